Source: an optimization exercise on an open RTL-to-GDS flow (aim: small area and a short achievable clock period). Production flows keep margins and buffers that such runs may drop.
Only simulation tests tie the RTL to the original design; equivalence was not proved.
The runs stand in the order in which they began. Some may have run side by side, so a run need not build on the results above it, and the first need not be the original design.
The series may have gaps, and a smaller design here may also do less where the tests do not look.

## design/flow/config.mk

```make
export PLATFORM = sky130hd
export DESIGN_NAME = mac_array_4x4
export DESIGN_NICKNAME = mac_array_4x4
export VERILOG_FILES = /design/flow/design.v
export SDC_FILE = /design/flow/constraint.sdc
export NUM_CORES = 4
export LEC_CHECK = 0
export CAP_MARGIN = 20
export CORE_MARGIN = 2
export CORE_UTILIZATION = 40
export SLEW_MARGIN = 20
```

## design/flow/constraint.sdc

```tcl
create_clock -name core_clock -period 18.0 [get_ports {clk}]
set_input_delay 3.6000 -clock core_clock [delete_from_list [all_inputs] [get_ports {clk}]]
set_output_delay 3.6000 -clock core_clock [all_outputs]
set_load 0.01 [all_outputs]
```

## design/flow/design.v

```verilog
`timescale 1ns/1ps
module adder_32bit (
    input wire [31:0] a,
    input wire [31:0] b,
    output wire [31:0] sum
);
    wire [31:0] p, g;
    wire [32:0] c;
    assign c[0] = 1'b0;
    wire [7:0] block_p, block_g;
    wire [8:0] block_c;
    assign block_c[0] = 1'b0;
    assign p = a ^ b;   
    assign g = a & b;   
    assign c[1] = g[0] | (p[0] & c[0]);
    assign c[2] = g[1] | (p[1] & c[1]);
    assign c[3] = g[2] | (p[2] & c[2]);
    assign c[4] = g[3] | (p[3] & c[3]);
    assign block_p[0] = p[0] & p[1] & p[2] & p[3];
    assign block_g[0] = g[3] | (p[3] & g[2]) | (p[3] & p[2] & g[1]) | (p[3] & p[2] & p[1] & g[0]);
    assign c[5] = g[4] | (p[4] & c[4]);
    assign c[6] = g[5] | (p[5] & c[5]);
    assign c[7] = g[6] | (p[6] & c[6]);
    assign c[8] = g[7] | (p[7] & c[7]);
    assign block_p[1] = p[4] & p[5] & p[6] & p[7];
    assign block_g[1] = g[7] | (p[7] & g[6]) | (p[7] & p[6] & g[5]) | (p[7] & p[6] & p[5] & g[4]);
    assign c[9]  = g[8]  | (p[8]  & c[8]);
    assign c[10] = g[9]  | (p[9]  & c[9]);
    assign c[11] = g[10] | (p[10] & c[10]);
    assign c[12] = g[11] | (p[11] & c[11]);
    assign block_p[2] = p[8] & p[9] & p[10] & p[11];
    assign block_g[2] = g[11] | (p[11] & g[10]) | (p[11] & p[10] & g[9]) | (p[11] & p[10] & p[9] & g[8]);
    assign c[13] = g[12] | (p[12] & c[12]);
    assign c[14] = g[13] | (p[13] & c[13]);
    assign c[15] = g[14] | (p[14] & c[14]);
    assign c[16] = g[15] | (p[15] & c[15]);
    assign block_p[3] = p[12] & p[13] & p[14] & p[15];
    assign block_g[3] = g[15] | (p[15] & g[14]) | (p[15] & p[14] & g[13]) | (p[15] & p[14] & p[13] & g[12]);
    assign c[17] = g[16] | (p[16] & c[16]);
    assign c[18] = g[17] | (p[17] & c[17]);
    assign c[19] = g[18] | (p[18] & c[18]);
    assign c[20] = g[19] | (p[19] & c[19]);
    assign block_p[4] = p[16] & p[17] & p[18] & p[19];
    assign block_g[4] = g[19] | (p[19] & g[18]) | (p[19] & p[18] & g[17]) | (p[19] & p[18] & p[17] & g[16]);
    assign c[21] = g[20] | (p[20] & c[20]);
    assign c[22] = g[21] | (p[21] & c[21]);
    assign c[23] = g[22] | (p[22] & c[22]);
    assign c[24] = g[23] | (p[23] & c[23]);
    assign block_p[5] = p[20] & p[21] & p[22] & p[23];
    assign block_g[5] = g[23] | (p[23] & g[22]) | (p[23] & p[22] & g[21]) | (p[23] & p[22] & p[21] & g[20]);
    assign c[25] = g[24] | (p[24] & c[24]);
    assign c[26] = g[25] | (p[25] & c[25]);
    assign c[27] = g[26] | (p[26] & c[26]);
    assign c[28] = g[27] | (p[27] & c[27]);
    assign block_p[6] = p[24] & p[25] & p[26] & p[27];
    assign block_g[6] = g[27] | (p[27] & g[26]) | (p[27] & p[26] & g[25]) | (p[27] & p[26] & p[25] & g[24]);
    assign c[29] = g[28] | (p[28] & c[28]);
    assign c[30] = g[29] | (p[29] & c[29]);
    assign c[31] = g[30] | (p[30] & c[30]);
    assign c[32] = g[31] | (p[31] & c[31]);
    assign block_p[7] = p[28] & p[29] & p[30] & p[31];
    assign block_g[7] = g[31] | (p[31] & g[30]) | (p[31] & p[30] & g[29]) | (p[31] & p[30] & p[29] & g[28]);
    assign block_c[1] = block_g[0] | (block_p[0] & block_c[0]);
    assign block_c[2] = block_g[1] | (block_p[1] & block_c[1]);
    assign block_c[3] = block_g[2] | (block_p[2] & block_c[2]);
    assign block_c[4] = block_g[3] | (block_p[3] & block_c[3]);
    assign block_c[5] = block_g[4] | (block_p[4] & block_c[4]);
    assign block_c[6] = block_g[5] | (block_p[5] & block_c[5]);
    assign block_c[7] = block_g[6] | (block_p[6] & block_c[6]);
    assign block_c[8] = block_g[7] | (block_p[7] & block_c[7]);
    assign sum = p ^ c[31:0];
endmodule
`timescale 1ns/1ps
module csa_32bit (
    input wire [31:0] a,
    input wire [31:0] b,
    input wire [31:0] c,
    output wire [31:0] sum,
    output wire [31:0] carry
);
    genvar i;
    generate
        for (i = 0; i < 32; i = i + 1) begin : csa_bit
            full_adder fa (
                .a(a[i]),
                .b(b[i]),
                .c_in(c[i]),
                .sum(sum[i]),
                .c_out(carry[i])
            );
        end
    endgenerate
endmodule
module full_adder (
    input wire a,
    input wire b,
    input wire c_in,
    output wire sum,
    output wire c_out
);
    wire xor_ab, and_ab, and_xor_cin;
    xor_gate xor1 (.a(a), .b(b), .out(xor_ab));
    xor_gate xor2 (.a(xor_ab), .b(c_in), .out(sum));
    and_gate and1 (.a(a), .b(b), .out(and_ab));
    and_gate and2 (.a(xor_ab), .b(c_in), .out(and_xor_cin));
    or_gate or1 (.a(and_ab), .b(and_xor_cin), .out(c_out));
endmodule
`timescale 1ns/1ps
module and_gate (
    input wire a,
    input wire b,
    output wire out
);
    and(out,a,b);
endmodule
module xor_gate (
    input wire a,
    input wire b,
    output wire out
);
    xor(out,a,b);
endmodule
module or_gate (
    input wire a,
    input wire b,
    output wire out
);
    or(out,a,b);
endmodule
module multiplier_16bit (
    input wire [15:0] a,
    input wire [15:0] b,
    output wire [31:0] product
);
    wire [31:0] pp [15:0];
    genvar i, j;
    generate
        for (i = 0; i < 16; i = i + 1) begin : pp_row
            for (j = 0; j < 16; j = j + 1) begin : pp_col
                wire pp_bit;
                and pp_and (pp_bit, a[j], b[i]);
                assign pp[i][j+i] = pp_bit;
            end
            if (i > 0) begin : lower_zeros
                for (j = 0; j < i; j = j + 1) begin : lz
                    assign pp[i][j] = 1'b0;
                end
            end
            if (i + 16 < 32) begin : upper_zeros
                for (j = i + 16; j < 32; j = j + 1) begin : uz
                    assign pp[i][j] = 1'b0;
                end
            end
        end
    endgenerate
    wire [31:0] s1_sum[5:0], s1_carry[5:0];
    csa_32bit csa1_0 (.a(pp[0]), .b(pp[1]), .c(pp[2]), .sum(s1_sum[0]), .carry(s1_carry[0]));
    csa_32bit csa1_1 (.a(pp[3]), .b(pp[4]), .c(pp[5]), .sum(s1_sum[1]), .carry(s1_carry[1]));
    csa_32bit csa1_2 (.a(pp[6]), .b(pp[7]), .c(pp[8]), .sum(s1_sum[2]), .carry(s1_carry[2]));
    csa_32bit csa1_3 (.a(pp[9]), .b(pp[10]), .c(pp[11]), .sum(s1_sum[3]), .carry(s1_carry[3]));
    csa_32bit csa1_4 (.a(pp[12]), .b(pp[13]), .c(pp[14]), .sum(s1_sum[4]), .carry(s1_carry[4]));
    assign s1_sum[5] = pp[15];
    assign s1_carry[5] = 32'd0;
    wire [31:0] s2_sum[3:0], s2_carry[3:0];
    csa_32bit csa2_0 (.a(s1_sum[0]), .b({s1_carry[0][30:0], 1'b0}), .c(s1_sum[1]),
                      .sum(s2_sum[0]), .carry(s2_carry[0]));
    csa_32bit csa2_1 (.a({s1_carry[1][30:0], 1'b0}), .b(s1_sum[2]), .c({s1_carry[2][30:0], 1'b0}),
                      .sum(s2_sum[1]), .carry(s2_carry[1]));
    csa_32bit csa2_2 (.a(s1_sum[3]), .b({s1_carry[3][30:0], 1'b0}), .c(s1_sum[4]),
                      .sum(s2_sum[2]), .carry(s2_carry[2]));
    csa_32bit csa2_3 (.a({s1_carry[4][30:0], 1'b0}), .b(s1_sum[5]), .c({s1_carry[5][30:0], 1'b0}),
                      .sum(s2_sum[3]), .carry(s2_carry[3]));
    wire [31:0] s3_sum[2:0], s3_carry[2:0];
    csa_32bit csa3_0 (.a(s2_sum[0]), .b({s2_carry[0][30:0], 1'b0}), .c(s2_sum[1]),
                      .sum(s3_sum[0]), .carry(s3_carry[0]));
    csa_32bit csa3_1 (.a({s2_carry[1][30:0], 1'b0}), .b(s2_sum[2]), .c({s2_carry[2][30:0], 1'b0}),
                      .sum(s3_sum[1]), .carry(s3_carry[1]));
    assign s3_sum[2] = s2_sum[3];
    assign s3_carry[2] = {s2_carry[3][30:0], 1'b0};
    wire [31:0] s4_sum[1:0], s4_carry[1:0];
    csa_32bit csa4_0 (.a(s3_sum[0]), .b({s3_carry[0][30:0], 1'b0}), .c(s3_sum[1]),
                      .sum(s4_sum[0]), .carry(s4_carry[0]));
    csa_32bit csa4_1 (.a({s3_carry[1][30:0], 1'b0}), .b(s3_sum[2]), .c(s3_carry[2]),
                      .sum(s4_sum[1]), .carry(s4_carry[1]));
    wire [31:0] final_sum, final_carry;
    csa_32bit csa_final (.a(s4_sum[0]), .b({s4_carry[0][30:0], 1'b0}), .c(s4_sum[1]),
                         .sum(final_sum), .carry(final_carry));
    wire [31:0] shifted_carry;
    assign shifted_carry = {final_carry[30:0], 1'b0};
    wire [31:0] temp_sum;
    adder_32bit final_adder1 (.a(final_sum), .b(shifted_carry), .sum(temp_sum));
    wire [31:0] shifted_carry2;
    assign shifted_carry2 = {s4_carry[1][30:0], 1'b0};
    adder_32bit final_adder2 (.a(temp_sum), .b(shifted_carry2), .sum(product));
endmodule
`timescale 1ns/1ps
module pe (
    input wire clk,
    input wire rst_n,
    input wire en,
    input wire [15:0] a_in,       
    input wire [15:0] b_in,       
    input wire [31:0] partial_sum_in,   
    input wire load_acc,          
    output reg [15:0] a_out,      
    output reg [15:0] b_out,      
    output wire [31:0] acc_out    
);
    wire [31:0] mult_result;
    wire [31:0] add_result;
    reg [31:0] accumulator;
    multiplier_16bit mult_inst (
        .a(a_in),
        .b(b_in),
        .product(mult_result)
    );
    adder_32bit add_inst (
        .a(accumulator),
        .b(mult_result),
        .sum(add_result)
    );
    always @(posedge clk or negedge rst_n) begin
        if (!rst_n) begin
            accumulator <= 32'd0;
        end else if (load_acc) begin
            accumulator <= partial_sum_in;
        end else if (en) begin
            accumulator <= add_result;
        end
    end
    always @(posedge clk or negedge rst_n) begin
        if (!rst_n) begin
            a_out <= 16'd0;
            b_out <= 16'd0;
        end else if (en) begin
            a_out <= a_in;
            b_out <= b_in;
        end
    end
    assign acc_out = accumulator;
endmodule
`timescale 1ns/1ps
module mac_array_4x4 (
    input wire clk,
    input wire rst_n,
    input wire en,
    input wire load_acc,
    input wire [15:0] a_in_0,
    input wire [15:0] a_in_1,
    input wire [15:0] a_in_2,
    input wire [15:0] a_in_3,
    input wire [15:0] b_in_0,
    input wire [15:0] b_in_1,
    input wire [15:0] b_in_2,
    input wire [15:0] b_in_3,
    input wire [511:0] partial_sum_init,
    output wire [31:0] result_0_0, result_0_1, result_0_2, result_0_3,
    output wire [31:0] result_1_0, result_1_1, result_1_2, result_1_3,
    output wire [31:0] result_2_0, result_2_1, result_2_2, result_2_3,
    output wire [31:0] result_3_0, result_3_1, result_3_2, result_3_3
);
    wire [15:0] a_wire [0:3][0:4];   
    wire [15:0] b_wire [0:4][0:3];   
    assign a_wire[0][0] = a_in_0;
    assign a_wire[1][0] = a_in_1;
    assign a_wire[2][0] = a_in_2;
    assign a_wire[3][0] = a_in_3;
    assign b_wire[0][0] = b_in_0;
    assign b_wire[0][1] = b_in_1;
    assign b_wire[0][2] = b_in_2;
    assign b_wire[0][3] = b_in_3;
    wire [31:0] acc_out [0:3][0:3];
    genvar row, col;
    generate
        for (row = 0; row < 4; row = row + 1) begin : pe_row
            for (col = 0; col < 4; col = col + 1) begin : pe_col
                pe pe_inst (
                    .clk(clk),
                    .rst_n(rst_n),
                    .en(en),
                    .a_in(a_wire[row][col]),
                    .b_in(b_wire[row][col]),
                    .partial_sum_in(partial_sum_init[(row*4+col)*32 +: 32]),
                    .load_acc(load_acc),
                    .a_out(a_wire[row][col+1]),
                    .b_out(b_wire[row+1][col]),
                    .acc_out(acc_out[row][col])
                );
            end
        end
    endgenerate
    assign result_0_0 = acc_out[0][0];
    assign result_0_1 = acc_out[0][1];
    assign result_0_2 = acc_out[0][2];
    assign result_0_3 = acc_out[0][3];
    assign result_1_0 = acc_out[1][0];
    assign result_1_1 = acc_out[1][1];
    assign result_1_2 = acc_out[1][2];
    assign result_1_3 = acc_out[1][3];
    assign result_2_0 = acc_out[2][0];
    assign result_2_1 = acc_out[2][1];
    assign result_2_2 = acc_out[2][2];
    assign result_2_3 = acc_out[2][3];
    assign result_3_0 = acc_out[3][0];
    assign result_3_1 = acc_out[3][1];
    assign result_3_2 = acc_out[3][2];
    assign result_3_3 = acc_out[3][3];
endmodule
```

## design/flow/run.sh

```bash
#!/bin/bash
# synth_recipe.tcl (not shown) runs the flow's synth.tcl, then flattens the netlist and writes it again
# the make line also repeats each setting of config.mk as NAME=value (left out here)
make -C /OpenROAD-flow-scripts/flow DESIGN_CONFIG=/design/flow/config.mk WORK_HOME=/design/flow/orfs CLKGATE_MAP_FILE= SYNTH_SCRIPT=/design/flow/synth_recipe.tcl finish
```

==> key figures, run 1 <==
Synthesis
  – Sequential area share after synthesis: 12.79%
  – Largest family of logic cells by synthesized area: adder cells
  – Yosys cell types: 24
  – Syn Inst Count: 17,770
  – Fraction of synthesized area in multiplexers: 2.565%
  – Post-Synth Adder-Cell Area: 53.37%
  – Warnings, synthesis: 3
  – Synth Area in Compound Gates: 2.933%
  – Cell Area, Synth: 175,200 um^2
  – Top cell type's share of synthesized area: 46.06%
  – Post-synthesis simple-gate area fraction: 16.57%
  – Synth top area cells: fa_1 (46%), and2_1 (14%), dfrtp_1 (13%), inv_1 (9.6%), ha_1 (7.3%)
  – Synth area leader: fa_1
  – Synth Area in XOR/XNOR: 0.2399%
  – Synth Register Bits: 896
  – Net Count, Synth: 23,470
  – Syn_area_per_cell: 9.860 um^2

Placed design
  – Port-buffer cells: 1,155
  – Final HPWL DP: 420,700 um
  – Placed Cells: 24,290
  – GPL Wtd Cong: 0.9020

STA
  – Slew of the pin with the lowest slew margin: 1113 ps
  – Setup TNS: 0 ps
  – RSZ-0062 raised after global routing: false
  – Max Freq: 0.05829 GHz
  – Final period utilization: 95.32%
  – Clock skew: 58.59 ps
  – Final slew viol count: 0
  – Setup violation total in the final timing report: 0
  – Post-layout min period: 17,160 ps
  – Max transition margin: 25.60%
  – Final Hold Fails: 0
  – Hold_ws: 508.9 ps

Final layout
  – # fillers: 41,980
  – Layout cells sized above 1: 5.297%
  – Fin nets: 24,370
  – Post-layout utilization of the core: 45.37%
  – Non-filler cells, final: 24,560
  – Layout area overhead: 13.20%

Critical path
  – CP max stage cell: fa_1
  – Crit-path max cell delay: 550 ps
  – Worst Path Required: 18,800 ps
  – CP arrival: 17,960 ps
  – CP Launch Type: primary input
  – Crit end category: register
  – Most frequent CP cell: fa_1
  – Worst-path fanout max: 10
  – Kind of critical path: in2reg

Detailed routing
  – Via count: 118,700
  – Final routed DRC violation total: 0
  – Drt first pass iters: 5
  – Routed wire per std cell: 20.97 um
  – Vias/cell: 4.831
  – WL final: 515,000 um
  – Post-DRT Antenna Nets: 0
  – Initial DRC Count: 6,188

Floorplanning
  – Io pins: 1,156
  – DIE WIDTH: 665.9 um
  – CORE AREA: 437,200 um^2
  – Row Count: 243
  – DIE HEIGHT: 665.9 um
  – Starting density of the core: 40.08%
  – Die area: 443,400 um^2

Clocking
  – Clk pin slew, worst setup/hold paths: 60 ps
  – H-tree depth: 4
  – Cts repair resizes: 0
  – CTS root buf: clkbuf_16
  – CTS buffer count: 135
  – Longest Clk Path Bufs: 4
  – Post-CTS Repair Setup Buffers: 0
  – Clock Latency Late Sink: 890 ps
  – Clk sinks: 896
  – CTS Hold Buffers Added: 0
  – TritonCTS clock tree: yes

GRT
  – Initial antenna violation count: 60
  – Vias in the first global route: 132,000
  – Overall Global Routing Usage: 24.08%
  – Largest net degree at the start of global routing: 214
  – Global-route wire length before repair: 815,800 um
  – GRT overflow: 0

Run status
  – Status: no timing/DRC/antenna violations

Min path
  – Worst hold path class: reg2reg

Flow run
  – Number of max-cap violations: 0
## registers in the layout, summed over array words and instances, names as in the netlist
register                           cells
pe_row.pe_col.pe_inst.a_out          192
pe_row.pe_col.pe_inst.accumulator    512
pe_row.pe_col.pe_inst.b_out          192
## kinds of logic (layout without fill, tap and decap cells)
logic type      Yosys count  in the layout
flops                   896            896
fa+ha+maj              5056           5056
mux                     401            401
buf+inv                5251           6245
xor+xnor                 48             48
simple gates           5114           5114
compound gates         1007           1007
other cells               0             40
## metal layers
layer | part of all wire, % | global-route usage (%) | vias up | routed length, um
met5 | 0.032 | 0 | - | 167
met4 | 3.2 | 6.734 | 24 | 16690
met3 | 5.0 | 3.403 | 603 | 25810
met2 | 49 | 40.98 | 2490 | 253200
met1 | 43 | 32.10 | 62780 | 219100
li1 | - | - | 52780 | -
## per-stage QoR
step	area, um^2	worst slack (ps)
final	198400	843.0
after global routing	198300	369.6
after CTS	198300	831.1
after detailed placement	193600	-214.7
after global placement	193600	-79.40
after floorplan	175200	1016
## synth_stat cells
library cell,instances
a22oi_1,7
nand2b_1,10
o211ai_1,9
nand2_1,1158
o21ai_0,912
mux2_2,385
buf_6,14
o311ai_0,7
ha_1,1024
and2_1,3920
mux2i_1,16
dfrtp_1,896
clkbuf_1,570
nand3_1,9
xor2_1,16
nor2_1,17
a2bb2oi_1,9
xnor2_1,32
fa_1,4032
buf_1,1
buf_2,142
o21ai_1,63
inv_1,4471
buf_4,53
## cells in the final DEF (no fill, tap or decap), types with 19 or more instances in the layout
master           Yosys  final
dfrtp_1            896    896
nand2_1           1158   1158
mux2_2             385    385
bufinv_16            0     20
clkbuf_16            0    136
clkdlybuf4s50_1      0   1152
xnor2_1             32     30
diode_2              0     40
o21ai_0            912    912
ha_1              1024   1024
o21ai_1             63     63
clkinv_2             0     19
inv_1             4471   4471
and2_1            3920   3920
fa_1              4032   4032
buf_4               53    376
## path summary, 6_finish.rpt
path / depth (start not counted) / slack, ps / start / endpoint
max: 43 / 840 / b_in_1[0] / pe_row[0].pe_col[1].pe_inst.accumulator[31]$_DFFE_PN0P_
min: 1 / 510 / pe_row[0].pe_col[0].pe_inst.b_out[3]$_DFFE_PN0P_ / pe_row[0].pe_col[0].pe_inst.b_out[3]$_DFFE_PN0P_
max reg2reg: 40 / 2210 / pe_row[1].pe_col[1].pe_inst.a_out[6]$_DFFE_PN0P_ / pe_row[1].pe_col[2].pe_inst.accumulator[31]$_DFFE_PN0P_
min reg2reg: 1 / 510 / pe_row[0].pe_col[0].pe_inst.b_out[3]$_DFFE_PN0P_ / pe_row[0].pe_col[0].pe_inst.b_out[3]$_DFFE_PN0P_
max in group asynchronous: 5 / 12040 / rst_n / pe_row[3].pe_col[3].pe_inst.accumulator[26]$_DFFE_PN0P_
min in group asynchronous: 1 / 2700 / rst_n / pe_row[0].pe_col[0].pe_inst.accumulator[5]$_DFFE_PN0P_
## area by class of cell
type                    instances  area (um^2)  area share, %
multi-input cells           11630       132600          66.87
flip-flops and latches        896        22420          11.30
inverters                    4471        16780          8.460
repair buffers               1538        14540          7.329
well taps                    5757         7203          3.631
clock buffers                 164         3618          1.824
clock inverters                72         1054         0.5311
diodes                         40        100.1        0.05046
## critical path: cells and delay by family
| kind | cells | cell delay, ps |
|---|---|---|
| AOI/OAI and AO/OA | 1 | 130 |
| xor gates and xnor gates | 2 | 390 |
| adders and majority gates | 31 | 12660 |
| buffers and inverters | 7 | 900 |
| and+or+nand+nor | 2 | 280 |
Power of run 1 is left out: the tool's default activity adds up to more than one toggle a clock period on the data nets, which glitch-free logic cannot reach.
==> run 2, diff against run 1 <==
==> design/flow/design.v (replaced) <==
`timescale 1ns/1ps
`timescale 1ns/1ps
module full_adder (
    input wire a,
    input wire b,
    input wire c_in,
    output wire sum,
    output wire c_out
);
    assign sum = a ^ b ^ c_in;
    assign c_out = (a & b) | (a & c_in) | (b & c_in);
endmodule
`timescale 1ns/1ps
`timescale 1ns/1ps
`timescale 1ns/1ps
module mac_array_4x4 (
    input wire clk,
    input wire rst_n,
    input wire en,
    input wire load_acc,
    input wire [15:0] a_in_0,
    input wire [15:0] a_in_1,
    input wire [15:0] a_in_2,
    input wire [15:0] a_in_3,
    input wire [15:0] b_in_0,
    input wire [15:0] b_in_1,
    input wire [15:0] b_in_2,
    input wire [15:0] b_in_3,
    input wire [511:0] partial_sum_init,
    output wire [31:0] result_0_0, result_0_1, result_0_2, result_0_3,
    output wire [31:0] result_1_0, result_1_1, result_1_2, result_1_3,
    output wire [31:0] result_2_0, result_2_1, result_2_2, result_2_3,
    output wire [31:0] result_3_0, result_3_1, result_3_2, result_3_3
);
    wire [15:0] a_op [0:3][0:3];    
    wire [15:0] b_op [0:3][0:3];    
    wire [31:0] acc_q [0:3][0:3];   
    genvar row, col;
    generate
        for (row = 0; row < 4; row = row + 1) begin : pe_row
            for (col = 0; col < 4; col = col + 1) begin : pe_col
                reg [15:0] a_out, b_out;
                reg [31:0] accumulator;
                wire [15:0] a_in = a_op[row][col];
                wire [15:0] b_in = b_op[row][col];
                wire [31:0] partial_sum_in = partial_sum_init[(row*4+col)*32 +: 32];
                wire [15:0] ag = a_in;
                wire [255:0] ppn;
                genvar i, j;
                for (i = 0; i < 16; i = i + 1) begin : ppr
                    for (j = 0; j < 16; j = j + 1) begin : ppc
                        assign ppn[i*16+j] = ~(ag[j] & b_in[i]);
                    end
                end
                reg [7:1] cb;
                wire [31:0] accn = ~accumulator;
                wire [7:1] cbn = ~cb;
                wire hs0, hc0, s0, c0, hs1, hc1, s1, c1, s2, c2, hs2, hc2, s3, c3, s4, c4;
                wire s5, c5, s6, c6, s7, c7, s8, c8, s9, c9, s10, c10, hs3, hc3, s11, c11;
                wire s12, c12, s13, c13, s14, c14, s15, c15, hs4, hc4, s16, c16, s17, c17, s18, c18;
                wire s19, c19, s20, c20, s21, c21, hs5, hc5, s22, c22, s23, c23, s24, c24, s25, c25;
                wire s26, c26, s27, c27, s28, c28, s29, c29, s30, c30, s31, c31, s32, c32, s33, c33;
                wire s34, c34, s35, c35, s36, c36, s37, c37, hs6, hc6, s38, c38, s39, c39, s40, c40;
                wire s41, c41, s42, c42, s43, c43, s44, c44, s45, c45, s46, c46, hs7, hc7, s47, c47;
                wire s48, c48, s49, c49, s50, c50, s51, c51, s52, c52, s53, c53, s54, c54, s55, c55;
                wire s56, c56, hs8, hc8, s57, c57, s58, c58, s59, c59, s60, c60, s61, c61, s62, c62;
                wire s63, c63, s64, c64, s65, c65, s66, c66, s67, c67, s68, c68, s69, c69, s70, c70;
                wire s71, c71, s72, c72, s73, c73, s74, c74, s75, c75, s76, c76, s77, c77, s78, c78;
                wire s79, c79, s80, c80, hs9, hc9, s81, c81, s82, c82, s83, c83, s84, c84, s85, c85;
                wire s86, c86, s87, c87, s88, c88, s89, c89, s90, c90, s91, c91, s92, c92, s93, c93;
                wire hs10, hc10, s94, c94, s95, c95, s96, c96, s97, c97, s98, c98, s99, c99, s100, c100;
                wire s101, c101, s102, c102, s103, c103, s104, c104, s105, c105, s106, c106, s107, c107, hs11, hc11;
                wire s108, c108, s109, c109, s110, c110, s111, c111, s112, c112, s113, c113, s114, c114, s115, c115;
                wire s116, c116, s117, c117, s118, c118, s119, c119, s120, c120, s121, c121, s122, c122, s123, c123;
                wire s124, c124, s125, c125, s126, c126, s127, c127, s128, c128, s129, c129, s130, c130, s131, c131;
                wire s132, c132, s133, c133, s134, c134, s135, c135, s136, c136, s137, c137, s138, c138, s139, c139;
                wire s140, c140, s141, c141, s142, c142, s143, c143, s144, c144, s145, c145, s146, c146, s147, c147;
                wire s148, c148, s149, c149, s150, c150, s151, c151, s152, c152, s153, c153, s154, c154, s155, c155;
                wire s156, c156, s157, c157, s158, c158, s159, c159, s160, c160, s161, c161, s162, c162, s163, c163;
                wire s164, c164, s165, c165, s166, c166, s167, c167, s168, c168, s169, c169, s170, c170, s171, c171;
                wire s172, c172, hs12, hc12, s173, c173, s174, c174, s175, c175, s176, c176, s177, c177, s178, c178;
                wire s179, c179, s180, c180, s181, c181, s182, c182, hs13, hc13, s183, c183, s184, c184, s185, c185;
                wire s186, c186, s187, c187, s188, c188, s189, c189, s190, c190, s191, c191, hs14, hc14, s192, c192;
                wire s193, c193, s194, c194, s195, c195, s196, c196, s197, c197, s198, c198, s199, c199, hs15, hc15;
                wire s200, c200, s201, c201, s202, c202, s203, c203, s204, c204, s205, c205, s206, c206, s207, c207;
                wire s208, c208, s209, c209, s210, c210, s211, c211, s212, c212, s213, c213, hs16, hc16, s214, c214;
                wire s215, c215, s216, c216, s217, c217, s218, c218, hs17, hc17, s219, c219, s220, c220, s221, c221;
                wire s222, c222, hs18, hc18, s223, c223, s224, c224, s225, c225, s226, c226, s227, c227, s228, c228;
                wire hs19, hc19, s229, c229, hs20, hc20, hs21, hc21;
                assign hs0 = ~(ppn[1] ^ ppn[16]);
                assign hc0 = ppn[1] | ppn[16];
                full_adder fa0 (.a(ppn[2]), .b(ppn[17]), .c_in(ppn[32]), .sum(s0), .c_out(c0));
                assign hs1 = ~(accn[2] ^ hc0);
                assign hc1 = accn[2] | hc0;
                full_adder fa1 (.a(ppn[3]), .b(ppn[18]), .c_in(ppn[33]), .sum(s1), .c_out(c1));
                full_adder fa2 (.a(ppn[48]), .b(accn[3]), .c_in(c0), .sum(s2), .c_out(c2));
                assign hs2 = ~(hc1 ^ s1);
                assign hc2 = hc1 | s1;
                full_adder fa3 (.a(ppn[4]), .b(ppn[19]), .c_in(ppn[34]), .sum(s3), .c_out(c3));
                full_adder fa4 (.a(ppn[49]), .b(ppn[64]), .c_in(accn[4]), .sum(s4), .c_out(c4));
                full_adder fa5 (.a(cbn[1]), .b(c1), .c_in(s3), .sum(s5), .c_out(c5));
                full_adder fa6 (.a(s4), .b(hc2), .c_in(c2), .sum(s6), .c_out(c6));
                full_adder fa7 (.a(ppn[5]), .b(ppn[20]), .c_in(ppn[35]), .sum(s7), .c_out(c7));
                full_adder fa8 (.a(ppn[50]), .b(ppn[65]), .c_in(ppn[80]), .sum(s8), .c_out(c8));
                full_adder fa9 (.a(accn[5]), .b(c3), .c_in(c4), .sum(s9), .c_out(c9));
                full_adder fa10 (.a(s7), .b(s8), .c_in(c5), .sum(s10), .c_out(c10));
                assign hs3 = ~(s9 ^ c6);
                assign hc3 = s9 | c6;
                full_adder fa11 (.a(ppn[6]), .b(ppn[21]), .c_in(ppn[36]), .sum(s11), .c_out(c11));
                full_adder fa12 (.a(ppn[51]), .b(ppn[66]), .c_in(ppn[81]), .sum(s12), .c_out(c12));
                full_adder fa13 (.a(ppn[96]), .b(accn[6]), .c_in(c7), .sum(s13), .c_out(c13));
                full_adder fa14 (.a(c8), .b(s11), .c_in(s12), .sum(s14), .c_out(c14));
                full_adder fa15 (.a(c9), .b(s13), .c_in(s14), .sum(s15), .c_out(c15));
                assign hs4 = ~(c10 ^ hc3);
                assign hc4 = c10 | hc3;
                full_adder fa16 (.a(ppn[7]), .b(ppn[22]), .c_in(ppn[37]), .sum(s16), .c_out(c16));
                full_adder fa17 (.a(ppn[52]), .b(ppn[67]), .c_in(ppn[82]), .sum(s17), .c_out(c17));
                full_adder fa18 (.a(ppn[97]), .b(ppn[112]), .c_in(accn[7]), .sum(s18), .c_out(c18));
                full_adder fa19 (.a(c11), .b(c12), .c_in(s16), .sum(s19), .c_out(c19));
                full_adder fa20 (.a(s17), .b(s18), .c_in(c13), .sum(s20), .c_out(c20));
                full_adder fa21 (.a(c14), .b(s19), .c_in(s20), .sum(s21), .c_out(c21));
                assign hs5 = ~(c15 ^ hc4);
                assign hc5 = c15 | hc4;
                full_adder fa22 (.a(ppn[8]), .b(ppn[23]), .c_in(ppn[38]), .sum(s22), .c_out(c22));
                full_adder fa23 (.a(ppn[53]), .b(ppn[68]), .c_in(ppn[83]), .sum(s23), .c_out(c23));
                full_adder fa24 (.a(ppn[98]), .b(ppn[113]), .c_in(ppn[128]), .sum(s24), .c_out(c24));
                full_adder fa25 (.a(accn[8]), .b(cbn[2]), .c_in(c16), .sum(s25), .c_out(c25));
                full_adder fa26 (.a(c17), .b(c18), .c_in(s22), .sum(s26), .c_out(c26));
                full_adder fa27 (.a(s23), .b(s24), .c_in(c19), .sum(s27), .c_out(c27));
                full_adder fa28 (.a(s25), .b(s26), .c_in(c20), .sum(s28), .c_out(c28));
                full_adder fa29 (.a(s27), .b(c21), .c_in(s28), .sum(s29), .c_out(c29));
                full_adder fa30 (.a(ppn[9]), .b(ppn[24]), .c_in(ppn[39]), .sum(s30), .c_out(c30));
                full_adder fa31 (.a(ppn[54]), .b(ppn[69]), .c_in(ppn[84]), .sum(s31), .c_out(c31));
                full_adder fa32 (.a(ppn[99]), .b(ppn[114]), .c_in(ppn[129]), .sum(s32), .c_out(c32));
                full_adder fa33 (.a(ppn[144]), .b(accn[9]), .c_in(c22), .sum(s33), .c_out(c33));
                full_adder fa34 (.a(c23), .b(c24), .c_in(s30), .sum(s34), .c_out(c34));
                full_adder fa35 (.a(s31), .b(s32), .c_in(c25), .sum(s35), .c_out(c35));
                full_adder fa36 (.a(c26), .b(s33), .c_in(s34), .sum(s36), .c_out(c36));
                full_adder fa37 (.a(c27), .b(s35), .c_in(s36), .sum(s37), .c_out(c37));
                assign hs6 = ~(c28 ^ s37);
                assign hc6 = c28 | s37;
                full_adder fa38 (.a(ppn[10]), .b(ppn[25]), .c_in(ppn[40]), .sum(s38), .c_out(c38));
                full_adder fa39 (.a(ppn[55]), .b(ppn[70]), .c_in(ppn[85]), .sum(s39), .c_out(c39));
                full_adder fa40 (.a(ppn[100]), .b(ppn[115]), .c_in(ppn[130]), .sum(s40), .c_out(c40));
                full_adder fa41 (.a(ppn[145]), .b(ppn[160]), .c_in(accn[10]), .sum(s41), .c_out(c41));
                full_adder fa42 (.a(c30), .b(c31), .c_in(c32), .sum(s42), .c_out(c42));
                full_adder fa43 (.a(s38), .b(s39), .c_in(s40), .sum(s43), .c_out(c43));
                full_adder fa44 (.a(s41), .b(c33), .c_in(c34), .sum(s44), .c_out(c44));
                full_adder fa45 (.a(s42), .b(s43), .c_in(c35), .sum(s45), .c_out(c45));
                full_adder fa46 (.a(c36), .b(s44), .c_in(s45), .sum(s46), .c_out(c46));
                assign hs7 = ~(c37 ^ s46);
                assign hc7 = c37 | s46;
                full_adder fa47 (.a(ppn[11]), .b(ppn[26]), .c_in(ppn[41]), .sum(s47), .c_out(c47));
                full_adder fa48 (.a(ppn[56]), .b(ppn[71]), .c_in(ppn[86]), .sum(s48), .c_out(c48));
                full_adder fa49 (.a(ppn[101]), .b(ppn[116]), .c_in(ppn[131]), .sum(s49), .c_out(c49));
                full_adder fa50 (.a(ppn[146]), .b(ppn[161]), .c_in(ppn[176]), .sum(s50), .c_out(c50));
                full_adder fa51 (.a(accn[11]), .b(c38), .c_in(c39), .sum(s51), .c_out(c51));
                full_adder fa52 (.a(c40), .b(c41), .c_in(s47), .sum(s52), .c_out(c52));
                full_adder fa53 (.a(s48), .b(s49), .c_in(s50), .sum(s53), .c_out(c53));
                full_adder fa54 (.a(c42), .b(c43), .c_in(s51), .sum(s54), .c_out(c54));
                full_adder fa55 (.a(s52), .b(s53), .c_in(c44), .sum(s55), .c_out(c55));
                full_adder fa56 (.a(s54), .b(c45), .c_in(s55), .sum(s56), .c_out(c56));
                assign hs8 = ~(c46 ^ s56);
                assign hc8 = c46 | s56;
                full_adder fa57 (.a(ppn[12]), .b(ppn[27]), .c_in(ppn[42]), .sum(s57), .c_out(c57));
                full_adder fa58 (.a(ppn[57]), .b(ppn[72]), .c_in(ppn[87]), .sum(s58), .c_out(c58));
                full_adder fa59 (.a(ppn[102]), .b(ppn[117]), .c_in(ppn[132]), .sum(s59), .c_out(c59));
                full_adder fa60 (.a(ppn[147]), .b(ppn[162]), .c_in(ppn[177]), .sum(s60), .c_out(c60));
                full_adder fa61 (.a(ppn[192]), .b(accn[12]), .c_in(cbn[3]), .sum(s61), .c_out(c61));
                full_adder fa62 (.a(c47), .b(c48), .c_in(c49), .sum(s62), .c_out(c62));
                full_adder fa63 (.a(c50), .b(s57), .c_in(s58), .sum(s63), .c_out(c63));
                full_adder fa64 (.a(s59), .b(s60), .c_in(s61), .sum(s64), .c_out(c64));
                full_adder fa65 (.a(c51), .b(c52), .c_in(c53), .sum(s65), .c_out(c65));
                full_adder fa66 (.a(s62), .b(s63), .c_in(s64), .sum(s66), .c_out(c66));
                full_adder fa67 (.a(c54), .b(s65), .c_in(s66), .sum(s67), .c_out(c67));
                full_adder fa68 (.a(c55), .b(s67), .c_in(c56), .sum(s68), .c_out(c68));
                full_adder fa69 (.a(ppn[13]), .b(ppn[28]), .c_in(ppn[43]), .sum(s69), .c_out(c69));
                full_adder fa70 (.a(ppn[58]), .b(ppn[73]), .c_in(ppn[88]), .sum(s70), .c_out(c70));
                full_adder fa71 (.a(ppn[103]), .b(ppn[118]), .c_in(ppn[133]), .sum(s71), .c_out(c71));
                full_adder fa72 (.a(ppn[148]), .b(ppn[163]), .c_in(ppn[178]), .sum(s72), .c_out(c72));
                full_adder fa73 (.a(ppn[193]), .b(ppn[208]), .c_in(accn[13]), .sum(s73), .c_out(c73));
                full_adder fa74 (.a(c57), .b(c58), .c_in(c59), .sum(s74), .c_out(c74));
                full_adder fa75 (.a(c60), .b(c61), .c_in(s69), .sum(s75), .c_out(c75));
                full_adder fa76 (.a(s70), .b(s71), .c_in(s72), .sum(s76), .c_out(c76));
                full_adder fa77 (.a(s73), .b(c62), .c_in(c63), .sum(s77), .c_out(c77));
                full_adder fa78 (.a(c64), .b(s74), .c_in(s75), .sum(s78), .c_out(c78));
                full_adder fa79 (.a(s76), .b(c65), .c_in(c66), .sum(s79), .c_out(c79));
                full_adder fa80 (.a(s77), .b(s78), .c_in(c67), .sum(s80), .c_out(c80));
                assign hs9 = ~(s79 ^ s80);
                assign hc9 = s79 | s80;
                full_adder fa81 (.a(ppn[14]), .b(ppn[29]), .c_in(ppn[44]), .sum(s81), .c_out(c81));
                full_adder fa82 (.a(ppn[59]), .b(ppn[74]), .c_in(ppn[89]), .sum(s82), .c_out(c82));
                full_adder fa83 (.a(ppn[104]), .b(ppn[119]), .c_in(ppn[134]), .sum(s83), .c_out(c83));
                full_adder fa84 (.a(ppn[149]), .b(ppn[164]), .c_in(ppn[179]), .sum(s84), .c_out(c84));
                full_adder fa85 (.a(ppn[194]), .b(ppn[209]), .c_in(ppn[224]), .sum(s85), .c_out(c85));
                full_adder fa86 (.a(accn[14]), .b(c69), .c_in(c70), .sum(s86), .c_out(c86));
                full_adder fa87 (.a(c71), .b(c72), .c_in(c73), .sum(s87), .c_out(c87));
                full_adder fa88 (.a(s81), .b(s82), .c_in(s83), .sum(s88), .c_out(c88));
                full_adder fa89 (.a(s84), .b(s85), .c_in(c74), .sum(s89), .c_out(c89));
                full_adder fa90 (.a(c75), .b(c76), .c_in(s86), .sum(s90), .c_out(c90));
                full_adder fa91 (.a(s87), .b(s88), .c_in(c77), .sum(s91), .c_out(c91));
                full_adder fa92 (.a(s89), .b(c78), .c_in(s90), .sum(s92), .c_out(c92));
                full_adder fa93 (.a(c79), .b(s91), .c_in(s92), .sum(s93), .c_out(c93));
                assign hs10 = ~(c80 ^ s93);
                assign hc10 = c80 | s93;
                full_adder fa94 (.a(ppn[15]), .b(ppn[30]), .c_in(ppn[45]), .sum(s94), .c_out(c94));
                full_adder fa95 (.a(ppn[60]), .b(ppn[75]), .c_in(ppn[90]), .sum(s95), .c_out(c95));
                full_adder fa96 (.a(ppn[105]), .b(ppn[120]), .c_in(ppn[135]), .sum(s96), .c_out(c96));
                full_adder fa97 (.a(ppn[150]), .b(ppn[165]), .c_in(ppn[180]), .sum(s97), .c_out(c97));
                full_adder fa98 (.a(ppn[195]), .b(ppn[210]), .c_in(ppn[225]), .sum(s98), .c_out(c98));
                full_adder fa99 (.a(ppn[240]), .b(accn[15]), .c_in(c81), .sum(s99), .c_out(c99));
                full_adder fa100 (.a(c82), .b(c83), .c_in(c84), .sum(s100), .c_out(c100));
                full_adder fa101 (.a(c85), .b(s94), .c_in(s95), .sum(s101), .c_out(c101));
                full_adder fa102 (.a(s96), .b(s97), .c_in(s98), .sum(s102), .c_out(c102));
                full_adder fa103 (.a(c86), .b(c87), .c_in(c88), .sum(s103), .c_out(c103));
                full_adder fa104 (.a(s99), .b(s100), .c_in(s101), .sum(s104), .c_out(c104));
                full_adder fa105 (.a(s102), .b(c89), .c_in(c90), .sum(s105), .c_out(c105));
                full_adder fa106 (.a(s103), .b(s104), .c_in(c91), .sum(s106), .c_out(c106));
                full_adder fa107 (.a(c92), .b(s105), .c_in(s106), .sum(s107), .c_out(c107));
                assign hs11 = ~(c93 ^ hc10);
                assign hc11 = c93 | hc10;
                full_adder fa108 (.a(ppn[31]), .b(ppn[46]), .c_in(ppn[61]), .sum(s108), .c_out(c108));
                full_adder fa109 (.a(ppn[76]), .b(ppn[91]), .c_in(ppn[106]), .sum(s109), .c_out(c109));
                full_adder fa110 (.a(ppn[121]), .b(ppn[136]), .c_in(ppn[151]), .sum(s110), .c_out(c110));
                full_adder fa111 (.a(ppn[166]), .b(ppn[181]), .c_in(ppn[196]), .sum(s111), .c_out(c111));
                full_adder fa112 (.a(ppn[211]), .b(ppn[226]), .c_in(ppn[241]), .sum(s112), .c_out(c112));
                full_adder fa113 (.a(accn[16]), .b(cbn[4]), .c_in(c94), .sum(s113), .c_out(c113));
                full_adder fa114 (.a(c95), .b(c96), .c_in(c97), .sum(s114), .c_out(c114));
                full_adder fa115 (.a(c98), .b(s108), .c_in(s109), .sum(s115), .c_out(c115));
                full_adder fa116 (.a(s110), .b(s111), .c_in(s112), .sum(s116), .c_out(c116));
                full_adder fa117 (.a(c99), .b(c100), .c_in(c101), .sum(s117), .c_out(c117));
                full_adder fa118 (.a(c102), .b(s113), .c_in(s114), .sum(s118), .c_out(c118));
                full_adder fa119 (.a(s115), .b(s116), .c_in(c103), .sum(s119), .c_out(c119));
                full_adder fa120 (.a(c104), .b(s117), .c_in(s118), .sum(s120), .c_out(c120));
                full_adder fa121 (.a(c105), .b(s119), .c_in(s120), .sum(s121), .c_out(c121));
                full_adder fa122 (.a(c106), .b(s121), .c_in(c107), .sum(s122), .c_out(c122));
                full_adder fa123 (.a(ppn[47]), .b(ppn[62]), .c_in(ppn[77]), .sum(s123), .c_out(c123));
                full_adder fa124 (.a(ppn[92]), .b(ppn[107]), .c_in(ppn[122]), .sum(s124), .c_out(c124));
                full_adder fa125 (.a(ppn[137]), .b(ppn[152]), .c_in(ppn[167]), .sum(s125), .c_out(c125));
                full_adder fa126 (.a(ppn[182]), .b(ppn[197]), .c_in(ppn[212]), .sum(s126), .c_out(c126));
                full_adder fa127 (.a(ppn[227]), .b(ppn[242]), .c_in(accn[17]), .sum(s127), .c_out(c127));
                full_adder fa128 (.a(c108), .b(c109), .c_in(c110), .sum(s128), .c_out(c128));
                full_adder fa129 (.a(c111), .b(c112), .c_in(s123), .sum(s129), .c_out(c129));
                full_adder fa130 (.a(s124), .b(s125), .c_in(s126), .sum(s130), .c_out(c130));
                full_adder fa131 (.a(s127), .b(c113), .c_in(c114), .sum(s131), .c_out(c131));
                full_adder fa132 (.a(c115), .b(c116), .c_in(s128), .sum(s132), .c_out(c132));
                full_adder fa133 (.a(s129), .b(s130), .c_in(c117), .sum(s133), .c_out(c133));
                full_adder fa134 (.a(c118), .b(s131), .c_in(s132), .sum(s134), .c_out(c134));
                full_adder fa135 (.a(c119), .b(c120), .c_in(s133), .sum(s135), .c_out(c135));
                full_adder fa136 (.a(s134), .b(c121), .c_in(s135), .sum(s136), .c_out(c136));
                full_adder fa137 (.a(ppn[63]), .b(ppn[78]), .c_in(ppn[93]), .sum(s137), .c_out(c137));
                full_adder fa138 (.a(ppn[108]), .b(ppn[123]), .c_in(ppn[138]), .sum(s138), .c_out(c138));
                full_adder fa139 (.a(ppn[153]), .b(ppn[168]), .c_in(ppn[183]), .sum(s139), .c_out(c139));
                full_adder fa140 (.a(ppn[198]), .b(ppn[213]), .c_in(ppn[228]), .sum(s140), .c_out(c140));
                full_adder fa141 (.a(ppn[243]), .b(accn[18]), .c_in(c123), .sum(s141), .c_out(c141));
                full_adder fa142 (.a(c124), .b(c125), .c_in(c126), .sum(s142), .c_out(c142));
                full_adder fa143 (.a(c127), .b(s137), .c_in(s138), .sum(s143), .c_out(c143));
                full_adder fa144 (.a(s139), .b(s140), .c_in(c128), .sum(s144), .c_out(c144));
                full_adder fa145 (.a(c129), .b(c130), .c_in(s141), .sum(s145), .c_out(c145));
                full_adder fa146 (.a(s142), .b(s143), .c_in(c131), .sum(s146), .c_out(c146));
                full_adder fa147 (.a(c132), .b(s144), .c_in(s145), .sum(s147), .c_out(c147));
                full_adder fa148 (.a(c133), .b(s146), .c_in(c134), .sum(s148), .c_out(c148));
                full_adder fa149 (.a(s147), .b(c135), .c_in(s148), .sum(s149), .c_out(c149));
                full_adder fa150 (.a(ppn[79]), .b(ppn[94]), .c_in(ppn[109]), .sum(s150), .c_out(c150));
                full_adder fa151 (.a(ppn[124]), .b(ppn[139]), .c_in(ppn[154]), .sum(s151), .c_out(c151));
                full_adder fa152 (.a(ppn[169]), .b(ppn[184]), .c_in(ppn[199]), .sum(s152), .c_out(c152));
                full_adder fa153 (.a(ppn[214]), .b(ppn[229]), .c_in(ppn[244]), .sum(s153), .c_out(c153));
                full_adder fa154 (.a(accn[19]), .b(c137), .c_in(c138), .sum(s154), .c_out(c154));
                full_adder fa155 (.a(c139), .b(c140), .c_in(s150), .sum(s155), .c_out(c155));
                full_adder fa156 (.a(s151), .b(s152), .c_in(s153), .sum(s156), .c_out(c156));
                full_adder fa157 (.a(c141), .b(c142), .c_in(c143), .sum(s157), .c_out(c157));
                full_adder fa158 (.a(s154), .b(s155), .c_in(s156), .sum(s158), .c_out(c158));
                full_adder fa159 (.a(c144), .b(c145), .c_in(s157), .sum(s159), .c_out(c159));
                full_adder fa160 (.a(s158), .b(c146), .c_in(c147), .sum(s160), .c_out(c160));
                full_adder fa161 (.a(s159), .b(c148), .c_in(s160), .sum(s161), .c_out(c161));
                full_adder fa162 (.a(ppn[95]), .b(ppn[110]), .c_in(ppn[125]), .sum(s162), .c_out(c162));
                full_adder fa163 (.a(ppn[140]), .b(ppn[155]), .c_in(ppn[170]), .sum(s163), .c_out(c163));
                full_adder fa164 (.a(ppn[185]), .b(ppn[200]), .c_in(ppn[215]), .sum(s164), .c_out(c164));
                full_adder fa165 (.a(ppn[230]), .b(ppn[245]), .c_in(accn[20]), .sum(s165), .c_out(c165));
                full_adder fa166 (.a(cbn[5]), .b(c150), .c_in(c151), .sum(s166), .c_out(c166));
                full_adder fa167 (.a(c152), .b(c153), .c_in(s162), .sum(s167), .c_out(c167));
                full_adder fa168 (.a(s163), .b(s164), .c_in(s165), .sum(s168), .c_out(c168));
                full_adder fa169 (.a(c154), .b(c155), .c_in(c156), .sum(s169), .c_out(c169));
                full_adder fa170 (.a(s166), .b(s167), .c_in(s168), .sum(s170), .c_out(c170));
                full_adder fa171 (.a(c157), .b(c158), .c_in(s169), .sum(s171), .c_out(c171));
                full_adder fa172 (.a(s170), .b(c159), .c_in(s171), .sum(s172), .c_out(c172));
                assign hs12 = ~(c160 ^ s172);
                assign hc12 = c160 | s172;
                full_adder fa173 (.a(ppn[111]), .b(ppn[126]), .c_in(ppn[141]), .sum(s173), .c_out(c173));
                full_adder fa174 (.a(ppn[156]), .b(ppn[171]), .c_in(ppn[186]), .sum(s174), .c_out(c174));
                full_adder fa175 (.a(ppn[201]), .b(ppn[216]), .c_in(ppn[231]), .sum(s175), .c_out(c175));
                full_adder fa176 (.a(ppn[246]), .b(accn[21]), .c_in(c162), .sum(s176), .c_out(c176));
                full_adder fa177 (.a(c163), .b(c164), .c_in(c165), .sum(s177), .c_out(c177));
                full_adder fa178 (.a(s173), .b(s174), .c_in(s175), .sum(s178), .c_out(c178));
                full_adder fa179 (.a(c166), .b(c167), .c_in(c168), .sum(s179), .c_out(c179));
                full_adder fa180 (.a(s176), .b(s177), .c_in(s178), .sum(s180), .c_out(c180));
                full_adder fa181 (.a(c169), .b(c170), .c_in(s179), .sum(s181), .c_out(c181));
                full_adder fa182 (.a(s180), .b(c171), .c_in(s181), .sum(s182), .c_out(c182));
                assign hs13 = ~(c172 ^ s182);
                assign hc13 = c172 | s182;
                full_adder fa183 (.a(ppn[127]), .b(ppn[142]), .c_in(ppn[157]), .sum(s183), .c_out(c183));
                full_adder fa184 (.a(ppn[172]), .b(ppn[187]), .c_in(ppn[202]), .sum(s184), .c_out(c184));
                full_adder fa185 (.a(ppn[217]), .b(ppn[232]), .c_in(ppn[247]), .sum(s185), .c_out(c185));
                full_adder fa186 (.a(accn[22]), .b(c173), .c_in(c174), .sum(s186), .c_out(c186));
                full_adder fa187 (.a(c175), .b(s183), .c_in(s184), .sum(s187), .c_out(c187));
                full_adder fa188 (.a(s185), .b(c176), .c_in(c177), .sum(s188), .c_out(c188));
                full_adder fa189 (.a(c178), .b(s186), .c_in(s187), .sum(s189), .c_out(c189));
                full_adder fa190 (.a(c179), .b(s188), .c_in(c180), .sum(s190), .c_out(c190));
                full_adder fa191 (.a(s189), .b(c181), .c_in(s190), .sum(s191), .c_out(c191));
                assign hs14 = ~(c182 ^ s191);
                assign hc14 = c182 | s191;
                full_adder fa192 (.a(ppn[143]), .b(ppn[158]), .c_in(ppn[173]), .sum(s192), .c_out(c192));
                full_adder fa193 (.a(ppn[188]), .b(ppn[203]), .c_in(ppn[218]), .sum(s193), .c_out(c193));
                full_adder fa194 (.a(ppn[233]), .b(ppn[248]), .c_in(accn[23]), .sum(s194), .c_out(c194));
                full_adder fa195 (.a(c183), .b(c184), .c_in(c185), .sum(s195), .c_out(c195));
                full_adder fa196 (.a(s192), .b(s193), .c_in(s194), .sum(s196), .c_out(c196));
                full_adder fa197 (.a(c186), .b(c187), .c_in(s195), .sum(s197), .c_out(c197));
                full_adder fa198 (.a(s196), .b(c188), .c_in(c189), .sum(s198), .c_out(c198));
                full_adder fa199 (.a(s197), .b(c190), .c_in(s198), .sum(s199), .c_out(c199));
                assign hs15 = ~(c191 ^ s199);
                assign hc15 = c191 | s199;
                full_adder fa200 (.a(ppn[159]), .b(ppn[174]), .c_in(ppn[189]), .sum(s200), .c_out(c200));
                full_adder fa201 (.a(ppn[204]), .b(ppn[219]), .c_in(ppn[234]), .sum(s201), .c_out(c201));
                full_adder fa202 (.a(ppn[249]), .b(accn[24]), .c_in(cbn[6]), .sum(s202), .c_out(c202));
                full_adder fa203 (.a(c192), .b(c193), .c_in(c194), .sum(s203), .c_out(c203));
                full_adder fa204 (.a(s200), .b(s201), .c_in(s202), .sum(s204), .c_out(c204));
                full_adder fa205 (.a(c195), .b(c196), .c_in(s203), .sum(s205), .c_out(c205));
                full_adder fa206 (.a(s204), .b(c197), .c_in(s205), .sum(s206), .c_out(c206));
                full_adder fa207 (.a(c198), .b(s206), .c_in(c199), .sum(s207), .c_out(c207));
                full_adder fa208 (.a(ppn[175]), .b(ppn[190]), .c_in(ppn[205]), .sum(s208), .c_out(c208));
                full_adder fa209 (.a(ppn[220]), .b(ppn[235]), .c_in(ppn[250]), .sum(s209), .c_out(c209));
                full_adder fa210 (.a(accn[25]), .b(c200), .c_in(c201), .sum(s210), .c_out(c210));
                full_adder fa211 (.a(c202), .b(s208), .c_in(s209), .sum(s211), .c_out(c211));
                full_adder fa212 (.a(c203), .b(c204), .c_in(s210), .sum(s212), .c_out(c212));
                full_adder fa213 (.a(s211), .b(c205), .c_in(s212), .sum(s213), .c_out(c213));
                assign hs16 = ~(c206 ^ s213);
                assign hc16 = c206 | s213;
                full_adder fa214 (.a(ppn[191]), .b(ppn[206]), .c_in(ppn[221]), .sum(s214), .c_out(c214));
                full_adder fa215 (.a(ppn[236]), .b(ppn[251]), .c_in(accn[26]), .sum(s215), .c_out(c215));
                full_adder fa216 (.a(c208), .b(c209), .c_in(s214), .sum(s216), .c_out(c216));
                full_adder fa217 (.a(s215), .b(c210), .c_in(c211), .sum(s217), .c_out(c217));
                full_adder fa218 (.a(s216), .b(c212), .c_in(s217), .sum(s218), .c_out(c218));
                assign hs17 = ~(c213 ^ s218);
                assign hc17 = c213 | s218;
                full_adder fa219 (.a(ppn[207]), .b(ppn[222]), .c_in(ppn[237]), .sum(s219), .c_out(c219));
                full_adder fa220 (.a(ppn[252]), .b(accn[27]), .c_in(c214), .sum(s220), .c_out(c220));
                full_adder fa221 (.a(c215), .b(s219), .c_in(c216), .sum(s221), .c_out(c221));
                full_adder fa222 (.a(s220), .b(c217), .c_in(s221), .sum(s222), .c_out(c222));
                assign hs18 = ~(c218 ^ s222);
                assign hc18 = c218 | s222;
                full_adder fa223 (.a(ppn[223]), .b(ppn[238]), .c_in(ppn[253]), .sum(s223), .c_out(c223));
                full_adder fa224 (.a(accn[28]), .b(cbn[7]), .c_in(c219), .sum(s224), .c_out(c224));
                full_adder fa225 (.a(s223), .b(c220), .c_in(s224), .sum(s225), .c_out(c225));
                full_adder fa226 (.a(c221), .b(s225), .c_in(c222), .sum(s226), .c_out(c226));
                full_adder fa227 (.a(ppn[239]), .b(ppn[254]), .c_in(accn[29]), .sum(s227), .c_out(c227));
                full_adder fa228 (.a(c223), .b(s227), .c_in(c224), .sum(s228), .c_out(c228));
                assign hs19 = ~(c225 ^ s228);
                assign hc19 = c225 | s228;
                full_adder fa229 (.a(ppn[255]), .b(accn[30]), .c_in(c227), .sum(s229), .c_out(c229));
                assign hs20 = ~(s229 ^ c228);
                assign hc20 = s229 | c228;
                assign hs21 = ~(accn[31] ^ c229);
                assign hc21 = accn[31] | c229;
                wire [31:0] xn = {hs21, hs20, hs19, hc18, hc17, hc16, hs16, hc15, hc14, hc13, hc12, c161, c149, c136, s136, hc11, s107, hc9, c68, hc8, hc7, hc6, c29, hc5, s21, s15, s10, s5, hs2, s0, accn[1], ppn[0]};
                wire [31:0] yn = {hc20, hc19, c226, s226, hs18, hs17, c207, s207, hs15, hs14, hs13, hs12, s161, s149, c122, s122, hs11, hs10, hs9, s68, hs8, hs7, hs6, s29, hs5, hs4, hs3, s6, s2, hs1, hs0, accn[0]};
                wire [31:0] x = ~xn;
                wire [31:0] y = ~yn;
                wire [31:0] sum;
                wire [7:1] cnext;
                assign {cnext[1], sum[3:0]} = x[3:0] + y[3:0];
                assign {cnext[2], sum[7:4]} = x[7:4] + y[7:4];
                assign {cnext[3], sum[11:8]} = x[11:8] + y[11:8];
                assign {cnext[4], sum[15:12]} = x[15:12] + y[15:12];
                assign {cnext[5], sum[19:16]} = x[19:16] + y[19:16];
                assign {cnext[6], sum[23:20]} = x[23:20] + y[23:20];
                assign {cnext[7], sum[27:24]} = x[27:24] + y[27:24];
                assign sum[31:28] = x[31:28] + y[31:28];
                always @(posedge clk or negedge rst_n) begin
                    if (!rst_n) accumulator <= 32'd0;
                    else if (load_acc) accumulator <= partial_sum_in;
                    else if (en) accumulator <= sum;
                end
                always @(posedge clk or negedge rst_n) begin
                    if (!rst_n) cb <= 0;
                    else if (load_acc) cb <= 0;
                    else if (en) cb <= cnext;
                end
                always @(posedge clk or negedge rst_n) begin
                    if (!rst_n) begin
                        a_out <= 16'd0;
                        b_out <= 16'd0;
                    end else if (en) begin
                        a_out <= a_in;
                        b_out <= b_in;
                    end
                end
                assign acc_q[row][col] = accumulator + {1'b0, 1'b0, 1'b0, cb[7], 1'b0, 1'b0, 1'b0, cb[6], 1'b0, 1'b0, 1'b0, cb[5], 1'b0, 1'b0, 1'b0, cb[4], 1'b0, 1'b0, 1'b0, cb[3], 1'b0, 1'b0, 1'b0, cb[2], 1'b0, 1'b0, 1'b0, cb[1], 1'b0, 1'b0, 1'b0, 1'b0};
                if (col < 3) begin : a_link
                    assign a_op[row][col+1] = a_out;
                end
                if (row < 3) begin : b_link
                    assign b_op[row+1][col] = b_out;
                end
            end
        end
    endgenerate
    assign a_op[0][0] = a_in_0;
    assign a_op[1][0] = a_in_1;
    assign a_op[2][0] = a_in_2;
    assign a_op[3][0] = a_in_3;
    assign b_op[0][0] = b_in_0;
    assign b_op[0][1] = b_in_1;
    assign b_op[0][2] = b_in_2;
    assign b_op[0][3] = b_in_3;
    assign result_0_0 = acc_q[0][0];
    assign result_0_1 = acc_q[0][1];
    assign result_0_2 = acc_q[0][2];
    assign result_0_3 = acc_q[0][3];
    assign result_1_0 = acc_q[1][0];
    assign result_1_1 = acc_q[1][1];
    assign result_1_2 = acc_q[1][2];
    assign result_1_3 = acc_q[1][3];
    assign result_2_0 = acc_q[2][0];
    assign result_2_1 = acc_q[2][1];
    assign result_2_2 = acc_q[2][2];
    assign result_2_3 = acc_q[2][3];
    assign result_3_0 = acc_q[3][0];
    assign result_3_1 = acc_q[3][1];
    assign result_3_2 = acc_q[3][2];
    assign result_3_3 = acc_q[3][3];
endmodule
--- a/design/flow/config.mk
+++ b/design/flow/config.mk
@@ -8,4 +8,6 @@
 export CAP_MARGIN = 20
 export CORE_MARGIN = 2
-export CORE_UTILIZATION = 40
+export CORE_UTILIZATION = 50
 export SLEW_MARGIN = 20
+export SYNTH_HIERARCHICAL = 1
+export SYNTH_MINIMUM_KEEP_SIZE = 0
==> run 2 against run 1 <==
Still clean. Critical path depth down 28. Setup slack improved by 8700 ps. Clock skew is 32 ps higher. Via count up 6.3%. Utilization rose by 10 points. Area after synthesis decreased by 2.6%.
==> key figures, run 2 <==
Run status
  – Status: no timing/DRC/antenna violations

Floorplanning
  – DIE WIDTH: 588.2 um
  – Io pins: 1,156
  – Row Count: 214
  – DIE HEIGHT: 588.2 um
  – Die area: 345,900 um^2
  – CORE AREA: 339,800 um^2
  – Starting density of the core: 50.22%

Flow run
  – Number of max-cap violations: 0

STA
  – Post-layout min period: 8459 ps
  – Setup TNS: 0 ps
  – Final slew viol count: 0
  – Max transition margin: 20.85%
  – Clock skew: 91.04 ps
  – Setup violation total in the final timing report: 0
  – Max Freq: 0.1182 GHz
  – Final period utilization: 47.00%
  – Slew of the pin with the lowest slew margin: 1187 ps
  – Final Hold Fails: 0
  – RSZ-0062 raised after global routing: false

Clocking
  – H-tree depth: 4
  – Clk sinks: 1,008
  – TritonCTS clock tree: yes
  – Cts repair resizes: 0
  – CTS root buf: clkbuf_16
  – Longest Clk Path Bufs: 4
  – CTS Hold Buffers Added: 0
  – Clk pin slew, worst setup/hold paths: 60 ps
  – Post-CTS Repair Setup Buffers: 0
  – CTS buffer count: 151
  – Clock Latency Late Sink: 930 ps

Critical path
  – Worst Path Required: 18,760 ps
  – Crit end category: register
  – Worst-path fanout max: 17
  – CP arrival: 9220 ps
  – R2r startpoint: pe_row[1].pe_col[2].b_out[3]$_DFFE_PN0P_
  – Kind of critical path: in2reg
  – Worst R2R Setup Slack: 12,080 ps
  – Start point of the critical path: b_in_2[1]
  – CP Launch Type: primary input

Final layout
  – # fillers: 30,000
  – Final Instance Area: 189,700 um^2
  – Layout cells sized above 1: 5.897%
  – Most flops, register: pe_row.pe_col.accumulator
  – Top flop regs: pe_row.pe_col.accumulator (512), pe_row.pe_col.a_out (192), pe_row.pe_col.b_out (192)
  – Fin nets: 22,860
  – Layout area overhead: 11.15%
  – Commonest non-fill, non-tap cell in the layout: nand2_1
  – Max FFs per register: 512
  – Non-filler cells, final: 22,150
  – Most frequent cells in the layout: nand2_1 (4,711), fa_1 (3,808), inv_1 (1,839), clkdlybuf4s50_1 (1,151), dfrtp_1 (1,007)

Synthesis
  – Synth Register Bits: 1,008
  – Syn Inst Count: 17,260
  – Warnings, synthesis: 7
  – Syn_area_per_cell: 9.886 um^2
  – Sequential area share after synthesis: 14.78%
  – Synth area leader: fa_1
  – Count leader, synth: nand2_1
  – Synth top area cells: fa_1 (45%), dfrtp_1 (15%), nand2_1 (10%), ha_1 (7.0%), inv_1 (4.0%)
  – Cell Area, Synth: 170,600 um^2
  – Top cell type's share of synthesized area: 44.68%
  – Top post-synthesis cells by count: nand2_1 (4,711), fa_1 (3,808), inv_1 (1,839)
  – Asr flop ratio synth: 100.0%
  – Yosys cell types: 82
  – Net Count, Synth: 22,670
  – EDFF count, synth: 0
  – Ys flop type: dfrtp_1

GRT
  – GRT overflow: 0
  – Vias in the first global route: 139,000
  – Initial antenna violation count: 59
  – Overall Global Routing Usage: 33.66%
  – Global-route wire length before repair: 876,200 um
  – Largest net degree at the start of global routing: 119

Placed design
  – Post-DP Area: 184,400 um^2
  – GPL Wtd Cong: 0.9335
  – Final HPWL DP: 435,700 um
  – Placed Cells: 21,830
  – Port-buffer cells: 1,155

Detailed routing
  – Drt first pass iters: 5
  – Routed wire per std cell: 25.76 um
  – WL final: 570,800 um
  – Vias/cell: 5.695
  – Via count: 126,200
  – Initial DRC Count: 9,411
  – Final routed DRC violation total: 0
  – Post-DRT Antenna Nets: 0

Min path
  – Hold Crit Start: pe_row[0].pe_col[3].b_out[6]$_DFFE_PN0P_
  – Worst hold path class: reg2reg
==> run 2: modules after synthesis (local to each module, per instance) <==
| module | cell area [um^2] | cells | flip-flops and latches | copies in the design |
|---|---|---|---|---|
| full_adder | 20.02 | 1 | 0 | 3680 |
| mac_array_4x4 | 96960 | 13580 | 1008 | 1 |
==> run 2: cell type report <==
type	instances	area (um^2)	area share, %
antenna	51	127.6	0.06729
clock buffer	205	4367	2.302
clock inverter	64	778.2	0.4104
inverter	1839	6903	3.640
multi-input combinational	13060	133100	70.20
sequential	1008	25230	13.30
tap	4536	5675	2.993
timing repair buffer	1394	13440	7.087
==> run 2: cells by family after synthesis <==
kind of cell,Yosys count,share of synthesized area [%]
AO/OA/AOI/OAI,1313,4.651
XOR/XNOR,693,3.557
adder cells (fa/ha/maj),4768,51.72
buffers and inverters,3194,7.189
flip-flops,1008,14.78
multiplexers,882,5.550
AND/OR/NAND/NOR,5401,12.55
==> run 2: worst paths after layout <==
path | to | cells past startpoint
setup / recovery | pe_row[0].pe_col[2].accumulator[17]$_DFFE_PN0P_ | 15
setup reg to reg | pe_row[2].pe_col[2].accumulator[18]$_DFFE_PN0P_ | 15
hold / removal | pe_row[0].pe_col[3].b_out[6]$_DFFE_PN0P_ | 1
hold reg to reg | pe_row[0].pe_col[3].b_out[6]$_DFFE_PN0P_ | 1
min in group asynchronous | pe_row[2].pe_col[0].accumulator[15]$_DFFE_PN0P_ | 1
max in group asynchronous | pe_row[0].pe_col[3].accumulator[31]$_DFFE_PN0P_ | 4
==> run 2: per-stage QoR <==
stage               worst slack [ps]  hold slack, ps  util, %
finish                          9541           506.1    55.82
global route                    9327           517.1    55.81
CTS                             9624           509.0    55.77
detailed placement              8657           496.7    54.26
global placement                8738           492.4    54.26
floorplan                       9682           529.3        -
==> run 2: metal layers <==
layer | up-vias | share of wire (%) | global-route usage [%]
met1 | 65640 | 40 | 44.31
met4 | 36 | 5.4 | 16.07
met2 | 5870 | 45 | 51.55
met5 | - | 0.038 | 0
met3 | 1169 | 9.9 | 9.463
li1 | 53450 | - | -
==> run 2: critical path, cell delays in order <==
cell and delay (ps):
clkdlybuf4s50_1 1180, nand2_1 180, fa_1 490, fa_1 480
fa_1 420, fa_1 390, fa_1 460, fa_1 390
fa_1 500, inv_1 40, ha_1 200, inv_1 70
fa_1 400, mux2_2 270, o21ai_0 130
Power of run 2 is left out for the same reason.
==> run 3, diff against run 2 <==
==> design/flow/flow/run.sh (new file) <==
#!/bin/bash
set -euo pipefail
bash standard.sh SETUP_SLACK_MARGIN=10.5 finish > orfs_make.log 2>&1
==> design/flow/standard.sh (new file) <==
#!/bin/bash
# synth_recipe.tcl (not shown) runs the flow's synth.tcl, then flattens the netlist and writes it again
# the make line also repeats each setting of config.mk as NAME=value (left out here)
make -C /OpenROAD-flow-scripts/flow DESIGN_CONFIG=/design/flow/config.mk WORK_HOME=/design/flow/orfs CLKGATE_MAP_FILE= SYNTH_SCRIPT=/design/flow/synth_recipe.tcl "${@:-finish}"
removed: design/flow/run.sh
==> run 3 against run 2 <==
Die area is the same. Clock skew shrank 44 ps. Sequential share of layout area fell by 0.35 points. Design area up 2.7%. Clock-buffer cell count down 8. First-iteration DRC count up 14%. Global-route usage is 1.0 points higher. Area after synthesis did not move. Synthesized cell count unchanged. Utilization is 1.5 points higher. Sequential cell count stayed put. Highest routed layer unchanged.
==> key figures, run 3 <==
Min path
  – Hold Path Cell Cnt: 1
  – Hold Crit Start: pe_row[0].pe_col[3].b_out[5]$_DFFE_PN0P_
  – Worst hold path class: reg2reg
  – Hold Path End: pe_row[0].pe_col[3].b_out[5]$_DFFE_PN0P_

Floorplanning
  – DIE HEIGHT: 588.2 um
  – Starting density of the core: 50.22%
  – Die area: 345,900 um^2
  – CORE AREA: 339,800 um^2
  – Row Count: 214
  – DIE WIDTH: 588.2 um
  – Io pins: 1,156

GRT
  – Overall Global Routing Usage: 34.70%
  – Largest net degree at the start of global routing: 152
  – Global-route wire length before repair: 896,500 um
  – GRT overflow: 0
  – Vias in the first global route: 138,900
  – Initial antenna violation count: 75

Critical path
  – Worst Path Required: 14,400 ps
  – Crit end category: output pin
  – Worst R2R Setup Slack: 12,070 ps
  – Start point of the critical path: pe_row[1].pe_col[2].cb[1]$_DFFE_PN0P_
  – CP arrival: 3920 ps
  – CP Launch Type: register
  – Worst R2R Path Depth: 15
  – Reg-to-reg critical path endpoint: pe_row[1].pe_col[1].accumulator[18]$_DFFE_PN0P_
  – Worst-path fanout max: 4
  – R2r startpoint: pe_row[0].pe_col[1].b_out[0]$_DFFE_PN0P_
  – Kind of critical path: reg2out

Clocking
  – Clock Latency Late Sink: 920 ps
  – Clk sinks: 1,008
  – Longest Clk Path Bufs: 4
  – TritonCTS clock tree: yes
  – CTS Hold Buffers Added: 0
  – CTS buffer count: 151
  – Clk pin slew, worst setup/hold paths: 60 ps
  – CTS root buf: clkbuf_16
  – H-tree depth: 4

STA
  – Max Freq: 0.1330 GHz
  – Setup violation total in the final timing report: 0
  – Setup TNS: 0 ps
  – Final slew viol count: 0
  – Post-layout min period: 7520 ps
  – RSZ-0062 raised after global routing: true
  – Max transition margin: 15.43%
  – Setup WS post-layout: 10,480 ps
  – Slew of the pin with the lowest slew margin: 1269 ps
  – Final Hold Fails: 0
  – Final period utilization: 41.78%
  – Clock skew: 47.52 ps

Detailed routing
  – Initial DRC Count: 10,690
  – Post-DRT Antenna Nets: 0
  – WL final: 596,600 um
  – Via count: 128,600
  – Routed wire per std cell: 26.64 um
  – Drt first pass iters: 6
  – Final routed DRC violation total: 0
  – Vias/cell: 5.741

Synthesis
  – Asr flop ratio synth: 100.0%
  – Ys flop type: dfrtp_1
  – Synth area leader: fa_1
  – Synth top area cells: fa_1 (45%), dfrtp_1 (15%), nand2_1 (10%), ha_1 (7.0%), inv_1 (4.0%)
  – Top post-synthesis cells by count: nand2_1 (4,711), fa_1 (3,808), inv_1 (1,839)
  – Net Count, Synth: 22,670
  – Warnings, synthesis: 7
  – Count leader, synth: nand2_1
  – Cell Area, Synth: 170,600 um^2
  – Sequential area share after synthesis: 14.78%
  – Syn Inst Count: 17,260
  – EDFF count, synth: 0
  – Yosys cell types: 82
  – Synth Register Bits: 1,008
  – Syn_area_per_cell: 9.886 um^2
  – Top cell type's share of synthesized area: 44.68%

Flow run
  – Number of max-cap violations: 0

Run status
  – Status: no timing/DRC/antenna violations

Final layout
  – # fillers: 29,500
  – Layout area overhead: 14.13%
  – Layout cells sized above 1: 11.16%
  – Top flop regs: pe_row.pe_col.accumulator (512), pe_row.pe_col.a_out (192), pe_row.pe_col.b_out (192)
  – Fin nets: 23,130
  – Most frequent cells in the layout: nand2_1 (4,638), fa_1 (3,386), inv_1 (1,824), clkdlybuf4s50_1 (1,004), dfrtp_1 (1,004)
  – Commonest non-fill, non-tap cell in the layout: nand2_1
  – Max FFs per register: 512
  – Most flops, register: pe_row.pe_col.accumulator

Placed design
  – Final HPWL DP: 447,900 um
  – Worst slack at placement: 8836 ps
  – Port-buffer cells: 1,155
  – GPL Wtd Cong: 0.9435
==> run 3: changes by cell type in the layout (fill, tap and decap cells not counted), sizes merged, moves of 3 or more <==
cell	change
clkdlybuf4s18	+5
clkinv	+8
clkinvlp	-6
diode	-23
buf	+290
dlymetal6s2s	+64
inv	+3
clkbuf	+32
dlygate4sd2	+8
clkdlybuf4s50	-147
bufinv	+4
==> run 3: stage by stage <==
| stage | cells | hold WS (ps) | instance area [um^2] | util [%] |
|---|---|---|---|---|
| final | 22390 | 505.1 | 194700 | 57.31 |
| after global routing | 22380 | 519.6 | 194700 | 57.30 |
| after CTS | 22280 | 508.4 | 193600 | 56.96 |
| after detailed placement | 21870 | 496.9 | 186100 | 54.76 |
| after global placement | 21870 | 491.2 | 186100 | 54.76 |
| after floorplan | 17260 | 515.3 | 174200 | - |
==> run 3: metal layers <==
metal,global-route usage [%],up-vias,wire length [um]
met5,0,-,242
met4,15.31,38,30540
met3,8.469,1156,57300
met2,52.82,6372,266400
met1,47.36,67020,242200
li1,-,53980,-
==> run 3: cell families after synthesis <==
kind of cell,Yosys count,share of synthesized area [%]
simple gates,5401,12.55
fa+ha+maj,4768,51.72
buf+inv,3194,7.189
compound gates,1313,4.651
flops,1008,14.78
mux,882,5.550
xor+xnor,693,3.557
==> run 3: worst max-delay path by stage <==
| stage | endpoint | cells past startpoint |
|---|---|---|
| 2_1_floorplan | pe_row[1].pe_col[0].accumulator[17]$_DFFE_PN0P_ | 15 |
| 3_3_place_gp | pe_row[0].pe_col[1].accumulator[17]$_DFFE_PN0P_ | 14 |
| 3_5_place_dp | pe_row[3].pe_col[0].accumulator[17]$_DFFE_PN0P_ | 14 |
| 4_1_cts | pe_row[3].pe_col[0].accumulator[17]$_DFFE_PN0P_ | 16 |
| 5_1_grt | result_1_0[24] | 9 |
| 6_report | result_1_2[16] | 7 |
==> run 3: repair_timing <==
item                       in CTS  in global routing
buffers inserted              136                 76
resized for setup             434                353
pin swaps                      34                123
setup endpoints to repair     201                160
gates cloned                    2                 10
==> run 3: modules after synthesis, one instance, submodules excluded <==
module	cell area (um^2)	cells	flip-flops and latches	copies in the design
mac_array_4x4	96960	13580	1008	1
full_adder	20.02	1	0	3680
==> run 3: area by class of cell <==
type | instances | area, um^2 | share of cell area (%)
Antenna cell | 28 | 70.07 | 0.03598
Clock buffer | 197 | 4227 | 2.170
Clock inverter | 73 | 958.4 | 0.4922
Inverter | 1839 | 6903 | 3.545
Multi-Input combinational cell | 13060 | 135200 | 69.41
Sequential cell | 1008 | 25230 | 12.96
Tap cell | 4536 | 5675 | 2.914
Timing Repair Buffer | 1656 | 16510 | 8.478
==> run 3: worst max-delay path, cell delays in order, from the launching register on <==
cell	delay [ps]
dfrtp_1	390
ha_1	280
ha_1	250
a41o_1	260
a21o_2	250
nand4_1	140
xnor2_1	750
clkdlybuf4s50_1	700
Power of run 3 is left out for the same reason.

## what the ideal ports hide
How much do the figures lean on ideal ports? The routed layouts below were timed once more, with nothing changed but the port constraints.
Step 1 sets driving cells, clkbuf_16 on the clock port and buf_2 on the other inputs (assumed; they add their load-dependent delay and slew).
Step 2 adds t to the input delays and takes it off the output delays; t is the mean of the earliest and latest rising clock arrival at the registers after step 1. Input paths then give back, and output paths get back, about the clock's delay inside the block.
a / b / c = ideal / step 1 / step 2; a / b = the first two.
run | t, ns | setup slack, ns | hold WS [ns] | clock arrival spread, ns | pins driven straight from the clock port
run 1 | 0.992 | 0.843 / 0.871 / -0.120 | 0.509 / 0.509 / 0.509 | 0.076 / 0.077 | 1
run 2 | 0.996 | 9.541 / 9.572 / 8.576 | 0.506 / 0.506 / 0.506 | 0.094 / 0.094 | 1
run 3 | 1.006 | 10.480 / 10.371 / 9.550 | 0.505 / 0.505 / 0.505 | 0.060 / 0.059 | 1
With both steps, setup timing fails in run 1, where it was met with ideal ports. For run 2, which loses most, drivers alone change the setup slack by +0.031 ns; drivers and shift together by -0.965 ns.
